This is an optimization exercise on Yosys and OpenROAD, whose aim is small area, not a production implementation.
The RTL was checked by simulation tests, not by an equivalence proof against the original design.
Runs are listed by start time; runs that overlapped did not see each other's results, and the first one shown may already differ from the original design.
Not every run is shown, and edits may drop behaviour that the tests do not exercise.
Power figures rest on the tool's default switching activity, not on a simulated workload.

<file path="config.mk">
export PLATFORM = sky130hd
export DESIGN_NAME = Main
export DESIGN_NICKNAME = Main
export VERILOG_FILES = /design/flow/design.v
export SDC_FILE = /design/flow/constraint.sdc
export NUM_CORES = 4
export LEC_CHECK = 0
export CAP_MARGIN = 20
export CORE_MARGIN = 2
export CORE_UTILIZATION = 40
export SLEW_MARGIN = 20
</file>
<file path="constraint.sdc">
create_clock -name core_clock -period 5.5 [get_ports {clk}]
set_input_delay 1.1000 -clock core_clock [delete_from_list [all_inputs] [get_ports {clk}]]
set_output_delay 1.1000 -clock core_clock [all_outputs]
set_load 0.01 [all_outputs]
</file>
<file path="design.v">
`timescale 1ns / 1ps
module bcd_decode(
    input [3:0] bcd,
    output reg [6:0] seg
    );
	always @(bcd) begin
		case (bcd)
			4'd0: seg <= 7'b0111111;
			4'd1: seg <= 7'b0000110;
			4'd2: seg <= 7'b1011011;
			4'd3: seg <= 7'b1001111;
			4'd4: seg <= 7'b1100110;
			4'd5: seg <= 7'b1101101;
			4'd6: seg <= 7'b1111101;
			4'd7: seg <= 7'b0000111;
			4'd8: seg <= 7'b1111111;
			4'd9: seg <= 7'b1101111;
			4'd10: seg <= 7'b1110111;
			4'd11: seg <= 7'b1111100;
			4'd12: seg <= 7'b0111001;
			4'd13: seg <= 7'b1011110;
			4'd14: seg <= 7'b1111001;
			4'd15: seg <= 7'b1110001;
		endcase
	end
endmodule
`timescale 1ns / 1ps
module DataMemory(
    input clk,
    input [7:0] address,
    input [7:0] writeData,
	 input reset,
	 input write,
    output [7:0] readData
    );
	 reg[7:0] memory [31:0];
	 integer i;
	 always @(posedge clk or posedge reset) begin
		if(reset) begin
			for(i = 0; i < 32; i= i+1) begin
				if(i > 16 && i < 32)
					memory[i] <= (i%16) * -1;
				else
					memory[i] <= i%16;
			end
		end
		else if(write)begin
		   memory[address[4:0]] <= writeData;
		end
	 end
	 assign readData = memory[address[4:0]];
endmodule
`timescale 1ns / 1ps
module Main(
   input [7:0] instruction,
	input clk,
	input reset,
	output[7:0] pcc,
	output[6:0] out1,
	output[6:0] out2,
	output[6:0] out3,
	output[6:0] out4,
	output[6:0] out5
   );
	reg[7:0]regi [3:0]; 
	reg[7:0] pc;  
	assign pcc = pc;
	wire[1:0] command; 
	wire[1:0] rs;
	wire[1:0] rt;
	wire[1:0] rd;
	wire[7:0] temprd;
	assign command = instruction[7:6];  
	assign rs = instruction[5:4];
	assign rt = instruction[3:2];
	assign rd = instruction[1:0];
	assign temprd = (instruction[1] == 0) ? instruction[1:0] : (instruction[1:0] - 4);
	wire[7:0] mem; 
	wire[7:0] a;  
	wire[7:0] b;  
	wire check;
	assign a = regi[rs] + temprd;
	assign b = regi[rt];
	wire[6:0] m1out;
	wire[6:0] m2out;
	wire[6:0] m4out;
	wire[6:0] m5out;
	reg [7:0] regstor;
	wire [6:0] outreg1 = 7'b1010000;
	wire [6:0] outreg2 = 7'b0011100;
	wire [6:0] outreg3 = 7'b1111100;
	wire [6:0] outreg4 = 7'b0010000;
	wire [6:0] outreg5 = 7'b1101101;
	assign out1 = (reset == 1) ? outreg1 : m1out;
	assign out2 = (reset == 1) ? outreg2 : m2out;
	assign out3 = (reset == 1) ? outreg3 : 7'b0000000;
	assign out4 = (reset == 1) ? outreg4 : m4out;
	assign out5 = (reset == 1) ? outreg5 : m5out;
	wire[3:0] m1;
	wire[3:0] m2;
	wire[3:0] m4;
	wire[3:0] m5;
	wire[7:0] printpc;
	assign printpc = pc;
	assign m1 = regstor[7:4];
	assign m2 = regstor[3:0];
	assign m4 = printpc[7:4];
	assign m5 = printpc[3:0];
	assign check = (command == 1) ? 0 :
						(command == 2) ? 1 : 0;
	DataMemory d(.clk(clk), .reset(reset), .address(a), .writeData(b), .write(check), .readData(mem));
	bcd_decode d5(.bcd(m5), .seg(m5out));
	bcd_decode d4(.bcd(m4), .seg(m4out));
	bcd_decode d2(.bcd(m2), .seg(m2out));
	bcd_decode d1(.bcd(m1), .seg(m1out));
	always@(posedge clk or posedge reset) begin
		if(reset) begin
			pc <= 0;
			regi[0] <= 0;
			regi[1] <= 0;
			regi[2] <= 0;
			regi[3] <= 0;
			regstor <= 0;
		end
		else begin
			if(command == 0) begin
				regi[rd] <= regi[rs] + regi[rt];
				regstor <= regi[rs] + regi[rt];
			end
			if(command == 1) begin
				regi[rt] <= mem[7:0];
				regstor <= mem[7:0];
			end
			if(command != 3) begin
				pc <= pc + 1;
			end
			else begin
				pc <= pc + 1 + temprd;
			end
		end
	end
endmodule
</file>
<file path="run.sh">
#!/bin/bash
# synth_recipe.tcl (not shown) runs the flow's synth.tcl, then flattens the netlist and writes it again
# the make line also repeats each setting of config.mk as NAME=value (left out here)
make -C /OpenROAD-flow-scripts/flow DESIGN_CONFIG=/design/flow/config.mk WORK_HOME=/design/flow/orfs CLKGATE_MAP_FILE= SYNTH_SCRIPT=/design/flow/synth_recipe.tcl finish
</file>
==> reports/results.tsv, run 1 <==
metric	value	unit
outcome	finished clean	
first-pass GRT wire length	81100	um
pins over their slew limit	0	
post-synthesis adder-cell area fraction	3.39	%
number of enable flip-flop cells after synthesis	0	
1st-iter DRT viols	1139	
core area	40800	um^2
Power Dens Cells	688	nW/um^2
WS Path Type	input port to flop	
Critical Path Fanout Max	10	
IO Port Bufs	50	
RSZ-0062 raised after global routing	no	
TritonCTS clock tree	done	
CTS H-Tree Depth	2	
Max Freq	0.195	GHz
switching share of total power	43.6	%
crit path capture type	flop	
hold buffers post-CTS	0	
Final Cell Area	19400	um^2
Slew @ Worst Pin	0.910	ns
syn avg cell area	10.3	um^2
DRT Wirelength	52000	um
share of cells above drive strength 1	29.4	%
Leak	8.26	nW
CP required	5.89	ns
internal power	7.53	mW
# clock sinks	304	
Initial Util	40.5	%
vias post-DR	13200	
maxcap violations	0	
number of global-route vias before repair	13300	
Warnings, synthesis	5	
switching power	5.83	mW
final hold violation count	0	
Comb pwr share	52.8	%
post-CTS setup buffers	0	
Post-Synth XOR/XNOR Area	1.49	%
largest family of logic cells by synthesized area	compound AO/OA/AOI/OAI gates	
DP Wirelength	36700	um
Tcrit/Tclk final	93.1	%
area grow syn2layout	17.5	%
register area share after synthesis	47.0	%
Final setup viols	0	
maximum vdd drop	0.351	mV
clock share of power	18.3	%
Clock Path Buffers	3	
GRT Util Overall	24.1	%
Layout Utilization	47.6	%
Flop pwr share	29.0	%
Yosys reg bits	304	
CP Data Arrival Time	5.51	ns
slack of the critical path	0.378	ns
GRT overflow	0	
DIE AREA	43000	um^2
Hold Slack	0.473	ns
Resized cells post-CTS	0	
CTS Buf Count	37	
routed len/inst	23.0	um
worst hold path type	flop to flop	
chip width	207	um
Die Ht	207	um
Root Driver	clkbuf_16	
Slew headroom	39.3	%
Worst-Skew Late Latency	0.52	ns
nets	1750	
Antenna Cells	0	
clock skew	0.0212	ns
area of the mapped netlist	16500	um^2
Synth async-reset ratio	100	%
post-route ant nets	0	
Post-Synth Simple-Gate Area	12.0	%
Pre-antenna DRT Iters	5	
placed instance area	18200	um^2
Row Count	74	
compound-gate portion of the synthesized area	16.2	%
fill count	3754	
post-synthesis mux area share	15.8	%
Primary FF master, synth	dfrtp_1	
initial antenna violation count	1	
Residual DRC	0	
Yosys cell types	86	
Mapped Cells	1607	
pin count of the biggest net entering global routing	163	
Placer Congestion	0.943	
Setup WS pre-CTS	0.0165	ns
CP Launch Type	input port	
clk slew on worst S/H paths	0.05	ns
post-layout min period	5.12	ns
vias per cell	5.86	
# IOs	53	
[cells in the mapped netlist, drive strengths merged (21+ instances only)]
cell | instances | area (um^2)
a211oi | 21 | 158
o21ai | 184 | 921
ha | 40 | 500
nor3 | 25 | 155
nand2 | 235 | 887
buf | 37 | 223
dfstp | 124 | 3260
a22oi | 35 | 263
mux2 | 155 | 1750
mux2i | 55 | 551
a21oi | 47 | 239
inv | 38 | 143
nand3 | 45 | 230
dfrtp | 180 | 4500
nor2 | 70 | 290
clkbuf | 82 | 308
[final timing paths]
| path | to | cells after the start | slack [ns] | start |
|---|---|---|---|---|
| worst max-delay path | regstor[7]$_DFFE_PP0P_ | 15 | 0.38 | instruction[4] |
| worst min-delay path | d.memory[16][3]$_DFFE_PP0P_ | 2 | 0.47 | d.memory[16][3]$_DFFE_PP0P_ |
| worst max register to register | regi[1][7]$_DFF_PP0_ | 14 | 1.14 | regi[3][0]$_DFF_PP0_ |
| worst min register to register | d.memory[16][3]$_DFFE_PP0P_ | 2 | 0.47 | d.memory[16][3]$_DFFE_PP0P_ |
| max in group asynchronous | d.memory[7][6]$_DFFE_PP0P_ | 4 | 2.23 | reset |
| min in group asynchronous | pc[6]$_DFF_PP0_ | 2 | 1.43 | reset |
[layout by cell type (no fill, tap or decap), types with 13 or more instances in the layout]
cell             synthesis  final
mux2_2                 155    155
clkbuf_1                82     13
nand3_1                 44     44
nor2_1                  59     58
dfstp_2                124    124
a21oi_1                 46     46
clkbuf_16                0     38
nor3_1                  19     17
a211oi_1                21     21
clkdlybuf4s50_1          0     50
inv_1                   38     37
mux2i_1                 55     55
xnor2_1                 16     15
mux4_2                  14     14
and3_1                  15     15
o21ai_0                173    173
ha_1                    40     39
nand2_1                233    233
a22oi_1                 35     35
buf_4                   11    110
dfrtp_1                180    180
[per-layer routing]
metal  vias to the layer above  global-route usage [%]  wire (um)
met5                         -                   0.222          0
met4                         0                    10.3       2300
met3                       131                    4.43       3930
met2                       564                    38.1      23700
met1                      6542                    32.6      22000
li1                       5986                       -          -
[power groups by stage]
stage / combinational, mW / sequential [mW] / clock, mW
after global placement: 6.81 / 3.87 / 0
after CTS: 6.92 / 3.86 / 2.48
final: 7.05 / 3.88 / 2.44
after floorplan: 4.28 / 3.60 / 0
after global routing: 7.51 / 3.98 / 2.58
after detailed placement: 6.89 / 3.89 / 0
[registers in the layout (all words and copies together) (netlist names)]
name	cells
regi	32
d.memory	256
pc	8
regstor	8
[per-stage QoR]
stage | std cells | TNS, ns | power (mW)
floorplan | 1608 | 0 | 7.88
global placement | 2190 | -0.0373 | 10.7
detailed placement | 2190 | 0 | 10.8
CTS | 2257 | 0 | 13.3
global route | 2257 | 0 | 14.1
finish | 2257 | 0 | 13.4
[cells by family (layout without fill, tap and decap cells)]
group	after synthesis	after routing
AO/OA/AOI/OAI	414	414
other	1	2
buffers and inverters	158	275
flip-flops	304	304
multiplexers	224	224
XOR/XNOR	24	24
adder cells (fa/ha/maj)	43	43
AND/OR/NAND/NOR	439	439
[worst max-delay path, stage by stage]
cell and delay, ns:
clkdlybuf4s50_1 0.62, mux4_2 0.29, ha_2 0.20, inv_1 0.06, fa_2 0.76, nor2_1 0.23
buf_4 0.23, a22o_1 0.24, a2111oi_0 0.59, a31o_2 0.20, a32oi_1 0.09, a211oi_1 0.35
buf_4 0.17, a2bb2oi_1 0.25, a21oi_1 0.11
[area by class of cell]
class	instances	area [um^2]	area share (%)
timing repair buffer	169	1500	7.71
inverter	39	154	0.792
clock inverter	10	139	0.715
clock buffer	57	1080	5.57
tap	532	666	3.43
multi-input combinational	1146	8120	41.8
sequential	304	7760	40.0
==> run 2, diff against run 1 <==
==> design.v (replaced) <==
`timescale 1ns / 1ps
module bcd_decode(
    input [3:0] bcd,
    output [6:0] seg
    );
	wire [6:0] s0 = bcd[0] ? 7'b0000110 : 7'b0111111;  
	wire [6:0] s1 = bcd[0] ? 7'b1001111 : 7'b1011011;  
	wire [6:0] s2 = bcd[0] ? 7'b1101101 : 7'b1100110;  
	wire [6:0] s3 = bcd[0] ? 7'b0000111 : 7'b1111101;  
	wire [6:0] s4 = bcd[0] ? 7'b1101111 : 7'b1111111;  
	wire [6:0] s5 = bcd[0] ? 7'b1111100 : 7'b1110111;  
	wire [6:0] s6 = bcd[0] ? 7'b1011110 : 7'b0111001;  
	wire [6:0] s7 = bcd[0] ? 7'b1110001 : 7'b1111001;  
	wire [6:0] t0 = bcd[1] ? s1 : s0;
	wire [6:0] t1 = bcd[1] ? s3 : s2;
	wire [6:0] t2 = bcd[1] ? s5 : s4;
	wire [6:0] t3 = bcd[1] ? s7 : s6;
	wire [6:0] u0 = bcd[2] ? t1 : t0;
	wire [6:0] u1 = bcd[2] ? t3 : t2;
	assign seg = bcd[3] ? u1 : u0;
endmodule
`timescale 1ns / 1ps
module DataMemory(
    input clk,
    input [4:0] address,
    input [7:0] writeData,
    input reset,
    input write,
    output [7:0] readData
    );
	reg [7:0] memory [0:31];
	wire [7:0] d0 = writeData & {8{~reset}};
	wire [7:0] d1 = writeData | {8{reset}};
	wire [31:0] sel = 32'd1 << address;
	reg [7:0] rd;
	integer k;
	always @(*) begin
		rd = 8'd0;
		for (k = 0; k < 32; k = k + 1)
			rd = rd | (memory[k] & {8{sel[k]}});
	end
	genvar i, j;
	generate
		for (i = 0; i < 32; i = i + 1) begin : w
			localparam [7:0] INIT = (i < 16) ? i : (i == 16) ? 0 : 256 - (i - 16);
			wire en = reset | (write & sel[i]);
			for (j = 0; j < 8; j = j + 1) begin : b
				always @(posedge clk)
					if (en) memory[i][j] <= INIT[j] ? d1[j] : d0[j];
			end
		end
	endgenerate
	assign readData = rd;
endmodule
`timescale 1ns / 1ps
module Main(
   input [7:0] instruction,
	input clk,
	input reset,
	output[7:0] pcc,
	output[6:0] out1,
	output[6:0] out2,
	output[6:0] out3,
	output[6:0] out4,
	output[6:0] out5
   );
	wire [1:0] op = instruction[7:6];
	wire [1:0] rs = instruction[5:4];
	wire [1:0] rt = instruction[3:2];
	wire [1:0] rd = instruction[1:0];
	wire [7:0] off = {{6{rd[1]}}, rd};
	reg [7:0] r0, r1, r2, r3;
	reg [7:0] last;
	reg [7:0] pc;
	assign pcc = pc;
	reg [7:0] vs, vt;
	always @(*) begin
		case (rs)
			2'd0: vs = r0;
			2'd1: vs = r1;
			2'd2: vs = r2;
			default: vs = r3;
		endcase
		case (rt)
			2'd0: vt = r0;
			2'd1: vt = r1;
			2'd2: vt = r2;
			default: vt = r3;
		endcase
	end
	wire [7:0] sum = vs + vt;
	wire [4:0] addr = vs[4:0] + off[4:0];
	wire [7:0] rdata;
	DataMemory d(.clk(clk), .reset(reset), .address(addr), .writeData(vt),
	             .write(op == 2'd2), .readData(rdata));
	wire [7:0] res = op[0] ? rdata : sum;
	wire wr = ~op[1];
	wire [1:0] dst = op[0] ? rt : rd;
	wire [7:0] resz = res & {8{~reset}};
	wire we0 = reset | (wr & (dst == 2'd0));
	wire we1 = reset | (wr & (dst == 2'd1));
	wire we2 = reset | (wr & (dst == 2'd2));
	wire we3 = reset | (wr & (dst == 2'd3));
	wire wel = reset | wr;
	always @(posedge clk) begin
		if (we0) r0 <= resz;
		if (we1) r1 <= resz;
		if (we2) r2 <= resz;
		if (we3) r3 <= resz;
		if (wel) last <= resz;
	end
	always @(posedge clk or posedge reset) begin
		if (reset) pc <= 8'd0;
		else pc <= pc + ((op == 2'd3) ? off + 8'd1 : 8'd1);
	end
	wire [6:0] s1, s2, s4, s5;
	bcd_decode d1(.bcd(last[7:4]), .seg(s1));
	bcd_decode d2(.bcd(last[3:0]), .seg(s2));
	bcd_decode d4(.bcd(pc[7:4]), .seg(s4));
	bcd_decode d5(.bcd(pc[3:0]), .seg(s5));
	assign out1 = reset ? 7'b1010000 : s1;
	assign out2 = reset ? 7'b0011100 : s2;
	assign out3 = reset ? 7'b1111100 : 7'b0000000;
	assign out4 = reset ? 7'b0010000 : s4;
	assign out5 = reset ? 7'b1101101 : s5;
endmodule
==> run 2 against run 1 <==
  * Cell area shrank 12%
  * Via count shrank 22%
  * Sequential share of layout area grew 13 points
  * Hold slack gained 0.23 ns
  * Cell count shrank 26%
  * Sequential power shrank 4%
  * Synthesized cell count shrank 36%
  * Power shrank 11%
  * Critical endpoint is now r1[2]$_DFFE_PP_
==> reports/results.tsv, run 2 <==
metric	value	unit
Residual DRC	0	
Pre-antenna DRT Iters	7	
Crit. path cell count	15	
post-synthesis mux area share	5.21	%
Row Count	69	
Setup WS pre-CTS	-0.222	ns
final std cells w/o fill	1673	
Post-Synth Simple-Gate Area	9.41	%
Worst-Skew Late Latency	0.53	ns
CP Launch Type	input port	
worst hold path type	flop to flop	
share of the synthesized area in the top cell type	62.6	%
DRT Wirelength	48400	um
area grow syn2layout	20.6	%
1st-iter DRT viols	1464	
hold buffers post-CTS	0	
post-layout min period	5.33	ns
most frequent cells in the layout	296 x edfxtp_1, 134 x buf_4, 67 x nand2_1	
Max Freq	0.187	GHz
Worst R2R End	r0[0]$_DFFE_PP_	
Final setup viols	0	
TritonCTS clock tree	done	
Warnings, synthesis	3	
Antenna Cells	0	
clock skew	0.0272	ns
GRT overflow	0	
Clock Path Buffers	3	
Resized cells post-CTS	0	
CTS H-Tree Depth	2	
FF-to-FF Start	r3[0]$_DFFE_PP_	
most common library cell in the layout ignoring fill and taps	edfxtp_1	
vias post-DR	10200	
routed len/inst	28.9	um
slack of the critical path	0.166	ns
nets	1240	
share of cells above drive strength 1	20.5	%
Yosys reg bits	304	
CP Data Arrival Time	5.60	ns
DP Wirelength	34100	um
syn avg cell area	13.8	um^2
pin count of the biggest net entering global routing	60	
area of the mapped netlist	14200	um^2
IO Port Bufs	50	
reg-to-reg slack, setup	1.10	ns
post-route ant nets	0	
Placer Congestion	0.984	
CP most frequent cell	buf_4	
# clock sinks	304	
largest family of logic cells by synthesized area	compound AO/OA/AOI/OAI gates	
area leader, netlist	edfxtp_1	
outcome	finished clean	
# IOs	53	
RSZ-0062 raised after global routing	no	
maximum vdd drop	0.326	mV
dpl cells	1613	
Largest register FFs	256	
clk slew on worst S/H paths	0.06	ns
Critical Path Fanout Max	6	
Synth top cells by count	296 x edfxtp_1, 67 x nand2_1, 61 x nand3_1, 61 x o21ai_0, 46 x nor2_1	
final hold violation count	0	
compound-gate portion of the synthesized area	12.6	%
chip width	192	um
post-synthesis adder-cell area fraction	3.86	%
DIE AREA	37000	um^2
Die Ht	192	um
register area share after synthesis	64.0	%
maxcap violations	0	
fill count	3094	
vias per cell	6.13	
core area	35200	um^2
Leak	6.19	nW
initial antenna violation count	1	
FF-to-FF path depth	13	
number of enable flip-flop cells after synthesis	296	
post-CTS setup buffers	0	
Yosys cell types	82	
Worst path max stage delay	0.55	ns
pins over their slew limit	0	
number of global-route vias before repair	9977	
Slew @ Worst Pin	1.12	ns
Power Dens Cells	691	nW/um^2
top cells by area, synth	edfxtp_1 63%, ha_1 3.4%, mux4_2 3.2%, nand3_1 2.1%, o21ai_0 2.1%	
CTS Buf Count	34	
first-pass GRT wire length	69300	um
GRT Util Overall	26.5	%
worst path buffer plus inverter count	5	
Slew headroom	25.6	%
Post-Synth XOR/XNOR Area	1.57	%
worst-path cell chain	clkdlybuf4s50_1 > buf_4 > mux4_2 > buf_4 > ha_1 > a211oi_1 > xnor2_2 > buf_4 > a22oi_1 > nor3_2 > a32o_1 > a221oi_2 > nor4b_2 > a41oi_1 > buf_4	
crit path capture type	flop	
count leader, synth	edfxtp_1	
Tcrit/Tclk final	97.0	%
Worst Setup SP	instruction[4]	
CP delay by family, top	compound AO/OA/AOI/OAI gates	
Synth async-reset ratio	2.63	%
Layout Utilization	48.6	%
crit path to	r1[2]$_DFFE_PP_	
Primary FF master, synth	edfxtp_1	
Mapped Cells	1029	
Largest Register	d.memory	
WS Path Type	input port to flop	
Initial Util	40.3	%
slowest library cell on the worst path	clkdlybuf4s50_1	
Root Driver	clkbuf_16	
CP required	5.76	ns
## run 2: stage by stage
step	power (mW)	hold slack, ns	area (um^2)	setup TNS (ns)
5_1_grt	12.3	0.738	17100	0
2_1_floorplan	6.84	0.676	14200	0
4_1_cts	11.7	0.704	17100	0
3_3_place_gp	9.58	0.673	16100	-3.02
3_5_place_dp	9.63	0.691	16100	-3.26
6_report	11.8	0.698	17100	0
## run 2: worst min path at each step
stage               cells after the start              end       startpoint
finish                                  1  pc[0]$_DFF_PP0_  pc[0]$_DFF_PP0_
global route                            1  pc[0]$_DFF_PP0_  pc[0]$_DFF_PP0_
CTS                                     1  pc[0]$_DFF_PP0_  pc[0]$_DFF_PP0_
detailed placement                      1  pc[0]$_DFF_PP0_  pc[0]$_DFF_PP0_
global placement                        1  pc[0]$_DFF_PP0_  pc[0]$_DFF_PP0_
floorplan                               1  pc[0]$_DFF_PP0_  pc[0]$_DFF_PP0_
## run 2: cell type report
type	count	area (um^2)	share of cell area, %
Clock inverter	18	121	0.708
Clock buffer	42	902	5.27
Timing Repair Buffer	193	1690	9.85
Sequential cell	304	9090	53.1
Tap cell	461	577	3.37
Multi-Input combinational cell	630	4660	27.2
Inverter	25	93.8	0.548
## run 2: routing by layer
layer  vias to the layer above  global-route usage, %  share of wire [%]
met4                         2                   13.4                6.0
li1                       4361                      -                  -
met1                      5039                   33.8                 38
met3                       165                   4.82                 10
met5                         -                      0              0.023
met2                       681                   43.3                 46
## run 2: worst reg2reg max path: cells and delay by family, from the launching register on
kind | cells | cell delay (ns)
AND/OR/NAND/NOR | 2 | 0.41
AO/OA/AOI/OAI | 4 | 1.05
flip-flops | 1 | 0.38
XOR/XNOR | 1 | 0.27
buffers and inverters | 3 | 0.87
adder cells (fa/ha/maj) | 2 | 0.62
multiplexers | 1 | 0.51
## run 2: where the power goes
group	leakage, nW	internal [mW]	switching [mW]
Clock	0.505	1.18	0.908
Sequential	3.00	3.37	0.352
Combinational	2.69	2.33	3.70
Total	6.19	6.87	4.96
## run 2: cell families after synthesis
group / count (synthesis)
flip-flops: 304
AND/OR/NAND/NOR: 259
AO/OA/AOI/OAI: 258
buffers and inverters: 96
multiplexers: 48
adder cells (fa/ha/maj): 42
XOR/XNOR: 21
other: 1
==> run 3, diff against run 2 <==
--- a/design.v
+++ b/design.v
@@ -30,13 +30,10 @@
     );
-	reg [7:0] memory [0:31];
-	wire [7:0] d0 = writeData & {8{~reset}};
-	wire [7:0] d1 = writeData | {8{reset}};
-	wire [31:0] sel = 32'd1 << address;
-	reg [7:0] rd;
-	integer k;
-	always @(*) begin
-		rd = 8'd0;
-		for (k = 0; k < 32; k = k + 1)
-			rd = rd | (memory[k] & {8{sel[k]}});
-	end
+	reg p;
+	wire pn = ~p & ~reset;
+	always @(posedge clk) p <= pn;
+	wire [7:0] x0 = ~((writeData & {8{~reset}}) ^ {8{pn}});
+	wire [7:0] x1 = ~((writeData | {8{reset}}) ^ {8{pn}});
+	wire [7:0] lo = 8'd1 << address[2:0];
+	wire [3:0] hi = 4'd1 << address[4:3];
+	wire [255:0] words;
 	genvar i, j;
@@ -45,10 +42,44 @@
 			localparam [7:0] INIT = (i < 16) ? i : (i == 16) ? 0 : 256 - (i - 16);
-			wire en = reset | (write & sel[i]);
+			wire en = reset | (write & lo[i % 8] & hi[i / 8]);
+			wire [7:0] x;
 			for (j = 0; j < 8; j = j + 1) begin : b
-				always @(posedge clk)
-					if (en) memory[i][j] <= INIT[j] ? d1[j] : d0[j];
+				assign x[j] = INIT[j] ? x1[j] : x0[j];
 			end
+			MemWord word(.clk(clk), .we(en), .we_n(~en), .x(x), .q(words[i * 8 +: 8]));
 		end
 	endgenerate
-	assign readData = rd;
+	wire [7:0] rd;
+	MemRead r(.lo(lo), .hi(hi), .words(words), .y(rd));
+	assign readData = rd ^ {8{p}};
+endmodule
+module MemWord(
+    input clk,
+    input we,
+    input we_n,
+    input [7:0] x,
+    output [7:0] q
+    );
+	reg [7:0] s;
+	always @(posedge clk) s <= ~((s | {8{we}}) & (x | {8{we_n}}));
+	assign q = s;
+endmodule
+module MemRead(
+    input [7:0] lo,
+    input [3:0] hi,
+    input [255:0] words,
+    output [7:0] y
+    );
+	reg [7:0] g [0:3];
+	reg [7:0] rd;
+	integer k, m;
+	always @(*) begin
+		rd = 8'd0;
+		for (m = 0; m < 4; m = m + 1) begin
+			g[m] = 8'd0;
+			for (k = 0; k < 8; k = k + 1)
+				g[m] = g[m] | (words[(m * 8 + k) * 8 +: 8] & {8{lo[k]}});
+			rd = rd | (g[m] & {8{hi[m]}});
+		end
+	end
+	assign y = rd;
 endmodule
==> flow/run.sh (new file) <==
#!/bin/bash
# Layout flow: the standard synthesis with an area-oriented abc script (the
# registers stay exactly the standard synthesis's; checked below), then the
# standard ORFS steps with a few placement/CTS settings changed.
set -euo pipefail
W=$PWD
R=orfs/results/$FLOW_PLATFORM/Main/base
export MY_ABC_SCRIPT=$W/flow/area.abc

# Reference: the unchanged standard synthesis, in its own work folder.
sed -e "s|WORK_HOME=[^ ]*|WORK_HOME=$W/ref|" standard.sh > ref_standard.sh
bash ref_standard.sh synth > ref_synth.log 2>&1

# This flow's synthesis.
bash standard.sh SYNTH_SCRIPT=$W/flow/my_synth.tcl synth > my_synth.log 2>&1

python3 flow/regs.py ref/results/$FLOW_PLATFORM/Main/base/1_2_yosys.v > regs_ref.log
python3 flow/regs.py $R/1_2_yosys.v > regs_mine.log
if ! cmp -s regs_ref.log regs_mine.log; then
  echo "registers differ from the standard synthesis: using its netlist" > regs_fallback.log
  cp ref/results/$FLOW_PLATFORM/Main/base/1_2_yosys.v $R/1_2_yosys.v
  rm -f $R/1_synth.odb
  bash standard.sh synth > my_synth_fallback.log 2>&1
fi

bash standard.sh GPL_TIMING_DRIVEN=0 \
  "CTS_ARGS=-sink_clustering_enable -repair_clock_nets -dont_use_dummy_load" \
  "BUFFER_PORTS_ARGS=-buffer_cell sky130_fd_sc_hd__buf_1" \
  finish > finish.log 2>&1
==> flow/area.abc (new file) <==
strash
dch
amap
strash
dch
amap
==> flow/my_synth.tcl (new file) <==
# The standard synthesis (synth_recipe.tcl), with abc's script replaced by an
# area-oriented one (MY_ABC_SCRIPT). Registers, their names and cell types are
# the same as the standard synthesis's: only the combinational mapping differs.
proc synth {args} { yosys synth -nofsm -noshare {*}$args }
proc abc {args} {
  set i [lsearch -exact $args -script]
  if { $i >= 0 } { lset args [expr { $i + 1 }] $::env(MY_ABC_SCRIPT) }
  set j [lsearch -exact $args -D]
  if { $j >= 0 } { set args [lreplace $args $j [expr { $j + 1 }]] }
  yosys abc {*}$args
}
source $::env(SCRIPTS_DIR)/synth.tcl
# left out here: clear keep_hierarchy, flatten, clean up, hide names made inside functions, write 1_2_yosys.v
==> flow/regs.py (new file) <==
#!/usr/bin/env python3
# regs.py NETLIST: list "instance celltype" of every sequential cell, sorted.
import re, sys
txt = open(sys.argv[1]).read()
out = []
for m in re.finditer(r'^\s*(sky130_fd_sc_hd__\w+)\s+(\\\S+|\w+)\s*\(', txt, re.M):
    cell, inst = m.group(1), m.group(2)
    if re.match(r'sky130_fd_sc_hd__(s?e?df|dl)', cell):
        out.append('%s %s' % (inst, re.sub(r'_\d+$', '', cell)))
print('\n'.join(sorted(out)))
==> standard.sh (new file) <==
#!/bin/bash
# synth_recipe.tcl (not shown) runs the flow's synth.tcl, then flattens the netlist and writes it again
# the make line also repeats each setting of config.mk as NAME=value (left out here)
make -C /OpenROAD-flow-scripts/flow DESIGN_CONFIG=/design/flow/config.mk WORK_HOME=/design/flow/orfs CLKGATE_MAP_FILE= SYNTH_SCRIPT=/design/flow/synth_recipe.tcl "${@:-finish}"
--- a/config.mk
+++ b/config.mk
@@ -11 +11,3 @@
 export SLEW_MARGIN = 20
+export SYNTH_HIERARCHICAL = 1
+export SYNTH_MINIMUM_KEEP_SIZE = 0
removed: run.sh
==> run 3 against run 2 <==
  * Highest routed layer is now met4
  * Register-to-register slack worse by 0.12 ns
  * First-iteration DRC count is 33% lower
  * Hold slack worse by 0.26 ns
  * Non-clock buffer count is 42 lower
==> reports/results.tsv, run 3 <==
metric	value	unit
outcome	finished clean	
post-layout min period	5.24	ns
clk slew on worst S/H paths	0.05	ns
Slew headroom	8.44	%
CTS H-Tree Depth	2	
Largest Register	d.w.word.s	
Antenna Cells	0	
CTS Buf Count	34	
most common library cell in the layout ignoring fill and taps	o22ai_1	
vias post-DR	11300	
GRT Util Overall	22.0	%
clock skew	0.0481	ns
GRT overflow	0	
share of cells above drive strength 1	13.6	%
DP Wirelength	25900	um
# IOs	53	
Mapped Cells	1280	
Primary FF master, synth	dfxtp_1	
Design Power	7.36	mW
worst path buffer plus inverter count	6	
Tcrit/Tclk final	95.3	%
Clock Path Buffers	3	
Largest register FFs	256	
WS Path Type	input port to flop	
area leader, netlist	dfxtp_1	
Yosys cell types	38	
syn avg cell area	9.86	um^2
Layout Utilization	49.2	%
Leak	5.62	nW
# clock sinks	305	
CP Data Arrival Time	5.45	ns
Worst-Skew Late Latency	0.52	ns
Die Ht	182	um
maximum vdd drop	0.273	mV
Warnings, synthesis	11	
Worst path max stage delay	0.52	ns
routed len/inst	20.3	um
Root Driver	clkbuf_16	
Final setup viols	0	
Initial Util	40.3	%
worst hold path type	flop to flop	
number of global-route vias before repair	10400	
register area share after synthesis	51.9	%
Synth async-reset ratio	2.62	%
Critical Path Fanout Max	16	
DIE AREA	33000	um^2
maxcap violations	0	
Row Count	65	
Synth top cells by count	266 x o22ai_1, 257 x dfxtp_1, 116 x clkinv_1	
Crit. path cell count	21	
TritonCTS clock tree	done	
Slew @ Worst Pin	1.36	ns
CP required	5.71	ns
Residual DRC	0	
CP delay by family, top	compound AO/OA/AOI/OAI gates	
pins over their slew limit	0	
post-route ant nets	0	
Placer Congestion	0.844	
DRT Wirelength	37700	um
hold buffers post-CTS	0	
chip width	182	um
final hold violation count	0	
crit path capture type	flop	
fill count	2831	
IO Port Bufs	50	
first-pass GRT wire length	57700	um
count leader, synth	o22ai_1	
initial antenna violation count	0	
vias per cell	6.05	
CP Launch Type	input port	
core area	31300	um^2
slowest library cell on the worst path	fa_1	
area of the mapped netlist	12600	um^2
1st-iter DRT viols	985	
number of enable flip-flop cells after synthesis	40	
Max Freq	0.191	GHz
share of the synthesized area in the top cell type	40.8	%
most frequent cells in the layout	266 x o22ai_1, 257 x dfxtp_1, 105 x a22oi_1	
FF-to-FF path depth	15	
area grow syn2layout	22.0	%
pin count of the biggest net entering global routing	37	
Power Dens Cells	478	nW/um^2
worst-path cell chain	clkbuf_2 > nor2_1 > clkinv_1 > nor2_1 > o32a_1 > ha_1 > clkinv_1 > fa_1 > clkinvlp_4 > clkinv_2 > nor3_4 > buf_6 > a22o_1 > a221oi_1 > and3_1 > o22a_1 > o221ai_1 > nand2_1 > o21ai_0 > a22oi_1 > nor2_2	
Pre-antenna DRT Iters	8	
hold depth	1	
Yosys reg bits	305	
nets	1520	
top cells by area, synth	dfxtp_1 41%, o22ai_1 13%, edfxtp_1 9.5%, a22oi_1 6.2%, ha_1 4.7%	
## run 3: cell types whose count changed in the layout (fill, tap and decap cells not counted), moves of 21 or more
cell / change
mux2i_1: -21
a22oi_1: +70
nor2_1: +22
dfxtp_1: +257
o22ai_1: +259
nand3_1: -57
clkinv_1: +97
inv_1: -24
buf_4: -58
buf_1: +49
o21ai_0: -24
edfxtp_1: -256
clkdlybuf4s50_1: -50
## run 3: layout make-up
type / count / area (um^2) / share of cell area [%]
sequential: 305 / 6550 / 42.5
multi-input combinational: 852 / 5890 / 38.3
timing repair buffer: 143 / 1070 / 6.96
clock buffer: 34 / 851 / 5.53
tap: 402 / 503 / 3.27
inverter: 116 / 475 / 3.09
buffer: 8 / 56.3 / 0.366
## run 3: worst paths after layout
| path | endpoint | slack [ns] | start |
|---|---|---|---|
| min in group asynchronous | pc[7]$_DFF_PP0_ | 0.96 | reset |
| worst min register to register | d.w[9].word.s[3]$_DFF_P_ | 0.44 | d.w[9].word.s[3]$_DFF_P_ |
| worst max-delay path | r0[7]$_DFFE_PP_ | 0.26 | instruction[5] |
| max in group asynchronous | pc[5]$_DFF_PP0_ | 4.30 | reset |
| worst min-delay path | d.w[9].word.s[3]$_DFF_P_ | 0.44 | d.w[9].word.s[3]$_DFF_P_ |
| worst max register to register | d.w[11].word.s[7]$_DFF_P_ | 0.98 | r1[1]$_DFFE_PP_ |
## run 3: layer usage
layer	wire (um)	vias to the layer above	GRT usage, %
li1	-	5362	-
met1	17000	5413	30.0
met2	17300	406	36.2
met3	2360	72	3.17
met4	1040	0	7.02
met5	0	-	0
## run 3: kinds of logic after synthesis
family	synth area share, %
fa+ha+maj	5.14
simple gates	9.39
other cells	0.0297
flops	51.9
buf+inv	3.90
compound gates	29.6
## run 3: where the power goes
| group | internal [mW] | switching, mW | total, mW |
|---|---|---|---|
| logic | 0.997 | 1.50 | 2.49 |
| registers | 2.69 | 0.286 | 2.98 |
| clock network | 1.08 | 0.803 | 1.89 |
## run 3: modules after synthesis (local to each module, per instance)
module	area [um^2]	copies in the design	flops+latches	cells inside
MemRead	1400	1	0	180
DataMemory	666	1	1	145
MemWord	210	32	8	16
Main	2920	1	48	299
bcd_decode	228	4	0	36
## run 3: metrics by stage
step	setup WS [ns]	hold WS [ns]	TNS (ns)	instance area [um^2]	instances
3_5_place_dp	-1.63	0.437	-301.50	13700	1755
6_report	0.261	0.441	0	15400	1860
2_1_floorplan	0.0572	0.422	0	12700	1281
5_1_grt	-0.0133	0.453	-0.0228	15400	1860
4_1_cts	-0.0540	0.445	-0.345	14700	1798
3_3_place_gp	-2.59	0.430	-593.02	13400	1733
## run 3: timing repair
| action | CTS | global route |
|---|---|---|
| buffers inserted | 9 | 62 |
| pin swaps | 3 | 21 |
| gates resized for setup | 36 | 47 |
| setup endpoints to repair | 282 | 296 |
## run 3: worst register-to-register path: stages, from the launching register on
cell      delay [ns]
edfxtp_1        0.40
a222oi_1        0.35
nand2_1         0.12
o21ai_1         0.26
clkinv_1        0.19
ha_1            0.31
a21oi_1         0.06
nor2_1          0.10
nor2_1          0.06
o21ai_0         0.58
clkinv_1        0.21
nor2_1          0.23
clkinv_1        0.29
o21ai_1         0.61
clkinv_1        0.44
o22ai_1         0.21
==> run 4, diff against run 3 <==
--- a/design.v
+++ b/design.v
@@ -33,6 +33,8 @@
 	always @(posedge clk) p <= pn;
-	wire [7:0] x0 = ~((writeData & {8{~reset}}) ^ {8{pn}});
-	wire [7:0] x1 = ~((writeData | {8{reset}}) ^ {8{pn}});
+	wire [7:0] t = writeData ^ {8{p}};
+	wire [7:0] x0 = t | {8{reset}};
+	wire [7:0] x1 = t & {8{~reset}};
 	wire [7:0] lo = 8'd1 << address[2:0];
 	wire [3:0] hi = 4'd1 << address[4:3];
+	wire [31:0] sel;
 	wire [255:0] words;
@@ -42,3 +44,4 @@
 			localparam [7:0] INIT = (i < 16) ? i : (i == 16) ? 0 : 256 - (i - 16);
-			wire en = reset | (write & lo[i % 8] & hi[i / 8]);
+			assign sel[i] = lo[i % 8] & hi[i / 8];
+			wire en = reset | (write & sel[i]);
 			wire [7:0] x;
@@ -51,3 +54,3 @@
 	wire [7:0] rd;
-	MemRead r(.lo(lo), .hi(hi), .words(words), .y(rd));
+	MemRead r(.sel(sel), .words(words), .y(rd));
 	assign readData = rd ^ {8{p}};
@@ -66,4 +69,3 @@
 module MemRead(
-    input [7:0] lo,
-    input [3:0] hi,
+    input [31:0] sel,
     input [255:0] words,
@@ -71,15 +73,18 @@
     );
-	reg [7:0] g [0:3];
-	reg [7:0] rd;
-	integer k, m;
-	always @(*) begin
-		rd = 8'd0;
-		for (m = 0; m < 4; m = m + 1) begin
-			g[m] = 8'd0;
-			for (k = 0; k < 8; k = k + 1)
-				g[m] = g[m] | (words[(m * 8 + k) * 8 +: 8] & {8{lo[k]}});
-			rd = rd | (g[m] & {8{hi[m]}});
+	genvar b, t;
+	generate
+		for (b = 0; b < 8; b = b + 1) begin : bt
+			wire [10:0] g;
+			for (t = 0; t < 11; t = t + 1) begin : grp
+				wire s0 = sel[t * 3];
+				wire s1 = sel[t * 3 + 1];
+				wire s2 = (t < 10) ? sel[t * 3 + 2] : 1'b0;
+				wire d0 = words[(t * 3) * 8 + b];
+				wire d1 = words[(t * 3 + 1) * 8 + b];
+				wire d2 = (t < 10) ? words[(t * 3 + 2) * 8 + b] : 1'b0;
+				assign g[t] = ~((s0 & d0) | (s1 & d1) | (s2 & d2));
+			end
+			assign y[b] = ~&g;
 		end
-	end
-	assign y = rd;
+	endgenerate
 endmodule
@@ -154,4 +159,4 @@
 	assign out3 = reset ? 7'b1111100 : 7'b0000000;
-	assign out4 = reset ? 7'b0010000 : s4;
-	assign out5 = reset ? 7'b1101101 : s5;
+	assign out4 = {s4[6], s4[5] & ~reset, s4[4], s4[3:0] & {4{~reset}}};
+	assign out5 = {s5[6] | reset, s5[5], s5[4] & ~reset, s5[3:2], s5[1] & ~reset, s5[0]};
 endmodule
--- a/flow/run.sh
+++ b/flow/run.sh
@@ -8,2 +8,3 @@
 export MY_ABC_SCRIPT=$W/flow/area.abc
+export MY_AREA_MODULES="Main DataMemory MemWord MemRead bcd_decode"
 
@@ -26,3 +27,3 @@
 bash standard.sh GPL_TIMING_DRIVEN=0 \
-  "CTS_ARGS=-sink_clustering_enable -repair_clock_nets -dont_use_dummy_load" \
+  "CTS_ARGS=-sink_clustering_enable -repair_clock_nets -dont_use_dummy_load -sink_clustering_size 30 -sink_clustering_max_diameter 80" \
   "BUFFER_PORTS_ARGS=-buffer_cell sky130_fd_sc_hd__buf_1" \
--- a/flow/my_synth.tcl
+++ b/flow/my_synth.tcl
@@ -5,7 +5,23 @@
 proc abc {args} {
-  set i [lsearch -exact $args -script]
-  if { $i >= 0 } { lset args [expr { $i + 1 }] $::env(MY_ABC_SCRIPT) }
+  # Modules named in MY_AREA_MODULES get the area script MY_ABC_SCRIPT; the
+  # rest keep the standard (speed) script, with its delay target dropped.
   set j [lsearch -exact $args -D]
   if { $j >= 0 } { set args [lreplace $args $j [expr { $j + 1 }]] }
+  set area_args $args
+  set i [lsearch -exact $area_args -script]
+  lset area_args [expr { $i + 1 }] $::env(MY_ABC_SCRIPT)
+  # Modules present in the design that are on the area list.
+  set mods [list]
+  foreach m $::env(MY_AREA_MODULES) {
+    if { [llength [yosys tee -q -s result.string select -list $m]] } { lappend mods $m }
+  }
+  if { [llength $mods] } { yosys abc {*}$area_args {*}$mods }
+  # Everything still unmapped (abc leaves mapped modules alone).
   yosys abc {*}$args
+}
+# No half/full-adder extraction and no Kogge-Stone carry map: plain gates
+# for abc to map for area.
+if { [info exists ::env(MY_KEEP_ADDERS)] == 0 } {
+  set ::env(ADDER_MAP_FILE) ""
+  set ::env(SYNTH_OPERATIONS_ARGS) "-noshare"
 }
--- a/config.mk
+++ b/config.mk
@@ -9,3 +9,3 @@
 export CORE_MARGIN = 2
-export CORE_UTILIZATION = 40
+export CORE_UTILIZATION = 60
 export SLEW_MARGIN = 20
==> run 4 against run 3 <==
  * Global-route usage increased by 9.3 points
  * Synthesized cell count decreased by 2.7%
  * Power decreased by 23%
  * Critical path depth decreased by 4
  * Combinational power decreased by 34%
  * Worst setup slack got worse by 0.11 ns
  * Fmax decreased by 2.1%
  * Largest cell class unchanged
==> reports/results.tsv, run 4 <==
metric	value	unit
outcome	finished clean	
Row Count	51	
share of the synthesized area in the top cell type	43.4	%
Primary FF master, synth	dfxtp_1	
Synth top cells by count	267 x o22ai_1, 257 x dfxtp_1, 155 x nor2_1	
count leader, synth	o22ai_1	
pins over their slew limit	0	
Root Driver	clkbuf_16	
number of global-route vias before repair	9581	
maximum vdd drop	0.318	mV
worst-path cell chain	buf_1 > or2_4 > nor2_1 > o32ai_1 > clkinv_1 > a21oi_1 > nor2_1 > a21oi_2 > clkinv_1 > nand2_2 > nor2_1 > a222oi_1 > nand4_1 > or4_1 > o21ai_0 > a22oi_1 > nor2_2	
Power Dens Cells	435	nW/um^2
CTS H-Tree Depth	1	
Leak	4.65	nW
number of enable flip-flop cells after synthesis	40	
TritonCTS clock tree	done	
most common library cell in the layout ignoring fill and taps	o22ai_1	
final hold violation count	0	
share of cells above drive strength 1	5.97	%
Worst-Skew Late Latency	0.50	ns
Slew @ Worst Pin	0.933	ns
slowest library cell on the worst path	or4_1	
Post-Synth XOR/XNOR Area	0	%
Setup WS pre-CTS	-1.17	ns
IO Port Bufs	50	
# IOs	53	
GRT Util Overall	31.3	%
post-synthesis mux area share	0	%
core area	19400	um^2
Initial Util	61.1	%
Worst R2R End	r3[3]$_DFFE_PP_	
CP Data Arrival Time	5.64	ns
DIE AREA	20900	um^2
Residual DRC	0	
clock skew	0.0302	ns
syn avg cell area	9.51	um^2
Critical Path Fanout Max	9	
Layout Utilization	67.4	%
post-layout min period	5.35	ns
Worst path max stage delay	0.56	ns
1st-iter DRT viols	1136	
Mapped Cells	1246	
Yosys reg bits	305	
Synth async-reset ratio	2.62	%
register area share after synthesis	55.2	%
most frequent cells in the layout	266 x o22ai_1, 257 x dfxtp_1, 132 x nor2_1	
Pre-antenna DRT Iters	10	
area of the mapped netlist	11800	um^2
vias post-DR	10700	
Yosys cell types	30	
Largest Register	d.w.word.s	
Worst Setup SP	instruction[4]	
WS Path Type	input port to flop	
CP required	5.79	ns
post-route ant nets	0	
clk slew on worst S/H paths	0.11	ns
Final setup viols	0	
DRT Wirelength	33200	um
Placer Congestion	0.890	
DP Wirelength	22600	um
pin count of the biggest net entering global routing	33	
vias per cell	6.73	
Clock Path Buffers	3	
worst hold path type	flop to flop	
initial antenna violation count	0	
# clock sinks	305	
compound-gate portion of the synthesized area	30.6	%
reg-to-reg slack, setup	0.72	ns
largest family of logic cells by synthesized area	compound AO/OA/AOI/OAI gates	
Die Ht	145	um
FF-to-FF Start	r2[3]$_DFFE_PP_	
nets	1336	
GRT overflow	0	
maxcap violations	0	
Final Cell Area	13100	um^2
CP most frequent cell	nor2_1	
Warnings, synthesis	9	
Tcrit/Tclk final	97.3	%
chip width	145	um
Max Freq	0.187	GHz
area grow syn2layout	10.3	%
FF-to-FF path depth	16	
CP Launch Type	input port	
Post-Synth Simple-Gate Area	9.99	%
hold buffers post-CTS	0	
Slew headroom	37.7	%
first-pass GRT wire length	51100	um
Largest register FFs	256	
top cells by area, synth	dfxtp_1 43%, o22ai_1 14%, edfxtp_1 10%, a222oi_1 6.8%, nor2_1 4.9%	
Antenna Cells	0	
post-synthesis adder-cell area fraction	0	%
CTS Buf Count	14	
crit path capture type	flop	
placed instance area	12600	um^2
crit path to	r3[3]$_DFFE_PP_	
slack of the critical path	0.147	ns
routed len/inst	20.9	um
area leader, netlist	dfxtp_1	
run 4: cell type report:
| cell class | instances | area, um^2 |
|---|---|---|
| multi-input cells | 820 | 4990 |
| flip-flops and latches | 305 | 6550 |
| well taps | 265 | 332 |
| plain buffers | 7 | 52.6 |
| inverters | 115 | 434 |
| repair buffers | 63 | 355 |
| clock buffers | 14 | 350 |
| fillers | 1634 | 6330 |
run 4: per-module statistics from Yosys (local to each module, per instance):
| module | flops+latches | cells | area, um^2 | times used |
|---|---|---|---|---|
| Main | 48 | 317 | 2760 | 1 |
| MemRead | 0 | 120 | 1060 | 1 |
| DataMemory | 1 | 165 | 706 | 1 |
| MemWord | 8 | 16 | 210 | 32 |
| bcd_decode | 0 | 33 | 149 | 4 |
run 4: cells by family (layout without fill, tap and decap cells):
logic type | after synthesis | after routing
and+or+nand+nor | 275 | 275
other | 1 | 2
AOI/OAI and AO/OA | 543 | 543
buffers and inverters | 122 | 199
DFF | 305 | 305
run 4: through the flow:
| stage | hold slack [ns] | instances | setup TNS, ns | total power, mW |
|---|---|---|---|---|
| floorplan | 0.396 | 1247 | 0 | 4.01 |
| global placement | 0.410 | 1562 | -180.58 | 4.46 |
| detailed placement | 0.410 | 1571 | -103.84 | 4.53 |
| CTS | 0.425 | 1585 | 0 | 5.63 |
| global route | 0.456 | 1589 | -0.154 | 6.01 |
| finish | 0.428 | 1589 | 0 | 5.69 |
run 4: layer usage:
metal / vias up / global-route usage [%] / part of all wire [%]
met5: - / 0 / 0
met4: 0 / 14.6 / 4.0
met3: 74 / 3.71 / 8.2
met2: 500 / 48.4 / 45
met1: 5038 / 44.2 / 42
li1: 5078 / - / -
run 4: timing repair:
item | in CTS | in global routing
resized for setup | 18 | 26
setup endpoints to repair | 40 | 40
pin swaps | 3 | 14
setup buffers | 0 | 4
run 4: where the power goes:
group / total, mW / switching [mW] / internal (mW) / leakage, nW
clock network: 1.11 / 0.651 / 0.462 / 0.173
logic: 1.65 / 1.05 / 0.601 / 1.80
registers: 2.92 / 0.259 / 2.66 / 2.67
total: 5.69 / 1.96 / 3.72 / 4.65
run 4: how the worst min path moves through the flow:
stage	startpoint	end	slack (ns)	cells past startpoint
2_1_floorplan	d.p$_DFF_P_	d.p$_DFF_P_	0.40	1
3_3_place_gp	d.p$_DFF_P_	d.p$_DFF_P_	0.41	1
3_5_place_dp	d.p$_DFF_P_	d.p$_DFF_P_	0.41	1
4_1_cts	d.p$_DFF_P_	d.p$_DFF_P_	0.43	1
5_1_grt	d.w[13].word.s[2]$_DFF_P_	d.w[13].word.s[2]$_DFF_P_	0.46	1
6_report	d.p$_DFF_P_	d.p$_DFF_P_	0.43	1
run 4: worst max-delay path: cells and delay by family:
family                 cells  cell delay, ns
AO/OA/AOI/OAI              6            1.98
AND/OR/NAND/NOR            8            1.90
buffers and inverters      3            0.64
==> run 5, diff against run 4 <==
--- a/design.v
+++ b/design.v
@@ -30,8 +30,4 @@
     );
-	reg p;
-	wire pn = ~p & ~reset;
-	always @(posedge clk) p <= pn;
-	wire [7:0] t = writeData ^ {8{p}};
-	wire [7:0] x0 = t | {8{reset}};
-	wire [7:0] x1 = t & {8{~reset}};
+	wire [7:0] x0 = writeData | {8{reset}};
+	wire [7:0] x1 = writeData & {8{~reset}};
 	wire [7:0] lo = 8'd1 << address[2:0];
@@ -53,5 +49,3 @@
 	endgenerate
-	wire [7:0] rd;
-	MemRead r(.sel(sel), .words(words), .y(rd));
-	assign readData = rd ^ {8{p}};
+	MemRead r(.sel(sel), .words(words), .y(readData));
 endmodule
@@ -107,30 +101,17 @@
 	wire [7:0] off = {{6{rd[1]}}, rd};
-	reg [7:0] r0, r1, r2, r3;
-	reg [7:0] last;
+	reg p;
+	always @(posedge clk) p <= ~p & ~reset;
 	reg [7:0] pc;
 	assign pcc = pc;
-	reg [7:0] vs, vt;
-	always @(*) begin
-		case (rs)
-			2'd0: vs = r0;
-			2'd1: vs = r1;
-			2'd2: vs = r2;
-			default: vs = r3;
-		endcase
-		case (rt)
-			2'd0: vt = r0;
-			2'd1: vt = r1;
-			2'd2: vt = r2;
-			default: vt = r3;
-		endcase
-	end
-	wire [7:0] sum = vs + vt;
-	wire [4:0] addr = vs[4:0] + off[4:0];
-	wire [7:0] rdata;
-	DataMemory d(.clk(clk), .reset(reset), .address(addr), .writeData(vt),
+	wire [7:0] q0, q1, q2, q3, ql;
+	wire [7:0] a = rs[1] ? (rs[0] ? q3 : q2) : (rs[0] ? q1 : q0);
+	wire [7:0] b = rt[1] ? (rt[0] ? q3 : q2) : (rt[0] ? q1 : q0);
+	wire [4:0] addr = (a[4:0] ^ {5{p}}) + off[4:0];
+	wire [7:0] rdata;	 
+	DataMemory d(.clk(clk), .reset(reset), .address(addr), .writeData(b),
 	             .write(op == 2'd2), .readData(rdata));
-	wire [7:0] res = op[0] ? rdata : sum;
+	wire [7:0] sum = a + b + {7'd0, p};
+	wire [7:0] x = (op[0] ? rdata : sum) | {8{reset}};
 	wire wr = ~op[1];
 	wire [1:0] dst = op[0] ? rt : rd;
-	wire [7:0] resz = res & {8{~reset}};
 	wire we0 = reset | (wr & (dst == 2'd0));
@@ -140,9 +121,7 @@
 	wire wel = reset | wr;
-	always @(posedge clk) begin
-		if (we0) r0 <= resz;
-		if (we1) r1 <= resz;
-		if (we2) r2 <= resz;
-		if (we3) r3 <= resz;
-		if (wel) last <= resz;
-	end
+	MemWord r0(.clk(clk), .we(we0), .we_n(~we0), .x(x), .q(q0));
+	MemWord r1(.clk(clk), .we(we1), .we_n(~we1), .x(x), .q(q1));
+	MemWord r2(.clk(clk), .we(we2), .we_n(~we2), .x(x), .q(q2));
+	MemWord r3(.clk(clk), .we(we3), .we_n(~we3), .x(x), .q(q3));
+	MemWord rl(.clk(clk), .we(wel), .we_n(~wel), .x(x), .q(ql));
 	always @(posedge clk or posedge reset) begin
@@ -151,2 +130,3 @@
 	end
+	wire [7:0] last = ql ^ {8{p}};
 	wire [6:0] s1, s2, s4, s5;
--- a/flow/run.sh
+++ b/flow/run.sh
@@ -9,2 +9,4 @@
 export MY_AREA_MODULES="Main DataMemory MemWord MemRead bcd_decode"
+export MY_DEEP_SCRIPT=$W/flow/deep.abc
+export MY_DEEP_MODULES="bcd_decode"
 
@@ -27,3 +29,3 @@
 bash standard.sh GPL_TIMING_DRIVEN=0 \
-  "CTS_ARGS=-sink_clustering_enable -repair_clock_nets -dont_use_dummy_load -sink_clustering_size 30 -sink_clustering_max_diameter 80" \
+  "CTS_ARGS=-sink_clustering_enable -repair_clock_nets -dont_use_dummy_load -sink_clustering_size 20 -sink_clustering_max_diameter 60 -buf_list sky130_fd_sc_hd__clkbuf_8" \
   "BUFFER_PORTS_ARGS=-buffer_cell sky130_fd_sc_hd__buf_1" \
==> flow/deep.abc (new file) <==
strash
&get -n
&deepsyn -T 10
&put
dch
amap
--- a/flow/my_synth.tcl
+++ b/flow/my_synth.tcl
@@ -12,6 +12,17 @@
   lset area_args [expr { $i + 1 }] $::env(MY_ABC_SCRIPT)
-  # Modules present in the design that are on the area list.
+  # Small modules named in MY_DEEP_MODULES first get the script
+  # MY_DEEP_SCRIPT (a longer search), then those on MY_AREA_MODULES the area
+  # script (glob patterns; abc leaves already mapped modules alone).
+  if { [info exists ::env(MY_DEEP_MODULES)] } {
+    set deep_args $area_args
+    lset deep_args [expr { $i + 1 }] $::env(MY_DEEP_SCRIPT)
+    set mods [list]
+    foreach m $::env(MY_DEEP_MODULES) {
+      if { [llength [yosys tee -q -s result.string select -list-mod $m]] } { lappend mods $m }
+    }
+    if { [llength $mods] } { yosys abc {*}$deep_args {*}$mods }
+  }
   set mods [list]
   foreach m $::env(MY_AREA_MODULES) {
-    if { [llength [yosys tee -q -s result.string select -list $m]] } { lappend mods $m }
+    if { [llength [yosys tee -q -s result.string select -list-mod $m]] } { lappend mods $m }
   }
@@ -23,2 +34,5 @@
 # for abc to map for area.
+# Outputs wired straight to an input or a constant get the smallest buffer
+# (the layout buffers every port again anyway).
+set ::env(MIN_BUF_CELL_AND_PORTS) "sky130_fd_sc_hd__buf_1 A X"
 if { [info exists ::env(MY_KEEP_ADDERS)] == 0 } {
--- a/config.mk
+++ b/config.mk
@@ -7,6 +7,6 @@
 export LEC_CHECK = 0
-export CAP_MARGIN = 20
+export CAP_MARGIN = 10
 export CORE_MARGIN = 2
 export CORE_UTILIZATION = 60
-export SLEW_MARGIN = 20
+export SLEW_MARGIN = 10
 export SYNTH_HIERARCHICAL = 1
==> run 5 against run 4 <==
  * Via count is 0.91% higher
  * Fmax increased by 3.0%
  * Die area fell by 3.2%
  * Count of clock-buffer cells in the layout rose by 7
  * Sequential share of layout area decreased by 0.50 points
  * Still clean
  * Clock power down 9%
  * Sequential power about the same
  * Combinational power is 8% higher
  * Critical path depth is 5 higher
  * Cell count down 3.9%
  * Cell area fell by 5.2%
==> reports/results.tsv, run 5 <==
metric	value	unit
outcome	finished clean	
Yosys cell types	27	
Synth async-reset ratio	2.62	%
chip width	142	um
worst-path cell chain	clkbuf_4 > clkinv_4 > o22ai_1 > o22ai_2 > o21ai_0 > nand2_1 > o21a_1 > nand2_1 > nand2_1 > nand2_1 > nand2_1 > nand2_1 > o21a_1 > clkinv_1 > nand2_1 > nor2_1 > a222oi_1 > nand4_1 > or4_1 > nand2_1 > o311ai_1 > o22ai_1	
share of the synthesized area in the top cell type	51.9	%
top cells by area, synth	dfxtp_1 52%, o22ai_1 19%, a222oi_1 7.0%, nor2_1 3.3%, clkinv_1 2.7%	
count leader, synth	o22ai_1	
routed len/inst	21.7	um
CP delay by family, top	compound AO/OA/AOI/OAI gates	
hold buffers post-CTS	0	
post-route ant nets	0	
Placer Congestion	0.906	
vias post-DR	10800	
core area	18700	um^2
Final setup viols	0	
Max Freq	0.192	GHz
Row Count	50	
Layout Utilization	66.2	%
crit path capture type	flop	
WS Path Type	input port to flop	
CP Launch Type	input port	
post-layout min period	5.20	ns
Setup WS pre-CTS	-1.35	ns
Power Dens Cells	463	nW/um^2
clk slew on worst S/H paths	0.07	ns
Final Cell Area	12400	um^2
Slew @ Worst Pin	1.25	ns
Slew headroom	16.4	%
number of global-route vias before repair	9396	
maximum vdd drop	0.232	mV
CTS H-Tree Depth	1	
Largest register FFs	256	
syn avg cell area	9.43	um^2
GRT met3 Usage	4.00	%
routing usage on met1	47.0	%
CP required	5.94	ns
Synth top cells by count	353 x o22ai_1, 297 x dfxtp_1, 100 x nor2_1	
Tcrit/Tclk final	94.5	%
maxcap violations	0	
most frequent cells in the layout	351 x o22ai_1, 297 x dfxtp_1, 99 x nor2_1	
number of enable flip-flop cells after synthesis	0	
initial antenna violation count	0	
Hold Slack	0.450	ns
Largest Register	d.w.word.s	
dpl cells	1506	
area leader, netlist	dfxtp_1	
IO Port Bufs	50	
Critical Path Fanout Max	17	
CP most frequent cell	nand2_1	
nets	1305	
Reg area	6150	um^2
TritonCTS clock tree	done	
Yosys reg bits	305	
Worst-Skew Late Latency	0.56	ns
share of cells above drive strength 1	3.79	%
pins over their slew limit	0	
placed instance area	12100	um^2
slack of the critical path	0.304	ns
final hold violation count	0	
fill count	1609	
gr busiest metal	met2	
DIE AREA	20200	um^2
Primary FF master, synth	dfxtp_1	
most common library cell in the layout ignoring fill and taps	o22ai_1	
1st-iter DRT viols	1206	
Pre-antenna DRT Iters	7	
M2 GR Usage	48.6	%
Warnings, synthesis	8	
GRT overflow	0	
Mapped Cells	1214	
pin count of the biggest net entering global routing	52	
# clock sinks	305	
Clock Path Buffers	3	
DRT Wirelength	33100	um
Root Driver	clkbuf_8	
register area share after synthesis	53.7	%
worst hold path type	flop to flop	
final std cells w/o fill	1527	
post-CTS setup buffers	0	
Worst path max stage delay	0.61	ns
DP Wirelength	22100	um
area of the mapped netlist	11500	um^2
Multi-input gate area	5040	um^2
Die Ht	142	um
Antenna Cells	0	
clock skew	0.0414	ns
worst path buffer plus inverter count	3	
RSZ-0062 raised after global routing	no	
Residual DRC	0	
slowest library cell on the worst path	a222oi_1	
# IOs	53	
CTS Buf Count	21	
area grow syn2layout	8.17	%
vias per cell	7.06	
first-pass GRT wire length	51400	um
Initial Util	61.2	%
CP Data Arrival Time	5.64	ns
GRT Util Overall	31.8	%
Leak	4.39	nW
[run 5: cell type report]
cell class / count / area share, %
inverter: 82 / 2.53
clock buffer: 21 / 2.33
tap: 234 / 2.36
buffer: 7 / 0.212
timing repair buffer: 57 / 2.28
multi-input combinational: 821 / 40.7
sequential: 305 / 49.6
[run 5: what timing repair did]
item	in CTS	in global routing
gates cloned	0	0
pin swaps	1	4
gates resized for setup	8	6
setup endpoints to repair	131	40
[run 5: per-module statistics from Yosys, one instance, submodules excluded]
| module | cells inside | cell area [um^2] | flops+latches | copies in the design |
|---|---|---|---|---|
| DataMemory | 129 | 574 | 0 | 1 |
| Main | 257 | 1520 | 9 | 1 |
| MemRead | 120 | 1060 | 0 | 1 |
| MemWord | 16 | 210 | 8 | 37 |
| bcd_decode | 29 | 130 | 0 | 4 |
[run 5: logic make-up (layout without fill, tap and decap cells)]
group | Yosys count | in the layout | synth area share [%]
other | 1 | 2 | 0.0327
DFF | 305 | 305 | 53.7
buffers and inverters | 89 | 167 | 2.92
and+or+nand+nor | 236 | 236 | 9.48
AOI/OAI and AO/OA | 583 | 583 | 33.9
[run 5: metal layers]
layer	wire length, um	part of all wire (%)
met5	0	0
met1	14400	44
met2	14400	44
met3	3030	9.2
met4	1170	3.5
[run 5: worst paths after layout]
check | to | slack [ns] | cells after the start | from
min in group asynchronous | pc[3]$_DFF_PP0_ | 0.86 | 2 | reset
worst min-delay path | d.w[25].word.s[6]$_DFF_P_ | 0.45 | 1 | d.w[25].word.s[6]$_DFF_P_
max in group asynchronous | pc[4]$_DFF_PP0_ | 4.36 | 2 | reset
worst max-delay path | r0.s[6]$_DFF_P_ | 0.30 | 22 | instruction[4]
worst min register to register | d.w[25].word.s[6]$_DFF_P_ | 0.45 | 1 | d.w[25].word.s[6]$_DFF_P_
worst max register to register | r0.s[6]$_DFF_P_ | 0.63 | 19 | p$_DFF_P_
[run 5: report_power, final]
part	switching (mW)	internal, mW	leakage (nW)	total [mW]
Sequential	0.290	2.64	2.59	2.93
Combinational	1.13	0.654	1.64	1.78
Clock	0.669	0.345	0.151	1.01
[run 5: through the flow]
stage          TNS, ns  power, mW
4_1_cts              0       5.69
3_5_place_dp   -172.84       4.70
5_1_grt              0       6.05
3_3_place_gp   -192.58       4.64
6_report             0       5.73
2_1_floorplan        0       4.13
==> run 6, diff against run 5 <==
--- a/design.v
+++ b/design.v
@@ -108,3 +108,20 @@
 	wire [7:0] b = rt[1] ? (rt[0] ? q3 : q2) : (rt[0] ? q1 : q0);
-	wire [4:0] addr = (a[4:0] ^ {5{p}}) + off[4:0];
+	wire [4:0] ar = a[4:0] ^ {5{p}};
+	wire aup = ~rd[1] & rd[0] & ar[0];
+	wire adn = rd[1] & (~rd[0] | ~ar[0]);
+	reg [4:0] aones, azeros, addr;
+	integer n;
+	always @(*) begin
+		aones[0] = 1'b0;
+		azeros[0] = 1'b0;
+		aones[1] = 1'b1;
+		azeros[1] = 1'b1;
+		for (n = 2; n < 5; n = n + 1) begin
+			aones[n] = aones[n - 1] & ar[n - 1];
+			azeros[n] = azeros[n - 1] & ~ar[n - 1];
+		end
+		addr[0] = ar[0] ^ rd[0];
+		for (n = 1; n < 5; n = n + 1)
+			addr[n] = ar[n] ^ ((aup & aones[n]) | (adn & azeros[n]));
+	end
 	wire [7:0] rdata;	 
@@ -112,3 +129,13 @@
 	             .write(op == 2'd2), .readData(rdata));
-	wire [7:0] sum = a + b + {7'd0, p};
+	reg [8:0] c;
+	reg [7:0] h, sum;
+	integer m;
+	always @(*) begin
+		c[0] = p;
+		for (m = 0; m < 8; m = m + 1) begin
+			h[m] = a[m] ^ b[m];
+			sum[m] = h[m] ^ c[m];
+			c[m + 1] = h[m] ? c[m] : a[m];
+		end
+	end
 	wire [7:0] x = (op[0] ? rdata : sum) | {8{reset}};
@@ -126,5 +153,24 @@
 	MemWord rl(.clk(clk), .we(wel), .we_n(~wel), .x(x), .q(ql));
+	wire jump = (op == 2'd3);
+	wire odd = ~jump | ~rd[0];
+	wire up = ((~jump | (rd == 2'b00)) & pc[0]) | (jump & (rd == 2'b01));
+	wire dn = jump & (rd == 2'b10) & ~pc[0];
+	reg [7:0] ones, zeros, pc_next;
+	integer k;
+	always @(*) begin
+		ones[1] = 1'b1;
+		zeros[1] = 1'b1;
+		for (k = 2; k < 8; k = k + 1) begin
+			ones[k] = ones[k - 1] & pc[k - 1];
+			zeros[k] = zeros[k - 1] & ~pc[k - 1];
+		end
+		ones[0] = 1'b0;
+		zeros[0] = 1'b0;
+		pc_next[0] = pc[0] ^ odd;
+		for (k = 1; k < 8; k = k + 1)
+			pc_next[k] = pc[k] ^ ((up & ones[k]) | (dn & zeros[k]));
+	end
 	always @(posedge clk or posedge reset) begin
 		if (reset) pc <= 8'd0;
-		else pc <= pc + ((op == 2'd3) ? off + 8'd1 : 8'd1);
+		else pc <= pc_next;
 	end
==> run 6 against run 5 <==
  * Still clean
  * Wire length is 0.54% higher
  * Via count fell by 0.74%
  * Combinational power down 2%
  * Sequential cell count stayed put
  * Critical path type unchanged
  * Largest power group unchanged
  * Synthesized cell count down 0.41%
==> reports/results.tsv, run 6 <==
metric	value	unit
Initial Util	61.1	%
TritonCTS clock tree	done	
Synth top cells by count	352 x o22ai_1, 297 x dfxtp_1, 118 x nor2_1	
final hold violation count	0	
most common library cell in the layout ignoring fill and taps	o22ai_1	
# IOs	53	
WS Path Type	input port to flop	
RSZ-0062 raised after global routing	no	
maxcap violations	0	
number of global-route vias before repair	9227	
DP Wirelength	22400	um
Multi-input gate area	4970	um^2
DRT Wirelength	33200	um
area leader, netlist	dfxtp_1	
Worst path max stage delay	0.59	ns
Leak	4.40	nW
maximum vdd drop	0.290	mV
Primary FF master, synth	dfxtp_1	
initial antenna violation count	0	
Clock Path Buffers	3	
CP Launch Type	input port	
Mapped Cells	1209	
CP delay by family, top	compound AO/OA/AOI/OAI gates	
Worst-Skew Late Latency	0.56	ns
outcome	finished clean	
Synth async-reset ratio	2.62	%
Placer Congestion	0.902	
Warnings, synthesis	8	
1st-iter DRT viols	1245	
Critical Path Fanout Max	17	
GRT Util Overall	31.9	%
share of the synthesized area in the top cell type	52.2	%
first-pass GRT wire length	51100	um
Max Freq	0.186	GHz
vias post-DR	10700	
CTS Buf Count	21	
Root Driver	clkbuf_8	
Residual DRC	0	
register area share after synthesis	53.9	%
Reg area	6150	um^2
chip width	142	um
worst-path cell chain	clkbuf_4 > clkinv_4 > o22ai_1 > o22ai_2 > nor2_1 > a21oi_2 > nand2_1 > clkinv_1 > o22ai_1 > nor2_1 > a21oi_1 > clkinv_1 > nand3_1 > nor2_1 > a222oi_1 > nand4_1 > or4_1 > clkinv_1 > o221ai_1 > o22ai_1	
nets	1299	
# clock sinks	305	
IO Port Bufs	50	
Largest Register	d.w.word.s	
slowest library cell on the worst path	a222oi_1	
crit path capture type	flop	
count leader, synth	o22ai_1	
Power Dens Cells	460	nW/um^2
Largest register FFs	256	
final std cells w/o fill	1521	
Layout Utilization	66.3	%
Design Power	5.69	mW
pin count of the biggest net entering global routing	39	
CP Data Arrival Time	5.81	ns
Row Count	50	
pins over their slew limit	0	
clock skew	0.0403	ns
Pre-antenna DRT Iters	8	
syn avg cell area	9.43	um^2
fill count	1551	
Yosys cell types	28	
Slew @ Worst Pin	1.02	ns
core area	18600	um^2
top cells by area, synth	dfxtp_1 52%, o22ai_1 19%, a222oi_1 7.0%, nor2_1 3.9%, clkinv_1 2.9%	
area grow syn2layout	8.36	%
vias per cell	7.04	
clk slew on worst S/H paths	0.10	ns
CP required	5.94	ns
Yosys reg bits	305	
routed len/inst	21.9	um
dpl cells	1500	
Antenna Cells	0	
Final setup viols	0	
worst hold path type	flop to flop	
most frequent cells in the layout	350 x o22ai_1, 297 x dfxtp_1, 117 x nor2_1	
worst path buffer plus inverter count	5	
Slew headroom	31.5	%
Die Ht	142	um
post-layout min period	5.37	ns
number of enable flip-flop cells after synthesis	0	
hold buffers post-CTS	0	
area of the mapped netlist	11400	um^2
CTS H-Tree Depth	1	
DIE AREA	20100	um^2
Tcrit/Tclk final	97.7	%
share of cells above drive strength 1	3.96	%
GRT overflow	0	
post-route ant nets	0	
==> run 6: cell count changes in the layout (fill, tap and decap cells not counted), sizes merged, moves of 4 or more <==
cell / previous run / this run
o21a: 13 / 0
o21ai: 55 / 44
o221ai: 1 / 7
a21o: 0 / 6
a21oi: 55 / 60
nor2: 100 / 118
clkinv: 82 / 87
nand2: 52 / 36
a221o: 5 / 1
==> run 6: Yosys stat by module (local to each module, per instance) <==
module      flops+latches  cells inside  cell area [um^2]  copies in the design
MemWord                 8            16               210                    37
bcd_decode              0            29               130                     4
MemRead                 0           120              1060                     1
Main                    9           252              1470                     1
DataMemory              0           129               574                     1
==> run 6: final timing paths <==
path                                     startpoint                       end  slack (ns)  depth (start not counted)
max in group asynchronous                     reset           pc[0]$_DFF_PP0_        4.22                          3
hold reg to reg            d.w[2].word.s[6]$_DFF_P_  d.w[2].word.s[6]$_DFF_P_        0.45                          1
setup reg to reg                          p$_DFF_P_           r0.s[4]$_DFF_P_        0.51                         15
setup / recovery                     instruction[4]           r0.s[4]$_DFF_P_        0.13                         20
min in group asynchronous                     reset           pc[6]$_DFF_PP0_        0.98                          3
hold / removal             d.w[2].word.s[6]$_DFF_P_  d.w[2].word.s[6]$_DFF_P_        0.45                          1
==> run 6: what timing repair did <==
action / 4_1_cts / 5_1_grt
resized for setup: 6 / 11
buffers inserted: 0 / 0
pin swaps: 1 / 3
setup endpoints to repair: 215 / 41
==> run 6: layer usage <==
layer	share of wire, %	routed length, um	global-route usage [%]
met2	43	14400	47.7
met3	8.7	2890	4.59
met5	0	0	0
met1	44	14600	47.0
met4	3.9	1300	11.9
==> run 6: logic make-up (layout without fill, tap and decap cells) <==
family	after synthesis	count (layout)	synth area share (%)
other cells	1	2	0.0329
buf+inv	94	171	3.10
flops	305	305	53.9
compound gates	567	567	33.1
simple gates	241	241	9.75
xor+xnor	1	1	0.0769
==> run 6: cell type report <==
cell class | count | area share, %
Multi-Input combinational cell | 811 | 40.2
Inverter | 87 | 2.69
Tap cell | 234 | 2.37
Timing Repair Buffer | 56 | 2.38
Clock buffer | 21 | 2.34
Buffer | 7 | 0.213
Sequential cell | 305 | 49.8
==> run 6: where the power goes <==
group / leakage (nW) / internal, mW / switching [mW]
registers: 2.60 / 2.64 / 0.295
logic: 1.65 / 0.626 / 1.11
clock network: 0.151 / 0.345 / 0.668
total: 4.40 / 3.61 / 2.07
==> run 6: per-stage QoR <==
stage / TNS (ns) / hold WS, ns / instance area (um^2) / worst slack [ns]
floorplan: 0 / 0.414 / 11400 / 0.902
detailed placement: -210.07 / 0.436 / 12000 / -1.42
CTS: 0 / 0.452 / 12300 / 0.0909
global placement: -198.63 / 0.424 / 11900 / -1.30
global route: 0 / 0.461 / 12400 / 0.0393
finish: 0 / 0.450 / 12400 / 0.129
==> run 7, diff against run 6 <==
--- a/design.v
+++ b/design.v
@@ -1,4 +1,7 @@
 `timescale 1ns / 1ps
-module bcd_decode(
+module bcd_decode #(
+    parameter [6:0] FORCED = 7'b0000000
+    ) (
     input [3:0] bcd,
+    input force_,
     output [6:0] seg
@@ -19,3 +22,4 @@
 	wire [6:0] u1 = bcd[2] ? t3 : t2;
-	assign seg = bcd[3] ? u1 : u0;
+	wire [6:0] s = bcd[3] ? u1 : u0;
+	assign seg = force_ ? FORCED : s;
 endmodule
@@ -177,12 +181,7 @@
 	wire [7:0] last = ql ^ {8{p}};
-	wire [6:0] s1, s2, s4, s5;
-	bcd_decode d1(.bcd(last[7:4]), .seg(s1));
-	bcd_decode d2(.bcd(last[3:0]), .seg(s2));
-	bcd_decode d4(.bcd(pc[7:4]), .seg(s4));
-	bcd_decode d5(.bcd(pc[3:0]), .seg(s5));
-	assign out1 = reset ? 7'b1010000 : s1;
-	assign out2 = reset ? 7'b0011100 : s2;
+	bcd_decode #(.FORCED(7'b1010000)) d1(.bcd(last[7:4]), .force_(reset), .seg(out1));
+	bcd_decode #(.FORCED(7'b0011100)) d2(.bcd(last[3:0]), .force_(reset), .seg(out2));
+	bcd_decode #(.FORCED(7'b0010000)) d4(.bcd(pc[7:4]), .force_(reset), .seg(out4));
+	bcd_decode #(.FORCED(7'b1101101)) d5(.bcd(pc[3:0]), .force_(reset), .seg(out5));
 	assign out3 = reset ? 7'b1111100 : 7'b0000000;
-	assign out4 = {s4[6], s4[5] & ~reset, s4[4], s4[3:0] & {4{~reset}}};
-	assign out5 = {s5[6] | reset, s5[5], s5[4] & ~reset, s5[3:2], s5[1] & ~reset, s5[0]};
 endmodule
--- a/flow/run.sh
+++ b/flow/run.sh
@@ -8,5 +8,5 @@
 export MY_ABC_SCRIPT=$W/flow/area.abc
-export MY_AREA_MODULES="Main DataMemory MemWord MemRead bcd_decode"
+export MY_AREA_MODULES="Main DataMemory MemWord MemRead *bcd_decode*"
 export MY_DEEP_SCRIPT=$W/flow/deep.abc
-export MY_DEEP_MODULES="bcd_decode"
+export MY_DEEP_MODULES="*bcd_decode*"
 
==> run 7 against run 6 <==
  * Cell area fell by 0.98%
  * Worst setup slack got worse by 0.0079 ns
  * Die area down 0.84%
  * Hold slack worse by 0.00086 ns
  * Synthesized area decreased by 0.87%
  * Cell count shrank 1.5%
  * Global-route usage increased by 0.22 points
  * Critical path depth down 1
  * Critical path type unchanged
  * Critical endpoint is now r2.s[0]$_DFF_P_
  * Highest routed layer unchanged
==> reports/results.tsv, run 7 <==
metric	value	unit
Row Count	50	
pins over their slew limit	0	
Slew @ Worst Pin	1.22	ns
Root Driver	clkbuf_8	
Antenna Cells	0	
number of enable flip-flop cells after synthesis	0	
# IOs	53	
slack of the critical path	0.121	ns
CP required	5.93	ns
Critical Path Fanout Max	17	
Tcrit/Tclk final	97.8	%
first-pass GRT wire length	51500	um
top cells by area, synth	dfxtp_1 53%, o22ai_1 19%, a222oi_1 7.1%, nor2_1 3.5%, clkinv_1 2.9%	
number of global-route vias before repair	9332	
pin count of the biggest net entering global routing	40	
Design Power	5.62	mW
final std cells w/o fill	1498	
share of the synthesized area in the top cell type	52.6	%
clock skew	0.0538	ns
DRT Wirelength	32500	um
hold depth	1	
vias post-DR	10500	
Mapped Cells	1188	
DIE AREA	19900	um^2
CTS Buf Count	20	
Leak	4.36	nW
Met1 Routed Length	14300	um
Max Freq	0.186	GHz
most common library cell in the layout ignoring fill and taps	o22ai_1	
Reg area	6150	um^2
Final setup viols	0	
post-layout min period	5.38	ns
DR WL met2	14200	um
area of the mapped netlist	11300	um^2
Met3 Wirelength	2820	um
Worst-Skew Late Latency	0.56	ns
total negative slack	0	ns
Initial Util	60.8	%
share of cells above drive strength 1	3.88	%
CP Data Arrival Time	5.81	ns
final hold violation count	0	
Final Cell Area	12200	um^2
slowest library cell on the worst path	a222oi_1	
Layout Utilization	65.8	%
IO Port Bufs	50	
GRT Util Overall	32.1	%
Clock Path Buffers	3	
reg-to-reg slack, setup	0.58	ns
dpl cells	1478	
maximum vdd drop	0.316	mV
Largest Register	d.w.word.s	
Primary FF master, synth	dfxtp_1	
post-route ant nets	0	
CTS H-Tree Depth	1	
Yosys reg bits	305	
Multi-input gate area	4870	um^2
Yosys cell types	34	
count leader, synth	o22ai_1	
Power Dens Cells	460	nW/um^2
Worst path max stage delay	0.63	ns
Slew headroom	18.6	%
Setup WS pre-CTS	-1.23	ns
Placer Congestion	0.915	
# clock sinks	305	
crit path capture type	flop	
placed instance area	11900	um^2
FF-to-FF path depth	17	
Warnings, synthesis	8	
Synth top cells by count	348 x o22ai_1, 297 x dfxtp_1, 104 x nor2_1	
area grow syn2layout	8.24	%
worst hold path type	flop to flop	
Synth async-reset ratio	2.62	%
top sig layer	met4	
Worst Hold Endpoint	d.w[8].word.s[2]$_DFF_P_	
RSZ-0062 raised after global routing	no	
maxcap violations	0	
Pre-antenna DRT Iters	10	
hold_sp	d.w[8].word.s[2]$_DFF_P_	
Hold Slack	0.449	ns
worst-path cell chain	clkbuf_4 > clkinv_4 > o22ai_1 > o22ai_2 > a21oi_1 > nor2b_2 > nand2_1 > o21ai_0 > nor2_1 > a21oi_2 > clkinv_1 > nand3_1 > nor2_1 > a222oi_1 > nand4_1 > or4_1 > clkinv_1 > o221ai_1 > o22ai_1	
nets	1276	
chip width	141	um
1st-iter DRT viols	1246	
FF-to-FF Start	p$_DFF_P_	
TritonCTS clock tree	done	
area leader, netlist	dfxtp_1	
post-CTS setup buffers	0	
Residual DRC	0	
routed len/inst	21.7	um
register area share after synthesis	54.4	%
initial antenna violation count	0	
syn avg cell area	9.51	um^2
clk slew on worst S/H paths	0.09	ns
outcome	finished clean	
WS Path Type	input port to flop	
Largest register FFs	256	
core area	18600	um^2
Worst R2R End	r2.s[0]$_DFF_P_	
Die Ht	141	um
most frequent cells in the layout	347 x o22ai_1, 297 x dfxtp_1, 103 x nor2_1	
GRT overflow	0	
vias per cell	7.00	
CP Launch Type	input port	
DP Wirelength	22100	um
fill count	1573	
[run 7: cell count changes in the layout (fill, tap and decap cells not counted), moves of 4 or more]
cell     before  now
nor3_1        8   14
or2_0         6    2
nor2b_1      16    2
nor2_1      117  103
o21ai_0      43   26
nand2_1      33   39
nand3_1       8   13
[run 7: layer usage]
layer / vias to the layer above / global-route usage, %
met5: - / 0
met4: 0 / 12.1
met1: 4926 / 48.1
met3: 73 / 4.59
li1: 4985 / -
met2: 504 / 47.0
[run 7: layout make-up]
cell class / instances / share of cell area (%)
inverters: 88 / 2.75
multi-input cells: 789 / 39.8
plain buffers: 7 / 0.215
well taps: 234 / 2.39
clock buffers: 20 / 2.25
flip-flops and latches: 305 / 50.3
repair buffers: 55 / 2.34
[run 7: power by group]
part           switching, mW  internal [mW]
clock                  0.652          0.330
combinational           1.09          0.591
sequential             0.306           2.65
[run 7: kinds of logic after synthesis]
family,Yosys count,synth area share (%)
xor+xnor,1,0.0775
compound gates,558,33.2
other cells,1,0.0332
simple gates,228,9.17
flops,305,54.4
buf+inv,95,3.16
[run 7: worst max-delay path by stage]
stage	start	to	slack, ns	cells past startpoint
floorplan	instruction[4]	r0.s[7]$_DFF_P_	0.85	19
global placement	instruction[4]	r2.s[3]$_DFF_P_	-1.10	21
detailed placement	instruction[4]	r2.s[0]$_DFF_P_	-1.23	21
CTS	instruction[4]	r2.s[0]$_DFF_P_	0.08	21
global route	instruction[4]	rl.s[6]$_DFF_P_	0.005	19
finish	instruction[4]	r2.s[0]$_DFF_P_	0.12	19
[run 7: per-module statistics from Yosys (local to each module, per instance), excerpt]
module,cells inside,area [um^2],copies in the design
Main,231,1330,1
MemRead,120,1060,1
DataMemory,129,574,1
MemWord,16,210,37
[run 7: critical path: cells and delay by family]
family	cells	cell delay, ns
AOI/OAI and AO/OA	8	2.10
and+or+nand+nor	7	1.87
buffers and inverters	4	0.72
[run 7: what timing repair did]
item,4_1_cts,5_1_grt
endpoints found under the setup margin,179,53
hold buffers,0,0
pin swaps,1,5
resized for setup,5,13
hold endpoints to repair,0,0
gates cloned,0,0
==> run 8, diff against run 7 <==
--- a/design.v
+++ b/design.v
@@ -40,3 +40,3 @@
 	wire [255:0] words;
-	genvar i, j;
+	genvar i;
 	generate
@@ -46,6 +46,3 @@
 			wire en = reset | (write & sel[i]);
-			wire [7:0] x;
-			for (j = 0; j < 8; j = j + 1) begin : b
-				assign x[j] = INIT[j] ? x1[j] : x0[j];
-			end
+			wire [7:0] x = (x1 & INIT) | (x0 & ~INIT);
 			MemWord word(.clk(clk), .we(en), .we_n(~en), .x(x), .q(words[i * 8 +: 8]));
@@ -71,18 +68,15 @@
     );
-	genvar b, t;
-	generate
-		for (b = 0; b < 8; b = b + 1) begin : bt
-			wire [10:0] g;
-			for (t = 0; t < 11; t = t + 1) begin : grp
-				wire s0 = sel[t * 3];
-				wire s1 = sel[t * 3 + 1];
-				wire s2 = (t < 10) ? sel[t * 3 + 2] : 1'b0;
-				wire d0 = words[(t * 3) * 8 + b];
-				wire d1 = words[(t * 3 + 1) * 8 + b];
-				wire d2 = (t < 10) ? words[(t * 3 + 2) * 8 + b] : 1'b0;
-				assign g[t] = ~((s0 & d0) | (s1 & d1) | (s2 & d2));
-			end
-			assign y[b] = ~&g;
-		end
-	endgenerate
+	reg [7:0] g [0:10];
+	reg [7:0] r;
+	integer t;
+	always @(*) begin
+		for (t = 0; t < 10; t = t + 1)
+			g[t] = ~((words[(t * 3) * 8 +: 8] & {8{sel[t * 3]}}) |
+			         (words[(t * 3 + 1) * 8 +: 8] & {8{sel[t * 3 + 1]}}) |
+			         (words[(t * 3 + 2) * 8 +: 8] & {8{sel[t * 3 + 2]}}));
+		g[10] = ~((words[240 +: 8] & {8{sel[30]}}) | (words[248 +: 8] & {8{sel[31]}}));
+		r = ~((((g[0] & g[1]) & (g[2] & g[3])) & ((g[4] & g[5]) & (g[6] & g[7]))) &
+		       ((g[8] & g[9]) & g[10]));
+	end
+	assign y = r;
 endmodule
==> run 8 against run 7 <==
  * Cell count rose by 0.27%
  * Count of clock-buffer cells in the layout stayed put
  * Die area about the same
  * Hold slack worse by 0.0019 ns
  * Wire length about the same
  * Cell area decreased by 0.22%
  * Synthesized area barely moved
==> reports/results.tsv, run 8 <==
metric	value	unit
most common library cell in the layout ignoring fill and taps	o22ai_1	
area leader, netlist	dfxtp_1	
Reg area	6150	um^2
core area	18600	um^2
Residual DRC	0	
Slew headroom	34.6	%
Largest Register	d.w.word.s	
nets	1280	
CP Data Arrival Time	5.69	ns
CTS H-Tree Depth	1	
CP required	5.94	ns
Warnings, synthesis	10	
RSZ-0062 raised after global routing	no	
Worst R2R End	rl.s[6]$_DFF_P_	
Final setup viols	0	
1st-iter DRT viols	1364	
Yosys cell types	34	
vias post-DR	10500	
Root Driver	clkbuf_8	
top cells by area, synth	dfxtp_1 53%, o22ai_1 19%, a222oi_1 7.1%, nor2_1 3.6%, clkinv_1 3.1%	
syn avg cell area	9.47	um^2
Worst Hold Endpoint	d.w[2].word.s[7]$_DFF_P_	
hold_sp	d.w[2].word.s[7]$_DFF_P_	
maxcap violations	0	
clk slew on worst S/H paths	0.11	ns
DP Wirelength	22200	um
post-route ant nets	0	
Antenna Cells	0	
pins over their slew limit	0	
slowest library cell on the worst path	a222oi_1	
Mapped Cells	1193	
DRT Wirelength	32500	um
first-pass GRT wire length	50700	um
Initial Util	60.8	%
Primary FF master, synth	dfxtp_1	
crit path capture type	flop	
Design Power	5.60	mW
register area share after synthesis	54.4	%
area grow syn2layout	8.02	%
share of the synthesized area in the top cell type	52.6	%
Slew @ Worst Pin	0.976	ns
FF-to-FF path depth	16	
area of the mapped netlist	11300	um^2
worst-path cell chain	clkbuf_4 > clkinv_4 > o22ai_1 > o22ai_2 > a21oi_1 > nor2b_2 > and3_1 > nand2b_1 > nand2_1 > nor2_1 > a21oi_2 > clkinv_1 > nand2_2 > nor2_1 > a222oi_1 > nand4_1 > or4_1 > clkinv_1 > o221ai_1 > o22ai_1	
Layout Utilization	65.7	%
chip width	141	um
routed len/inst	21.6	um
maximum vdd drop	0.294	mV
initial antenna violation count	0	
vias per cell	7.01	
WS Path Type	input port to flop	
final hold violation count	0	
Largest register FFs	256	
GRT Util Overall	31.6	%
Placer Congestion	0.940	
Pre-antenna DRT Iters	9	
most frequent cells in the layout	347 x o22ai_1, 297 x dfxtp_1, 103 x nor2_1	
clock skew	0.0717	ns
Power Dens Cells	459	nW/um^2
post-layout min period	5.25	ns
Yosys reg bits	305	
Tcrit/Tclk final	95.4	%
Synth async-reset ratio	2.62	%
Die Ht	141	um
count leader, synth	o22ai_1	
CTS Buf Count	20	
post-CTS setup buffers	0	
worst path buffer plus inverter count	4	
reg-to-reg slack, setup	0.63	ns
number of enable flip-flop cells after synthesis	0	
DIE AREA	19900	um^2
CP delay by family, top	compound AO/OA/AOI/OAI gates	
CP Launch Type	input port	
TritonCTS clock tree	done	
outcome	finished clean	
Max Freq	0.191	GHz
# IOs	53	
Critical Path Fanout Max	17	
total negative slack	0	ns
share of cells above drive strength 1	3.86	%
GRT overflow	0	
Worst-Skew Late Latency	0.57	ns
pin count of the biggest net entering global routing	38	
Worst path max stage delay	0.74	ns
Synth top cells by count	348 x o22ai_1, 297 x dfxtp_1, 108 x nor2_1	
worst hold path type	flop to flop	
number of global-route vias before repair	9345	
FF-to-FF Start	p$_DFF_P_	
fill count	1583	
hold depth	1	
Multi-input gate area	4850	um^2
# clock sinks	305	
Clock Path Buffers	3	
IO Port Bufs	50	
Row Count	50	
Leak	4.36	nW
Hold Slack	0.447	ns
hold buffers post-CTS	0	
## run 8: cell type report
cell class,instances,share of cell area (%)
multi-input combinational,789,39.7
sequential,305,50.4
clock buffer,20,2.26
buffer,7,0.215
tap,234,2.40
inverter,93,2.94
timing repair buffer,54,2.12
## run 8: what timing repair did
action                                  in CTS  in global routing
endpoints found under the setup margin     236                 42
gates resized for setup                      6                 13
pin swaps                                    1                  4
## run 8: worst reg2reg max path, stage by stage, from the launching register on
cell      delay (ns)
dfxtp_1         0.46
clkinv_1        0.52
o21ai_1         0.46
and3_1          0.24
nand2b_1        0.10
nand2_1         0.11
nor2_1          0.07
a21oi_2         0.23
clkinv_1        0.17
nand2_2         0.18
nor2_1          0.19
a222oi_1        0.74
nand4_1         0.22
or4_1           0.54
clkinv_1        0.07
o221ai_1        0.29
o22ai_1         0.22
## run 8: worst max path at each step
stage / cells after the start / endpoint / startpoint
final: 20 / rl.s[6]$_DFF_P_ / instruction[4]
after CTS: 20 / r0.s[7]$_DFF_P_ / instruction[4]
after global placement: 19 / r3.s[6]$_DFF_P_ / instruction[4]
after global routing: 20 / r0.s[6]$_DFF_P_ / instruction[4]
after detailed placement: 20 / r0.s[7]$_DFF_P_ / instruction[4]
after floorplan: 19 / r0.s[7]$_DFF_P_ / instruction[4]
## run 8: per-stage QoR
stage | instance area, um^2 | setup slack [ns] | cells
after CTS | 12200 | 0.0536 | 1502
after detailed placement | 11900 | -1.31 | 1482
after global placement | 11800 | -1.20 | 1478
after global routing | 12200 | 0.00928 | 1502
final | 12200 | 0.251 | 1502
after floorplan | 11300 | 0.852 | 1194
## run 8: where the power goes
group	switching (mW)	internal [mW]	total (mW)
Sequential	0.302	2.65	2.95
Clock	0.645	0.330	0.975
Combinational	1.09	0.581	1.67
## run 8: logic make-up after synthesis
kind of cell	Yosys count	synth area share [%]
and+or+nand+nor	228	8.99
xor gates and xnor gates	1	0.0775
other	1	0.0332
DFF	305	54.4
AOI/OAI and AO/OA	558	33.2
buffers and inverters	100	3.32
## run 8: per-module statistics from Yosys (local to each module, per instance), excerpt
| module | cells | copies in the design | flops+latches |
|---|---|---|---|
| MemRead | 120 | 1 | 0 |
| Main | 231 | 1 | 9 |
| DataMemory | 134 | 1 | 0 |
| MemWord | 16 | 37 | 8 |
## run 8: per-layer routing
layer	part of all wire (%)	up-vias	global-route usage, %
met3	8.4	92	3.91
met2	44	502	48.0
met4	4.2	0	12.1
met5	0	-	0
met1	44	4940	46.2
li1	-	4996	-

==> port drivers added, routing unchanged <==
The flow's constraints put no driver on any port. The routed layouts listed below were extracted and timed again, unchanged, in two steps. Step 1 sets driving cells, clkbuf_16 on the clock port and buf_2 on the other inputs (assumed; they add their load-dependent delay and slew). Step 2, shift: input delay + t, output delay - t, t = (earliest + latest rising clock arrival at the registers) / 2. This alone moves slack from input paths to output paths. Three values: ideal, step 1, step 2; two values: the first two.
| run | t, ns | setup WS [ns] | hold WS [ns] | slew at the worst register clock pin (ns) | pins driven straight from the clock port |
|---|---|---|---|---|---|
| run 1 | 0.566 | 0.378 / 0.389 / -0.177 | 0.473 / 0.473 / 0.473 | 0.06 / 0.06 | 1 |
| run 2 | 0.572 | 0.166 / 0.193 / -0.379 | 0.698 / 0.698 / 0.698 | 0.06 / 0.06 | 1 |
| run 3 | 0.547 | 0.261 / 0.289 / -0.258 | 0.441 / 0.441 / 0.441 | 0.06 / 0.06 | 1 |
| run 4 | 0.534 | 0.147 / 0.171 / -0.364 | 0.428 / 0.428 / 0.428 | 0.11 / 0.11 | 1 |
| run 5 | 0.584 | 0.304 / 0.318 / -0.266 | 0.450 / 0.450 / 0.450 | 0.12 / 0.12 | 1 |
| run 6 | 0.582 | 0.129 / 0.148 / -0.434 | 0.450 / 0.450 / 0.450 | 0.12 / 0.12 | 1 |
| run 7 | 0.575 | 0.121 / 0.140 / -0.435 | 0.449 / 0.449 / 0.449 | 0.12 / 0.12 | 1 |
| run 8 | 0.580 | 0.251 / 0.273 / -0.307 | 0.447 / 0.447 / 0.447 | 0.12 / 0.12 | 1 |
With both steps, setup timing fails in every run listed, where it was met with ideal ports. The setup slack of run 5, which loses most, moves by +0.014 ns with the drivers and by -0.570 ns with both steps.
